Background: an optimization exercise with open tools, aiming at small area. Do not read the settings as production practice. The RTL was checked by simulation tests, not by an equivalence proof against the original design. Order is by start time. A run may have started before the one above it ended, and the first run may already hold edits. Not every run is shown, and edits may drop behaviour that the tests do not exercise. Power is estimated from default activity; no workload was simulated.

## flow/design.v

```verilog
module adder(
    input logic [31:0] a,
    input logic [31:0] b,
    output logic [31:0] out);
    assign out = a + b;
endmodule
module sub(
    input logic [31:0] a,
    input logic [31:0] b,
    output logic [31:0] out
);
    assign out = a - b;
endmodule
module multiplier(
    input logic [31:0] a,
    input logic [31:0] b,
    output logic [31:0] out
);
    assign out = a * b;
endmodule
module divider(
    input logic [31:0] a,
    input logic [31:0] b,
    output logic [31:0] out
);
    assign out = (b == 32'd0) ? 32'hFFFFFFFF : a / b;
endmodule
module alu(
    input logic [31:0] a,
    input logic [31:0] b,
    input logic [1:0] sel,
    output logic [31:0] out
);
    logic [31:0] y1;
    adder add(.a (a), .b (b), .out (y1));
    logic [31:0] y2;
    sub sub2(.a (a), .b (b), .out (y2));
    logic [31:0] y3;
    multiplier mul(.a (a), .b (b), .out (y3));
    logic [31:0] y4;
    divider div(.a (a), .b (b), .out (y4));
    assign out = sel[1] ? (sel[0] ? y4 : y3)
            : (sel[0] ? y2 : y1);
endmodule
module cpu_register(
    input logic [4:0] addr1,
    input logic [4:0] addr2,
    input logic [4:0] addrw,
    input logic writeen,
    input logic [31:0] writeint,
    input logic clk,
    output logic [31:0] RD1,
    output logic [31:0] RD2
);
    logic [31:0] DATA [31:0];
    assign RD1 = DATA[addr1];
    assign RD2 = DATA[addr2];
    always @(posedge clk) begin
        DATA[0] <= 49;
        DATA[1] <= 7;
        DATA[2] <= 3;
        if (writeen) DATA[addrw] <= writeint;
    end
endmodule
module cpuv1(
    input logic clk,
    input logic [31:0] inst,
    output logic [31:0] result
);
    logic [31:0] a,b;
    logic [1:0] sel;
    logic [31:0] out;
    alu a1(.*);
    logic [4:0] addr1, addr2, addrw;
    logic writeen;
    cpu_register r1(
        .addr1(addr1),
        .addr2(addr2),
        .addrw(addrw),
        .writeen(writeen),
        .writeint(out),
        .RD1(a),
        .RD2(b),
        .clk(clk));
    assign sel = {inst[1:0]};
    assign addr1 = {inst[12:8]};
    assign addr2 = {inst[17:13]};
    assign addrw = {inst[22:18]};
    assign writeen = (inst[2:0] < 4);
    assign result = out;
endmodule
```

## flow/run.sh

```bash
#!/bin/bash
# synth_recipe.tcl (not shown) runs the flow's synth.tcl, then flattens the netlist and writes it again
# the make line also repeats each setting of config.mk as NAME=value (left out here)
make -C /OpenROAD-flow-scripts/flow DESIGN_CONFIG=/design/flow/config.mk WORK_HOME=/design/flow/orfs CLKGATE_MAP_FILE= SYNTH_SCRIPT=/design/flow/synth_recipe.tcl finish
```

## flow/constraint.sdc

```tcl
create_clock -name core_clock -period 130.0 [get_ports {clk}]
set_input_delay 26.0000 -clock core_clock [delete_from_list [all_inputs] [get_ports {clk}]]
set_output_delay 26.0000 -clock core_clock [all_outputs]
set_load 0.01 [all_outputs]
```

## flow/config.mk

```make
export PLATFORM = sky130hd
export DESIGN_NAME = cpuv1
export DESIGN_NICKNAME = cpuv1
export VERILOG_FILES = /design/flow/design.v
export SDC_FILE = /design/flow/constraint.sdc
export NUM_CORES = 4
export LEC_CHECK = 0
export CAP_MARGIN = 20
export CORE_MARGIN = 2
export CORE_UTILIZATION = 40
export SLEW_MARGIN = 20
```

==> results of run 1 <==
## worst reg2reg max path, delay by kind of cell (launching register included)
family                     cells  cell delay, ns
AOI/OAI and AO/OA            209           41.53
DFF                            1            0.39
adders and majority gates     31            9.27
buffers and inverters         46            7.21
and+or+nand+nor               82           14.14
muxes                          9            2.69
## worst paths after layout
| path | start | end | slack, ns | depth (start not counted) |
|---|---|---|---|---|
| setup reg to reg | r1.DATA[30][20] | r1.DATA[20][0] | 54.43 | 377 |
| hold reg to reg | r1.DATA[0][22] | r1.DATA[2][22] | 1.76 | 9 |
| hold / removal | r1.DATA[0][22] | r1.DATA[2][22] | 1.76 | 9 |
| setup / recovery | inst[11] | result[0] | 2.91 | 381 |
## per-layer routing
metal  vias up  wire [um]  track usage (%)
met1     43800     160000             43.1
met5         -        141                0
met4        22      28200             18.5
met3      1162      46900             7.72
met2      4990     176000             49.2
li1      38900          -                -
## cell type report
type / instances / area, um^2
repair buffers: 2307 / 18200
clock buffers: 141 / 2910
multi-input cells: 7327 / 63500
diodes: 7 / 17.5
clock inverters: 59 / 652
well taps: 3167 / 3960
inverters: 724 / 2730
flip-flops and latches: 1024 / 29800
fillers: 21500 / 117000
## logic make-up (layout without fill, tap and decap cells)
| family | Yosys count | in the layout | synth area share (%) |
|---|---|---|---|
| AO/OA/AOI/OAI | 1959 | 1960 | 13.7 |
| XOR/XNOR | 482 | 482 | 4.40 |
| adder cells (fa/ha/maj) | 1097 | 1097 | 17.5 |
| buffers and inverters | 1181 | 3231 | 5.17 |
| flip-flops | 1024 | 1024 | 31.0 |
| multiplexers | 1017 | 1017 | 14.7 |
| other | 0 | 7 | 0 |
| AND/OR/NAND/NOR | 2771 | 2771 | 13.5 |
## through the flow
step / area [um^2] / setup slack, ns / hold WS, ns / TNS, ns
4_1_cts: 120000 / 0.0145 / 1.73 / 0
2_1_floorplan: 96100 / 0.00652 / 1.32 / 0
3_3_place_gp: 116000 / -3.31 / 1.73 / -3.95
6_report: 122000 / 2.91 / 1.76 / 0
3_5_place_dp: 116000 / -3.68 / 1.72 / -4.70
5_1_grt: 122000 / -0.346 / 1.81 / -0.346
## cell usage in the layout (no fill, tap or decap), types with 172 or more instances in the layout
cell	count
a21oi_1	387
nor3_1	207
mux2i_1	555
a22oi_1	182
a21o_1	172
nor2_1	729
xor2_1	175
o21ai_0	303
xnor2_1	307
nand2_1	870
mux4_2	298
ha_1	683
inv_1	709
nand3_1	211
buf_4	2183
edfxtp_1	928
fa_1	409
## what timing repair did
action / in CTS / in global routing
setup endpoints to repair: 2 / 2
buffers inserted: 21 / 52
pin swaps: 23 / 141
resized for setup: 106 / 296
cloned: 1 / 6
## synth_stat cells (87+ instances only)
| library cell | number | share of area, % |
|---|---|---|
| a22oi_1 | 182 | 1.4 |
| xnor2_1 | 307 | 2.8 |
| xor2_1 | 175 | 1.6 |
| buf_2 | 92 | 0.48 |
| inv_1 | 716 | 2.8 |
| o21a_1 | 148 | 1.2 |
| dfxtp_1 | 96 | 2.0 |
| edfxtp_1 | 928 | 29 |
| nand2b_1 | 87 | 0.57 |
| mux2i_1 | 571 | 6.0 |
| and2_1 | 87 | 0.57 |
| nand3_1 | 216 | 1.1 |
| nor2_1 | 779 | 3.0 |
| fa_1 | 409 | 8.5 |
| a21oi_1 | 451 | 2.4 |
| o21ai_0 | 352 | 1.8 |
| mux4_2 | 298 | 7.0 |
| nand2_1 | 878 | 3.4 |
| mux2_2 | 146 | 1.7 |
| clkbuf_1 | 238 | 0.93 |
| nor2b_1 | 107 | 0.70 |
| a31oi_1 | 92 | 0.60 |
| ha_1 | 688 | 9.0 |
| nor3_1 | 221 | 1.2 |
| a21o_1 | 173 | 1.4 |
==> summary.md, run 1 <==
| Metric | Value |
|---|---|
| Num ports | `65` |
| Sink Count | `1024` |
| Via/cell ratio | `6.02` |
| Syn avg cell area | `10.1 um^2` |
| Final setup fails | `0` |
| Clk latency of the worst-skew pair | `0.72 ns` |
| Number of synthesized flops with an enable pin | `928` |
| Critical-path maximum fanout | `29` |
| Via count | `88900` |
| First-pass GRT wire length | `587000 um` |
| Routability Congestion | `0.997` |
| Fin nets | `12600` |
| Die X-Extent | `494 um` |
| Sequential fraction of the synthesis area | `31.0%` |
| DIE AREA | `0.244 mm^2` |
| Die Y-Extent | `494 um` |
| Startpoint Class | `primary input` |
| Remaining antenna violation count | `0` |
| Largest regs | `r1.DATA (1024)` |
| Slowest stage delay, CP | `0.69 ns` |
| Final Non-Filler Cells | `14800` |
| Area grow syn2layout | `26.9%` |
| Hpwl dp | `301000 um` |
| Synth warn | `1` |
| Measured slew at the worst slew-check pin | `1.30 ns` |
| CTS buffer count | `105` |
| Worst Skew | `0.0292 ns` |
| Number of flip-flops in the largest register | `1024` |
| Worst-case clock buffer depth | `3` |
| Fraction of layout cells with a size suffix above 1 | `29.1%` |
| Most flops, register | `r1.DATA` |
| Core ar. | `0.238 mm^2` |
| Slew margin rel. | `13.1%` |
| Final Hold Fails | `0` |
| GRT Util Overall | `32.7%` |
| Initial drt markers | `10300` |
| Critical path buffers and inverters | `52` |
| Worst path slowest cell | `a222oi_1` |
| Row cnt | `179` |
| Largest net degree at the start of global routing | `130` |
| Top delay family on crit path | `compound AO/OA/AOI/OAI gates` |
| CTS root buf | `clkbuf_16` |
| CTS clock-pin slew for the worst setup and hold paths | `0.06 ns` |
| Initial antenna violation count | `26` |
| H-tree levels | `3` |
| Syn_nets | `10700` |
| Critical path arrival | `101.09 ns` |
| # DRC | `0` |
| GR Overflow Total | `0` |
| Input/output buffers | `50` |
| HP Class | `reg2reg` |
| Max Slew Vio Count | `0` |
| CP endpoint kind | `primary output` |
| Synth Flop Type | `edfxtp_1` |
| Critical path's most frequent cell | `buf_4` |
| Highest clock rate | `7.87 MHz` |
| TritonCTS clock tree | `built` |
| CP Class | `in2out` |
| Dpl cells | `14500` |
| Post-CTS Hold Buffers | `0` |
| Cell count after synthesis | `9531` |
| Post-synth cell types | `126` |
| Max cap viols | `0` |
| Outcome | `timing/DRC/antenna clean` |
| Routed len/inst | `27.9 um` |
| CP required | `104.00 ns` |
| Ys async rst share | `0%` |
| Final period utilization | `97.8%` |
| Drt pass-1 iters | `7` |
| Synthesized cell area | `0.0960 mm^2` |
| Layout Utilization | `51.1%` |
| Drt total wl | `411000 um` |
| Synthesis-stage register bit count | `1024` |
| Vias in the first global route | `87600` |
| Crit path time final | `127.09 ns` |
| Initial Util | `40.3%` |
Power of run 1 is left out: the tool's default activity adds up to more than one toggle a clock period on the data nets, which glitch-free logic cannot reach.
==> run 2: too many edits to list; what changed since run 1 <==
flow/design.v: 91 -> 8425 lines; modules unchanged: 0
  c_inv: new, 1 line
  c_nand2: new, 1 line
  c_nor2: new, 1 line
  c_and2: new, 1 line
  c_or2: new, 1 line
  c_xor2: new, 1 line
  c_xnor2: new, 1 line
  c_a21oi: new, 1 line
  c_o21ai: new, 1 line
  c_mux2i: new, 1 line
  c_a21o: new, 1 line
  c_o21a: new, 1 line
  c_mux2: new, 1 line
  c_o22ai: new, 1 line
  alu_ctl: new, 31 lines
  alu: edited, 17 -> 8249 lines, shown in part
  rf_aoi222: new, 3 lines
  rf_nand4: new, 3 lines
  rf_nand3: new, 3 lines
  rf_or3: new, 3 lines
  rf_or4: new, 3 lines
  rf_dec: new, 21 lines
  rf_rbit: new, 17 lines
  rf_rbitk: new, 18 lines
  cpu_register: edited, 20 -> 33 lines
  cpuv1: edited, 27 -> 27 lines
  removed: adder, sub, multiplier, divider
==> module c_inv as of run 2 <==
module c_inv(input logic a, output logic y); assign y = ~a; endmodule
==> module c_nand2 as of run 2 <==
module c_nand2(input logic a, b, output logic y); assign y = ~(a & b); endmodule
==> module c_nor2 as of run 2 <==
module c_nor2(input logic a, b, output logic y); assign y = ~(a | b); endmodule
==> module c_and2 as of run 2 <==
module c_and2(input logic a, b, output logic y); assign y = a & b; endmodule
==> module c_or2 as of run 2 <==
module c_or2(input logic a, b, output logic y); assign y = a | b; endmodule
==> module c_xor2 as of run 2 <==
module c_xor2(input logic a, b, output logic y); assign y = a ^ b; endmodule
==> module c_xnor2 as of run 2 <==
module c_xnor2(input logic a, b, output logic y); assign y = ~(a ^ b); endmodule
==> module c_a21oi as of run 2 <==
module c_a21oi(input logic a1, a2, b1, output logic y); assign y = ~((a1 & a2) | b1); endmodule
==> module c_o21ai as of run 2 <==
module c_o21ai(input logic a1, a2, b1, output logic y); assign y = ~((a1 | a2) & b1); endmodule
==> module c_mux2i as of run 2 <==
module c_mux2i(input logic s, a0, a1, output logic y); assign y = ~(s ? a1 : a0); endmodule
==> module c_a21o as of run 2 <==
module c_a21o(input logic a1, a2, b1, output logic y); assign y = (a1 & a2) | b1; endmodule
==> module c_o21a as of run 2 <==
module c_o21a(input logic a1, a2, b1, output logic y); assign y = (a1 | a2) & b1; endmodule
==> module c_mux2 as of run 2 <==
module c_mux2(input logic s, a0, a1, output logic y); assign y = s ? a1 : a0; endmodule
==> module c_o22ai as of run 2 <==
module c_o22ai(input logic a1, a2, b1, b2, output logic y); assign y = ~((a1 | a2) & (b1 | b2)); endmodule
==> module alu_ctl as of run 2 <==
module alu_ctl(
    input logic [31:0] a,
    input logic [31:0] b,
    input logic [1:0] sel,
    output logic [31:0] ca, can, cb, cbn, cb0, cb0n, r32, r32n, bp, bq,
    output logic [31:1] dh, dhn,
    output logic m, mn, dv, dvn, cin, cinn
);
    assign m = (sel == 2'd2);
    assign mn = ~m;
    assign dv = (sel == 2'd3);
    assign dvn = ~dv;
    assign cin = sel[0];
    assign cinn = ~sel[0];
    wire add = (sel == 2'd0);
    assign ca = a & {32{m}};
    assign can = ~ca;
    assign cb = ~b & {32{~m}};
    assign cbn = ~cb;
    assign cb0 = (add ? b : ~b) & {32{~m}};
    assign cb0n = ~cb0;
    assign r32 = a & {32{~m}};
    assign r32n = ~r32;
    assign bp = b;
    assign bq = ~b;
    genvar i;
    for (i = 1; i < 32; i = i + 1) begin : g_hz
        assign dh[i] = dv & ~|b[31:32-i];
        assign dhn[i] = ~dh[i];
    end
endmodule
==> module alu, changes in run 2, first 48 of 8256 lines <==
@@ -5,13 +5,8245 @@
     output logic [31:0] out
 );
-    logic [31:0] y1;
-    adder add(.a (a), .b (b), .out (y1));
-    logic [31:0] y2;
-    sub sub2(.a (a), .b (b), .out (y2));
-    logic [31:0] y3;
-    multiplier mul(.a (a), .b (b), .out (y3));
-    logic [31:0] y4;
-    divider div(.a (a), .b (b), .out (y4));
-    assign out = sel[1] ? (sel[0] ? y4 : y3)
-            : (sel[0] ? y2 : y1);
+    logic [31:0] ca, can, cb, cbn, cb0, cb0n, r32, r32n, bp, bq;
+    logic [31:1] dh, dhn;
+    logic m, mn, dv, dvn, cin, cinn;
+    alu_ctl ctl(.a(a), .b(b), .sel(sel), .ca(ca), .can(can), .cb(cb), .cbn(cbn),
+                .cb0(cb0), .cb0n(cb0n), .r32(r32), .r32n(r32n), .bp(bp), .bq(bq),
+                .dh(dh), .dhn(dhn), .m(m), .mn(mn), .dv(dv), .dvn(dvn), .cin(cin), .cinn(cinn));
+    wire w1;
+    c_o21ai u1(.a1(can[0]), .a2(bq[31]), .b1(cbn[0]), .y(w1));
+    wire w2;
+    c_nand2 u2(.a(r32[31]), .b(w1), .y(w2));
+    wire w3;
+    c_xnor2 u3(.a(r32[31]), .b(w1), .y(w3));
+    wire w4;
+    c_o21ai u4(.a1(w3), .a2(cinn), .b1(w2), .y(w4));
+    wire w5;
+    c_o22ai u5(.a1(m), .a2(dh[31]), .b1(m), .b2(w4), .y(w5));
+    wire w6;
+    c_inv u6(.a(w5), .y(w6));
+    wire w7;
+    c_xnor2 u7(.a(w3), .b(cin), .y(w7));
+    wire w8;
+    c_o22ai u8(.a1(w5), .a2(w7), .b1(w6), .b2(r32[31]), .y(w8));
+    wire w9;
+    c_o22ai u9(.a1(cb[0]), .a2(ca[0]), .b1(cb[0]), .b2(bp[30]), .y(w9));
+    wire w10;
+    c_nor2 u10(.a(r32n[30]), .b(w9), .y(w10));
+    wire w11;
+    c_xor2 u11(.a(r32n[30]), .b(w9), .y(w11));
+    wire w12;
+    c_o22ai u12(.a1(cb[1]), .a2(ca[1]), .b1(cb[1]), .b2(bp[30]), .y(w12));
+    wire w13;
+    c_or2 u13(.a(w8), .b(w12), .y(w13));
+    wire w14;
+    c_xnor2 u14(.a(w8), .b(w12), .y(w14));
+    wire w15;
==> module rf_aoi222 as of run 2 <==
module rf_aoi222(input logic a0, s0, a1, s1, a2, s2, output logic y);
    assign y = ~((a0 & s0) | (a1 & s1) | (a2 & s2));
endmodule
==> module rf_nand4 as of run 2 <==
module rf_nand4(input logic a, b, c, d, output logic y);
    assign y = ~(a & b & c & d);
endmodule
==> module rf_nand3 as of run 2 <==
module rf_nand3(input logic a, b, c, output logic y);
    assign y = ~(a & b & c);
endmodule
==> module rf_or3 as of run 2 <==
module rf_or3(input logic a, b, c, output logic y);
    assign y = a | b | c;
endmodule
==> module rf_or4 as of run 2 <==
module rf_or4(input logic a, b, c, d, output logic y);
    assign y = a | b | c | d;
endmodule
==> module rf_dec as of run 2 <==
module rf_dec(
    input logic [4:0] addr,
    input logic lw,                 
    input logic [4:0] la,
    output logic [31:3] s,
    output logic sl,
    output logic [3:0] kc
);
    wire z0 = (addr == 5'd0), z1 = (addr == 5'd1), z2 = (addr == 5'd2);
    genvar k;
    for (k = 3; k < 32; k = k + 1) begin : g_s
        assign s[k] = (addr == k);
    end
    wire hit = lw & (la == addr);
    assign sl = hit & (z0 | z1 | z2);
    wire c0 = z0 & ~hit, c1 = z1 & ~hit, c2 = z2 & ~hit;
    assign kc[0] = c0 | c1 | c2;    
    assign kc[1] = c1 | c2;         
    assign kc[2] = c1;              
    assign kc[3] = c0;              
endmodule
==> module rf_rbit as of run 2 <==
module rf_rbit(
    input logic [29:0] d,
    input logic [29:0] s,
    output logic y
);
    logic [9:0] x;
    genvar i;
    for (i = 0; i < 10; i = i + 1) begin : g_a
        rf_aoi222 u(.a0(d[3*i]), .s0(s[3*i]), .a1(d[3*i+1]), .s1(s[3*i+1]),
                    .a2(d[3*i+2]), .s2(s[3*i+2]), .y(x[i]));
    end
    logic n0, n1, n2;
    rf_nand4 u0(.a(x[0]), .b(x[1]), .c(x[2]), .d(x[3]), .y(n0));
    rf_nand3 u1(.a(x[4]), .b(x[5]), .c(x[6]), .y(n1));
    rf_nand3 u2(.a(x[7]), .b(x[8]), .c(x[9]), .y(n2));
    rf_or3 u3(.a(n0), .b(n1), .c(n2), .y(y));
endmodule
==> module rf_rbitk as of run 2 <==
module rf_rbitk(
    input logic [29:0] d,
    input logic [29:0] s,
    input logic k,
    output logic y
);
    logic [9:0] x;
    genvar i;
    for (i = 0; i < 10; i = i + 1) begin : g_a
        rf_aoi222 u(.a0(d[3*i]), .s0(s[3*i]), .a1(d[3*i+1]), .s1(s[3*i+1]),
                    .a2(d[3*i+2]), .s2(s[3*i+2]), .y(x[i]));
    end
    logic n0, n1, n2;
    rf_nand4 u0(.a(x[0]), .b(x[1]), .c(x[2]), .d(x[3]), .y(n0));
    rf_nand3 u1(.a(x[4]), .b(x[5]), .c(x[6]), .y(n1));
    rf_nand3 u2(.a(x[7]), .b(x[8]), .c(x[9]), .y(n2));
    rf_or4 u3(.a(n0), .b(n1), .c(n2), .d(k), .y(y));
endmodule
==> module cpu_register as of run 2 <==
module cpu_register(
    input logic [4:0] addr1,
    input logic [4:0] addr2,
    input logic lw,
    input logic [4:0] la,
    input logic [31:0] last,
    input logic [32*29-1:0] q,
    output logic [31:0] RD1,
    output logic [31:0] RD2
);
    logic [31:3] s1, s2;
    logic sl1, sl2;
    logic [3:0] k1, k2;
    rf_dec d1(.addr(addr1), .lw(lw), .la(la), .s(s1), .sl(sl1), .kc(k1));
    rf_dec d2(.addr(addr2), .lw(lw), .la(la), .s(s2), .sl(sl2), .kc(k2));
    genvar b, k;
    for (b = 0; b < 32; b = b + 1) begin : g_bit
        logic [29:0] dd;
        for (k = 3; k < 32; k = k + 1) begin : g_k
            assign dd[k-3] = q[32*(k-3) + b];
        end
        assign dd[29] = last[b];
        if (b == 0 || b == 1 || b == 2 || b == 4 || b == 5) begin : g_kc
            wire kk1 = (b == 0) ? k1[0] : (b == 1) ? k1[1] : (b == 2) ? k1[2] : k1[3];
            wire kk2 = (b == 0) ? k2[0] : (b == 1) ? k2[1] : (b == 2) ? k2[2] : k2[3];
            rf_rbitk p1(.d(dd), .s({sl1, s1}), .k(kk1), .y(RD1[b]));
            rf_rbitk p2(.d(dd), .s({sl2, s2}), .k(kk2), .y(RD2[b]));
        end else begin : g_n
            rf_rbit p1(.d(dd), .s({sl1, s1}), .y(RD1[b]));
            rf_rbit p2(.d(dd), .s({sl2, s2}), .y(RD2[b]));
        end
    end
endmodule
==> module cpuv1 as of run 2 <==
module cpuv1(
    input logic clk,
    input logic [31:0] inst,
    output logic [31:0] result
);
    wire [4:0] addr1 = inst[12:8];
    wire [4:0] addr2 = inst[17:13];
    wire [4:0] addrw = inst[22:18];
    wire writeen = ~inst[2];           
    logic [37:0] DATA [3:32];
    logic [31:0] out;
    always @(posedge clk) begin
        if (writeen && addrw >= 5'd3) DATA[addrw] <= {6'd0, out};
        DATA[32] <= {writeen, addrw, out};
    end
    logic [32*29-1:0] q;
    genvar k;
    for (k = 3; k < 32; k = k + 1) begin : g_q
        assign q[32*(k-3) +: 32] = DATA[k][31:0];
    end
    wire [37:0] lastw = DATA[32];
    logic [31:0] a, b;
    cpu_register r1(.addr1(addr1), .addr2(addr2), .lw(lastw[37]), .la(lastw[36:32]),
                    .last(lastw[31:0]), .q(q), .RD1(a), .RD2(b));
    alu a1(.a(a), .b(b), .sel(inst[1:0]), .out(out));
    assign result = out;
endmodule
--- a/flow/config.mk
+++ b/flow/config.mk
@@ -6,6 +6,9 @@
 export NUM_CORES = 4
 export LEC_CHECK = 0
-export CAP_MARGIN = 20
+export CAP_MARGIN = 5
 export CORE_MARGIN = 2
-export CORE_UTILIZATION = 40
-export SLEW_MARGIN = 20
+export CORE_UTILIZATION = 70
+export CTS_BUF_LIST = sky130_fd_sc_hd__clkbuf_8
+export GPL_TIMING_DRIVEN = 0
+export SLEW_MARGIN = 5
+export SYNTH_HIERARCHICAL = 1
==> run 2 against run 1 <==
Net effect:
- the run now fails in global routing
- synthesized cell count down 31%
- synthesized area is 33% lower
==> summary.md, run 2 <==
| Metric | Value |
|---|---|
| Hpwl dp | `186000 um (was 301000 um)` |
| Die X-Extent | `307 um (was 494 um)` |
| Failing step | `global routing` |
| Log Error | `[ERROR GRT-0232] Routing congestion too high. Check the congestion heatmap in the GUI.` |
| Dpl cells | `7947 (was 14500)` |
| H-tree levels | `4 (was 3)` |
| CTS buffer count | `131 (was 105)` |
| Worst-case clock buffer depth | `3 (unchanged)` |
| Num ports | `65 (unchanged)` |
| Row cnt | `111 (was 179)` |
| Cell count after synthesis | `6550 (was 9531)` |
| Input/output buffers | `47 (was 50)` |
| Largest net degree at the start of global routing | `83` |
| Synthesized cell area | `0.0644 mm^2 (was 0.0960 mm^2)` |
| Sink Count | `966 (was 1024)` |
| Syn_nets | `6583 (was 10700)` |
| Initial Util | `70.5% (was 40.3%)` |
| Area post-placement | `0.0702 mm^2 (was 0.116 mm^2)` |
| Die Y-Extent | `307 um (was 494 um)` |
| Routability Congestion | `1.08 (was 0.997)` |
| CTS root buf | `clkbuf_8 (was clkbuf_16)` |
| Outcome | `aborted with a tool error (was timing/DRC/antenna clean)` |
| Synth warn | `7 (was 1)` |
| Syn avg cell area | `9.84 um^2 (was 10.1 um^2)` |
| WEP type | `primary output` |
| Worst-path endpoint after global-route repair_timing | `result[27]` |
## run 2: how the worst max path moves through the flow
stage	end	depth (start not counted)	slack [ns]	startpoint
3_5_place_dp	result[27]	322	-17.59	inst[14]
3_3_place_gp	result[31]	320	-21.77	inst[15]
4_1_cts	result[27]	322	0.003	inst[17]
2_1_floorplan	result[31]	319	13.86	inst[13]
## run 2: timing repair
item,in CTS
hold buffers,0
gates cloned,1
pin swaps,7
resized for setup,91
buffers inserted,14
endpoints found under the setup margin,32
## run 2: per-stage QoR
stage | utilization [%] | setup WS (ns)
4_1_cts | 80.4 | 0.00345
3_3_place_gp | 72.6 | -21.77
3_5_place_dp | 76.9 | -17.59
2_1_floorplan | - | 13.86
==> run 3: changes to the inputs <==
--- a/flow/config.mk
+++ b/flow/config.mk
@@ -8,5 +8,5 @@
 export CAP_MARGIN = 5
 export CORE_MARGIN = 2
-export CORE_UTILIZATION = 70
+export CORE_UTILIZATION = 50
 export CTS_BUF_LIST = sky130_fd_sc_hd__clkbuf_8
 export GPL_TIMING_DRIVEN = 0
==> run 3 against run 2 <==
Net effect:
- now clean on timing, DRC and antenna
- synthesized cell count stayed put
- synthesized area stayed put
==> summary.md, run 3 <==
| Metric | Value |
|---|---|
| Outcome | `timing/DRC/antenna clean (was aborted with a tool error)` |
| Startpoint Class | `primary input` |
| Max cap viols | `0` |
| Post-CTS Hold Buffers | `0 (unchanged)` |
| Cell count after synthesis | `6550 (unchanged)` |
| Worst path slowest cell | `or3_1` |
| Final setup fails | `0` |
| Highest clock rate | `7.94 MHz` |
| Area grow syn2layout | `17.5%` |
| CTS buffer count | `135 (was 131)` |
| Area post-placement | `0.0712 mm^2 (was 0.0702 mm^2)` |
| Initial antenna violation count | `20` |
| Input/output buffers | `47 (unchanged)` |
| DIE AREA | `0.132 mm^2` |
| Critical-path maximum fanout | `25` |
| Slowest stage delay, CP | `0.70 ns` |
| Hpwl dp | `191000 um (was 186000 um)` |
| Clk latency of the worst-skew pair | `0.81 ns` |
| Critical path's most frequent cell | `o22ai_1` |
| HP Class | `reg2reg` |
| Fin nets | `6993` |
| Row cnt | `131 (was 111)` |
| Routability Congestion | `0.989 (was 1.08)` |
| Post-route design area | `0.0757 mm^2` |
| CP endpoint kind | `primary output` |
| Die X-Extent | `363 um (was 307 um)` |
| Initial drt markers | `10900` |
| Most flops, register | `DATA` |
| Drt total wl | `280000 um` |
| Max Slew Vio Count | `0` |
| TritonCTS clock tree | `built` |
| Via count | `63800` |
| Commonest non-fill, non-tap cell in the layout | `o22ai_1` |
| Multi-input logic area | `0.0365 mm^2` |
| Num ports | `65 (unchanged)` |
| Worst Skew | `0.0319 ns` |
| Hold slack | `1.71 ns` |
| Final Hold Fails | `0` |
| Layout fillers | `10800` |
| CTS root buf | `clkbuf_8 (unchanged)` |
| Fraction of layout cells with a size suffix above 1 | `11.3%` |
| Critical path arrival | `99.94 ns` |
| Core ar. | `0.128 mm^2` |
| H-tree levels | `4 (unchanged)` |
| Number of flip-flops in the largest register | `966` |
| Slew margin rel. | `8.93%` |
| Remaining antenna violation count | `0` |
| Sink Count | `966 (unchanged)` |
| GRT Util Overall | `40.8%` |
| First-pass GRT wire length | `395000 um` |
| CP Class | `in2out` |
| Worst-case clock buffer depth | `3 (unchanged)` |
| Largest net degree at the start of global routing | `90` |
| Drt pass-1 iters | `13` |
| Most frequent cells in the layout | `o22ai_1 (1157), edfxtp_1 (928), a222oi_1 (640), o21ai_1 (637), xnor2_1 (594)` |
| GR Overflow Total | `0` |
| Largest regs | `DATA (966)` |
| Synth warn | `7 (unchanged)` |
| CTS clock-pin slew for the worst setup and hold paths | `0.07 ns` |
| Reg area | `0.0286 mm^2` |
| Vias in the first global route | `59500` |
| # DRC | `0` |
| Crit path time final | `125.94 ns` |
| Initial Util | `50.5% (was 70.5%)` |
| Via/cell ratio | `7.30` |
| Routed len/inst | `32.0 um` |
| Measured slew at the worst slew-check pin | `1.36 ns` |
| Syn_nets | `6583 (unchanged)` |
| Die Y-Extent | `363 um (was 307 um)` |
| Synthesized cell area | `0.0644 mm^2 (unchanged)` |
| Final period utilization | `96.9%` |
| CP required | `104.00 ns` |
| Syn avg cell area | `9.84 um^2 (unchanged)` |
==> run 3: layer usage <==
metal	global-route usage [%]	wire [um]
met5	0.908	179
met3	9.83	34400
met1	49.4	97700
met4	29.4	23600
met2	63.8	124000
==> run 3: path summary, 6_finish.rpt <==
check,from,endpoint,slack (ns),depth (start not counted)
worst max-delay path,inst[14],result[18],4.06,316
worst min-delay path,DATA[28][0],DATA[32][1],1.71,10
worst max register to register,DATA[32][35],DATA[14][27],56.72,321
worst min register to register,DATA[28][0],DATA[32][1],1.71,10
==> run 3: cell type report <==
| type | count | area share (%) |
|---|---|---|
| sequential | 966 | 37.8 |
| clock inverter | 95 | 0.864 |
| clock buffer | 153 | 2.78 |
| multi-input combinational | 5172 | 48.2 |
| timing repair buffer | 278 | 5.37 |
| tap | 1662 | 2.75 |
| buffer | 56 | 0.431 |
| antenna | 3 | 0.00992 |
| inverter | 351 | 1.78 |
==> run 3: worst max-delay path, delay by kind of cell <==
family	cells	cell delay [ns]
buffers and inverters	58	11.36
AND/OR/NAND/NOR	10	3.21
XOR/XNOR	32	6.86
AO/OA/AOI/OAI	216	52.18
==> run 3: through the flow <==
stage / utilization, % / setup slack [ns] / instances / TNS, ns
3_3_place_gp: 52.5 / -23.24 / 8259 / -709.32
3_5_place_dp: 55.7 / -19.22 / 8430 / -576.55
4_1_cts: 58.4 / 0.0811 / 8689 / 0
2_1_floorplan: - / 13.86 / 6550 / 0
6_report: 59.3 / 4.06 / 8736 / 0
5_1_grt: 59.3 / -0.0661 / 8734 / -0.267
==> run 3: timing repair <==
action                                  CTS  global route
endpoints found under the setup margin   32            32
setup buffers                            16            42
pin swaps                                 9            22
gates resized for setup                 105           139
Power of run 3 is left out for the same reason.
==> run 4: changes to the inputs <==
--- a/flow/config.mk
+++ b/flow/config.mk
@@ -8,5 +8,5 @@
 export CAP_MARGIN = 5
 export CORE_MARGIN = 2
-export CORE_UTILIZATION = 50
+export CORE_UTILIZATION = 58
 export CTS_BUF_LIST = sky130_fd_sc_hd__clkbuf_8
 export GPL_TIMING_DRIVEN = 0
==> run 4 against run 3 <==
Net effect:
- non-clock buffer count decreased by 12
- design area decreased by 1.4%
- critical path depth increased by 6
- critical path type unchanged
==> summary.md, run 4 <==
| Metric | Value |
|---|---|
| CTS clock-pin slew for the worst setup and hold paths | `0.07 ns (about the same)` |
| DIE AREA | `0.114 mm^2 (was 0.132 mm^2)` |
| Die X-Extent | `337 um (was 363 um)` |
| Worst path slowest cell | `or3_1 (unchanged)` |
| Largest regs | `DATA (966) (unchanged)` |
| Sink Count | `966 (unchanged)` |
| CP endpoint kind | `primary output (unchanged)` |
| Slew margin rel. | `8.68% (was 8.93%)` |
| Initial drt markers | `12000 (was 10900)` |
| Critical path arrival | `100.60 ns (was 99.94 ns)` |
| Die Y-Extent | `337 um (was 363 um)` |
| Startpoint Class | `primary input (unchanged)` |
| CTS root buf | `clkbuf_8 (unchanged)` |
| Num ports | `65 (unchanged)` |
| Drt total wl | `275000 um (was 280000 um)` |
| Most flops, register | `DATA (unchanged)` |
| Final Hold Fails | `0 (unchanged)` |
| Largest net degree at the start of global routing | `89 (was 90)` |
| Vias in the first global route | `60300 (was 59500)` |
| Hold slack | `1.74 ns (was 1.71 ns)` |
| Critical-path maximum fanout | `22 (was 25)` |
| Commonest non-fill, non-tap cell in the layout | `o22ai_1 (unchanged)` |
| First-pass GRT wire length | `389000 um (was 395000 um)` |
| Initial antenna violation count | `23 (was 20)` |
| Worst-case clock buffer depth | `3 (unchanged)` |
| Routability Congestion | `1.01 (was 0.989)` |
| Max Slew Vio Count | `0 (unchanged)` |
| Area post-placement | `0.0707 mm^2 (was 0.0712 mm^2)` |
| Syn_nets | `6583 (unchanged)` |
| HP Class | `reg2reg (unchanged)` |
| Top delay family on crit path | `compound AO/OA/AOI/OAI gates (unchanged)` |
| GRT Util Overall | `46.8% (was 40.8%)` |
| Critical path's most frequent cell | `o22ai_1 (unchanged)` |
| Number of flip-flops in the largest register | `966 (unchanged)` |
| Via/cell ratio | `7.57 (was 7.30)` |
| Most frequent cells in the layout | `o22ai_1 (1175), edfxtp_1 (928), a222oi_1 (640), o21ai_1 (634), xnor2_1 (599) (was o22ai_1 (1157), edfxtp_1 (928), a222oi_1 (640), o21ai_1 (637), xnor2_1 (594))` |
| CTS buffer count | `135 (unchanged)` |
| Initial Util | `58.4% (was 50.5%)` |
| Highest clock rate | `7.90 MHz (was 7.94 MHz)` |
| Cell count after synthesis | `6550 (unchanged)` |
| Layout fillers | `8605 (was 10800)` |
| GR Overflow Total | `0 (unchanged)` |
| Critical path buffers and inverters | `59 (was 58)` |
| TritonCTS clock tree | `built (unchanged)` |
| Slowest stage delay, CP | `0.77 ns (was 0.70 ns)` |
| Fraction of layout cells with a size suffix above 1 | `10.4% (was 11.3%)` |
| Hpwl dp | `188000 um (was 191000 um)` |
| Core ar. | `0.110 mm^2 (was 0.128 mm^2)` |
| CP Class | `in2out (unchanged)` |
| H-tree levels | `4 (unchanged)` |
| Synthesized cell area | `0.0644 mm^2 (unchanged)` |
| Syn avg cell area | `9.84 um^2 (unchanged)` |
| Fin nets | `6982 (was 6993)` |
| Max cap viols | `0 (unchanged)` |
| Final setup fails | `0 (unchanged)` |
| Outcome | `timing/DRC/antenna clean (unchanged)` |
| Row cnt | `122 (was 131)` |
| # DRC | `0 (unchanged)` |
| Synth warn | `7 (unchanged)` |
| Layout Utilization | `67.6% (was 59.3%)` |
| Drt pass-1 iters | `21 (was 13)` |
| CP required | `104.00 ns (about the same)` |
| Final period utilization | `97.4% (was 96.9%)` |
| Worst Skew | `0.0514 ns (was 0.0319 ns)` |
| Area grow syn2layout | `15.8% (was 17.5%)` |
| Remaining antenna violation count | `0 (unchanged)` |
| Measured slew at the worst slew-check pin | `1.37 ns (was 1.36 ns)` |
| Routed len/inst | `32.2 um (was 32.0 um)` |
| Input/output buffers | `47 (unchanged)` |
| Clk latency of the worst-skew pair | `0.81 ns (about the same)` |
| Post-route design area | `0.0746 mm^2 (was 0.0757 mm^2)` |
| Via count | `64700 (was 63800)` |
| Crit path time final | `126.60 ns (was 125.94 ns)` |
==> run 4: worst reg2reg max path, delay by kind of cell (launching register included) <==
kind / cells / cell delay [ns]
AO/OA/AOI/OAI: 215 / 51.86
XOR/XNOR: 33 / 7.44
buffers and inverters: 55 / 9.82
AND/OR/NAND/NOR: 15 / 4.00
flip-flops: 1 / 0.33
==> run 4: routing by layer <==
layer	global-route usage, %	share of wire (%)	up-vias
met5	0	0.066	-
met2	71.2	43	5259
met3	14.6	14	1510
met4	38.9	10	16
li1	-	-	27800
met1	54.3	33	30200
==> run 4: layout make-up <==
type / instances / area [um^2] / share of cell area [%]
inverters: 351 / 1330 / 1.79
diodes: 10 / 25.0 / 0.0335
plain buffers: 56 / 327 / 0.438
multi-input cells: 5173 / 36200 / 48.5
flip-flops and latches: 966 / 28600 / 38.4
clock inverters: 88 / 408 / 0.547
repair buffers: 266 / 3830 / 5.13
clock buffers: 148 / 2040 / 2.73
well taps: 1488 / 1860 / 2.50
==> run 4: final timing paths <==
| path | end | depth (start not counted) | startpoint | slack (ns) |
|---|---|---|---|---|
| hold / removal | DATA[32][31] | 9 | DATA[19][31] | 1.74 |
| setup reg to reg | DATA[6][31] | 318 | DATA[32][36] | 56.29 |
| setup / recovery | result[31] | 322 | inst[17] | 3.40 |
| hold reg to reg | DATA[32][31] | 9 | DATA[19][31] | 1.74 |
==> run 4: through the flow <==
stage | instances | worst slack, ns | setup TNS (ns)
after floorplan | 6550 | 13.86 | 0
after global placement | 8085 | -22.25 | -679.64
after detailed placement | 8257 | -16.93 | -507.81
after CTS | 8502 | 0.0465 | 0
after global routing | 8537 | -0.312 | -1.22
final | 8546 | 3.40 | 0
==> run 4: what timing repair did <==
action,4_1_cts,5_1_grt
buffers inserted,13,34
hold buffers,0,0
pin swaps,7,21
endpoints found under the setup margin,32,32
gates resized for setup,96,105
cloned,1,0
Power of run 4 is left out for the same reason.
## Run 5: large edit since run 4, in outline
flow/design.v: 8425 -> 8509 lines; modules unchanged: 24
  alu: edited, 8249 -> 8329 lines, shown in part
  cpu_register: edited, 33 -> 37 lines
==> module alu, changes in run 5, first 49 of 11973 lines <==
@@ -22,5 +22,5 @@
     c_o22ai u5(.a1(m), .a2(dh[31]), .b1(m), .b2(w4), .y(w5));
     wire w6;
-    c_inv u6(.a(w5), .y(w6));
+    c_a21o u6(.a1(dh[31]), .a2(w4), .b1(m), .y(w6));
     wire w7;
     c_xnor2 u7(.a(w3), .b(cin), .y(w7));
@@ -46,5 +46,5 @@
     c_o22ai u17(.a1(m), .a2(dh[30]), .b1(m), .b2(w16), .y(w17));
     wire w18;
-    c_inv u18(.a(w17), .y(w18));
+    c_a21o u18(.a1(dh[30]), .a2(w16), .b1(m), .y(w18));
     wire w19;
     c_xnor2 u19(.a(w11), .b(cin), .y(w19));
@@ -82,5 +82,5 @@
     c_o22ai u35(.a1(m), .a2(dh[29]), .b1(m), .b2(w34), .y(w35));
     wire w36;
-    c_inv u36(.a(w35), .y(w36));
+    c_a21o u36(.a1(dh[29]), .a2(w34), .b1(m), .y(w36));
     wire w37;
     c_xnor2 u37(.a(w25), .b(cin), .y(w37));
@@ -130,5 +130,5 @@
     c_o22ai u59(.a1(m), .a2(dh[28]), .b1(m), .b2(w58), .y(w59));
     wire w60;
-    c_inv u60(.a(w59), .y(w60));
+    c_a21o u60(.a1(dh[28]), .a2(w58), .b1(m), .y(w60));
     wire w61;
     c_xnor2 u61(.a(w45), .b(cin), .y(w61));
@@ -190,5 +190,5 @@
     c_o22ai u89(.a1(m), .a2(dh[27]), .b1(m), .b2(w88), .y(w89));
     wire w90;
-    c_inv u90(.a(w89), .y(w90));
+    c_a21o u90(.a1(dh[27]), .a2(w88), .b1(m), .y(w90));
     wire w91;
     c_xnor2 u91(.a(w71), .b(cin), .y(w91));
@@ -262,5 +262,5 @@
     c_o22ai u125(.a1(m), .a2(dh[26]), .b1(m), .b2(w124), .y(w125));
     wire w126;
-    c_inv u126(.a(w125), .y(w126));
+    c_a21o u126(.a1(dh[26]), .a2(w124), .b1(m), .y(w126));
     wire w127;
     c_xnor2 u127(.a(w103), .b(cin), .y(w127));
@@ -358,7892 +358,7972 @@
     c_o22ai u173(.a1(m), .a2(dh[25]), .b1(m), .b2(w172), .y(w173));
     wire w174;
-    c_inv u174(.a(w173), .y(w174));
+    c_a21o u174(.a1(dh[25]), .a2(w172), .b1(m), .y(w174));
     wire w175;
-    c_xnor2 u175(.a(w141), .b(cin), .y(w175));
==> module cpu_register as of run 5 <==
module cpu_register(
    input logic [4:0] addr1,
    input logic [4:0] addr2,
    input logic lw,
    input logic [4:0] la,
    input logic [31:0] last,
    input logic [32*29-1:0] q,
    output logic [31:0] RD1,
    output logic [31:0] RD2
);
    localparam int NG = 1;
    logic [31:3] s1 [NG], s2 [NG];
    logic [NG-1:0] sl1, sl2;
    logic [3:0] k1 [NG], k2 [NG];
    genvar b, k, j;
    for (j = 0; j < NG; j = j + 1) begin : g_dec
        rf_dec d1(.addr(addr1), .lw(lw), .la(la), .s(s1[j]), .sl(sl1[j]), .kc(k1[j]));
        rf_dec d2(.addr(addr2), .lw(lw), .la(la), .s(s2[j]), .sl(sl2[j]), .kc(k2[j]));
    end
    for (b = 0; b < 32; b = b + 1) begin : g_bit
        localparam int G = b / (32 / NG);
        logic [29:0] dd;
        for (k = 3; k < 32; k = k + 1) begin : g_k
            assign dd[k-3] = q[32*(k-3) + b];
        end
        assign dd[29] = last[b];
        if (b == 0 || b == 1 || b == 2 || b == 4 || b == 5) begin : g_kc
            wire kk1 = (b == 0) ? k1[G][0] : (b == 1) ? k1[G][1] : (b == 2) ? k1[G][2] : k1[G][3];
            wire kk2 = (b == 0) ? k2[G][0] : (b == 1) ? k2[G][1] : (b == 2) ? k2[G][2] : k2[G][3];
            rf_rbitk p1(.d(dd), .s({sl1[G], s1[G]}), .k(kk1), .y(RD1[b]));
            rf_rbitk p2(.d(dd), .s({sl2[G], s2[G]}), .k(kk2), .y(RD2[b]));
        end else begin : g_n
            rf_rbit p1(.d(dd), .s({sl1[G], s1[G]}), .y(RD1[b]));
            rf_rbit p2(.d(dd), .s({sl2[G], s2[G]}), .y(RD2[b]));
        end
    end
endmodule
--- a/flow/config.mk
+++ b/flow/config.mk
@@ -8,5 +8,5 @@
 export CAP_MARGIN = 5
 export CORE_MARGIN = 2
-export CORE_UTILIZATION = 58
+export CORE_UTILIZATION = 50
 export CTS_BUF_LIST = sky130_fd_sc_hd__clkbuf_8
 export GPL_TIMING_DRIVEN = 0
==> run 5 against run 4 <==
Net effect:
- routed wire length rose by 4.8%
- cell count rose by 3.2%
- global-route usage fell by 4.9 points
- critical path depth fell by 31
- register-to-register slack improved by 0.44 ns
- synthesized area rose by 0.86%
- first-iteration DRC count fell by 6.4%
- design area rose by 1.3%
- critical endpoint unchanged
- largest cell class unchanged
==> summary.md, run 5 <==
| Metric | Value |
|---|---|
| Number of flip-flops in the largest register | `966 (unchanged)` |
| Post-route design area | `0.0756 mm^2 (was 0.0746 mm^2)` |
| TritonCTS clock tree | `built (unchanged)` |
| Largest net degree at the start of global routing | `142 (was 89)` |
| Die X-Extent | `365 um (was 337 um)` |
| Final period utilization | `97.1% (was 97.4%)` |
| CP endpoint kind | `primary output (unchanged)` |
| Area post-placement | `0.0719 mm^2 (was 0.0707 mm^2)` |
| CTS root buf | `clkbuf_8 (unchanged)` |
| Most frequent cells in the layout | `o22ai_1 (1189), edfxtp_1 (928), o21ai_1 (645), a222oi_1 (640), xnor2_1 (604) (was o22ai_1 (1175), edfxtp_1 (928), a222oi_1 (640), o21ai_1 (634), xnor2_1 (599))` |
| Synth warn | `12 (was 7)` |
| Hpwl dp | `202000 um (was 188000 um)` |
| Hold depth | `8 (was 9)` |
| Syn_nets | `6623 (was 6583)` |
| Fin nets | `6989 (was 6982)` |
| Sink Count | `966 (unchanged)` |
| Area grow syn2layout | `16.3% (was 15.8%)` |
| Fraction of layout cells with a size suffix above 1 | `10.0% (was 10.4%)` |
| Final Hold Fails | `0 (unchanged)` |
| CTS buffer count | `136 (was 135)` |
| Core ar. | `0.129 mm^2 (was 0.110 mm^2)` |
| CP Class | `in2out (unchanged)` |
| Measured slew at the worst slew-check pin | `1.37 ns (about the same)` |
| GR Overflow Total | `0 (unchanged)` |
| Outcome | `timing/DRC/antenna clean (unchanged)` |
| FF-to-FF Start | `DATA[32][35] (was DATA[32][36])` |
| DIE AREA | `0.133 mm^2 (was 0.114 mm^2)` |
| Crit path time final | `126.20 ns (was 126.60 ns)` |
| Synthesized cell area | `0.0650 mm^2 (was 0.0644 mm^2)` |
| Initial Util | `50.3% (was 58.4%)` |
| Leak Pwr | `24.7 nW` |
| Capturing point of the worst reg2reg path | `DATA[6][23] (was DATA[6][31])` |
| Internal power | `1.18 mW` |
| Comb power frac | `66.2%` |
| Routed len/inst | `32.7 um (was 32.2 um)` |
| Largest regs | `DATA (966) (unchanged)` |
| Cell Pwr Density | `30.3 mW/mm^2` |
| Syn avg cell area | `9.86 um^2 (was 9.84 um^2)` |
| GRT Util Overall | `41.9% (was 46.8%)` |
| Drt pass-1 iters | `12 (was 21)` |
| Highest clock rate | `7.92 MHz (was 7.90 MHz)` |
| R2R depth | `286 (was 318)` |
| Routability Congestion | `0.960 (was 1.01)` |
| Reg2reg setup slack | `56.73 ns (was 56.29 ns)` |
| Multi-input logic area | `0.0371 mm^2 (was 0.0362 mm^2)` |
| Sw frac | `48.5%` |
| Most flops, register | `DATA (unchanged)` |
| Die Y-Extent | `365 um (was 337 um)` |
| Reg area | `0.0286 mm^2 (unchanged)` |
| CP required | `104.00 ns (about the same)` |
| Clock network fraction of total power | `10.3%` |
| Critical path arrival | `100.20 ns (was 100.60 ns)` |
| Input/output buffers | `47 (unchanged)` |
| CP endpoint | `result[31] (unchanged)` |
| Num ports | `65 (unchanged)` |
| CTS clock-pin slew for the worst setup and hold paths | `0.06 ns (was 0.07 ns)` |
| Slew margin rel. | `8.26% (was 8.68%)` |
| Clk latency of the worst-skew pair | `0.82 ns (was 0.81 ns)` |
| Initial antenna violation count | `14 (was 23)` |
| Max cap viols | `0 (unchanged)` |
| Via count | `64500 (was 64700)` |
| Post-CTS Hold Buffers | `0 (unchanged)` |
| # DRC | `0 (unchanged)` |
| Commonest non-fill, non-tap cell in the layout | `o22ai_1 (unchanged)` |
| Final setup fails | `0 (unchanged)` |
| Drt total wl | `288000 um (was 275000 um)` |
| Vias in the first global route | `59700 (was 60300)` |
| Via/cell ratio | `7.31 (was 7.57)` |
| Row cnt | `132 (was 122)` |
| Layout fillers | `11100 (was 8605)` |
| Slowest stage delay, CP | `0.98 ns (was 0.77 ns)` |
| Maximum VDD drop | `28.7 uV` |
| Critical-path maximum fanout | `22 (unchanged)` |
| Worst-case clock buffer depth | `3 (unchanged)` |
| Worst path slowest cell | `or4_1 (was or3_1)` |
| First-pass GRT wire length | `403000 um (was 389000 um)` |
| Setup_tns | `0 ns (unchanged)` |
| Initial drt markers | `11300 (was 12000)` |
| Startpoint Class | `primary input (unchanged)` |
| Sequential share of power | `23.4%` |
| Worst Skew | `0.0420 ns (was 0.0514 ns)` |
| Cell count after synthesis | `6590 (was 6550)` |
| H-tree levels | `4 (unchanged)` |
| Critical path's most frequent cell | `o22ai_1 (unchanged)` |
| Switching power | `1.11 mW` |
| HP Class | `reg2reg (unchanged)` |
| Max Slew Vio Count | `0 (unchanged)` |
| CP startpoint | `inst[17] (unchanged)` |
| Remaining antenna violation count | `0 (unchanged)` |
-- run 5: routing by layer --
layer / track usage (%) / share of wire, %
met1: 49.8 / 35
met2: 64.6 / 44
met3: 9.11 / 11
met4: 36.0 / 10
met5: 0.726 / 0.064
-- run 5: repair_timing --
item / CTS / global route
gates resized for setup: 68 / 104
setup endpoints to repair: 32 / 32
gates cloned: 1 / 2
setup buffers: 3 / 5
pin swaps: 1 / 7
-- run 5: critical path: cells and delay by family --
family          cells  cell delay, ns
compound gates    220           59.26
xor+xnor           33            6.94
buf+inv            27            4.84
simple gates       11            2.80
-- run 5: worst min-delay path by stage --
stage                       from      endpoint
global route         DATA[31][7]  DATA[32][26]
detailed placement   DATA[28][0]   DATA[32][1]
global placement    DATA[19][31]  DATA[32][31]
finish               DATA[31][7]  DATA[32][26]
CTS                  DATA[28][7]  DATA[32][25]
floorplan            DATA[28][0]   DATA[32][0]
-- run 5: cell type report --
cell class              instances  share of cell area [%]
multi-input cells            5291                    49.1
flip-flops and latches        966                    37.9
inverters                     275                    1.38
plain buffers                  56                   0.430
clock inverters               101                   0.790
clock buffers                 150                    2.73
well taps                    1742                    2.88
diodes                          8                  0.0265
repair buffers                230                    4.82
-- run 5: metrics by stage --
| stage | hold slack (ns) | instances | util, % | total power [mW] | setup WS, ns |
|---|---|---|---|---|---|
| after floorplan | 1.62 | 6590 | - | 1.47 | 12.70 |
| after global placement | 2.63 | 8379 | 52.3 | 1.86 | -19.61 |
| after detailed placement | 1.83 | 8553 | 55.6 | 1.98 | -11.16 |
| after CTS | 1.76 | 8803 | 57.9 | 2.22 | 0.111 |
| after global routing | 1.84 | 8812 | 58.4 | 2.39 | -0.0667 |
| final | 1.81 | 8819 | 58.4 | 2.29 | 3.80 |
-- run 5: power groups by stage --
stage | combinational (mW) | clock, mW | sequential (mW)
6_report | 1.51 | 0.236 | 0.536
5_1_grt | 1.61 | 0.248 | 0.537
4_1_cts | 1.45 | 0.237 | 0.535
3_5_place_dp | 1.43 | 0 | 0.543
3_3_place_gp | 1.29 | 0 | 0.570
2_1_floorplan | 0.925 | 0 | 0.550
==> run 6: changes to the inputs <==
--- a/flow/config.mk
+++ b/flow/config.mk
@@ -8,6 +8,8 @@
 export CAP_MARGIN = 5
 export CORE_MARGIN = 2
-export CORE_UTILIZATION = 50
-export CTS_BUF_LIST = sky130_fd_sc_hd__clkbuf_8
+export CORE_UTILIZATION = 58
+export CTS_BUF_LIST = sky130_fd_sc_hd__clkbuf_16
+export CTS_CLUSTER_DIAMETER = 100
+export CTS_CLUSTER_SIZE = 22
 export GPL_TIMING_DRIVEN = 0
 export SLEW_MARGIN = 5
==> run 6 against run 5 <==
Net effect:
- still clean on timing, DRC and antenna
- sequential share of layout area rose by 0.67 points
- synthesized cell count is the same
- routed wire length is 3.6% lower
- global-route usage rose by 4.5 points
- total power is 2.4% lower
- critical endpoint is now result[26]
- largest cell class unchanged
==> summary.md, run 6 <==
| Metric | Value |
|---|---|
| CP endpoint kind | `primary output (unchanged)` |
| H-tree levels | `2 (was 4)` |
| HP Class | `reg2reg (unchanged)` |
| Synthesized cell area | `0.0650 mm^2 (unchanged)` |
| CTS root buf | `clkbuf_16 (was clkbuf_8)` |
| Row cnt | `122 (was 132)` |
| GR Overflow Total | `0 (unchanged)` |
| Worst Skew | `0.0289 ns (was 0.0420 ns)` |
| Final setup fails | `0 (unchanged)` |
| Clk latency of the worst-skew pair | `0.67 ns (was 0.82 ns)` |
| Leak Pwr | `24.2 nW (was 24.7 nW)` |
| Routability Congestion | `1.01 (was 0.960)` |
| Sink Count | `966 (unchanged)` |
| Critical path arrival | `100.61 ns (was 100.20 ns)` |
| Remaining antenna violation count | `0 (unchanged)` |
| Num ports | `65 (unchanged)` |
| Most flops, register | `DATA (unchanged)` |
| Dpl cells | `8300 (was 8553)` |
| Worst-case clock buffer depth | `3 (unchanged)` |
| Initial Util | `58.6% (was 50.3%)` |
| Input/output buffers | `47 (unchanged)` |
| Crit path time final | `126.61 ns (was 126.20 ns)` |
| Hold Path Sink | `DATA[32][26] (unchanged)` |
| Total power | `2.23 mW (was 2.29 mW)` |
| CTS clock-pin slew for the worst setup and hold paths | `0.09 ns (was 0.06 ns)` |
| Syn avg cell area | `9.86 um^2 (unchanged)` |
| # DRC | `0 (unchanged)` |
| Synth warn | `12 (unchanged)` |
| Post-CTS Hold Buffers | `0 (unchanged)` |
| Routing usage on met3 | `11.9% (was 9.11%)` |
| CP startpoint | `inst[17] (unchanged)` |
| Area post-placement | `0.0717 mm^2 (was 0.0719 mm^2)` |
| CP required | `104.00 ns (about the same)` |
| Post-route design area | `0.0743 mm^2 (was 0.0756 mm^2)` |
| Max Slew Vio Count | `0 (unchanged)` |
| PnR worst setup slack | `3.39 ns (was 3.80 ns)` |
| Vias in the first global route | `59700 (about the same)` |
| Fin nets | `6911 (was 6989)` |
| Hold depth | `8 (unchanged)` |
| Startpoint Class | `primary input (unchanged)` |
| GRT Util Overall | `46.4% (was 41.9%)` |
| Largest net degree at the start of global routing | `139 (was 142)` |
| Cell count after synthesis | `6590 (unchanged)` |
| Drt pass-1 iters | `11 (was 12)` |
| DIE AREA | `0.115 mm^2 (was 0.133 mm^2)` |
| Critical path buffers and inverters | `31 (was 27)` |
| Top delay family on crit path | `compound AO/OA/AOI/OAI gates (unchanged)` |
| Die X-Extent | `339 um (was 365 um)` |
| Max cap viols | `0 (unchanged)` |
| TritonCTS clock tree | `built (unchanged)` |
| Layout fillers | `8673 (was 11100)` |
| Routed len/inst | `33.0 um (was 32.7 um)` |
| Commonest non-fill, non-tap cell in the layout | `o22ai_1 (unchanged)` |
| Core ar. | `0.111 mm^2 (was 0.129 mm^2)` |
| Slew margin rel. | `6.98% (was 8.26%)` |
| CP Class | `in2out (unchanged)` |
| Final period utilization | `97.4% (was 97.1%)` |
| First-pass GRT wire length | `393000 um (was 403000 um)` |
| Most frequent cells in the layout | `o22ai_1 (1197), edfxtp_1 (928), o21ai_1 (646), a222oi_1 (640), xnor2_1 (604) (was o22ai_1 (1189), edfxtp_1 (928), o21ai_1 (645), a222oi_1 (640), xnor2_1 (604))` |
| Hpwl dp | `197000 um (was 202000 um)` |
| Outcome | `timing/DRC/antenna clean (unchanged)` |
| Syn_nets | `6623 (unchanged)` |
| Highest clock rate | `7.90 MHz (was 7.92 MHz)` |
| Pre-CTS setup slack | `-11.57 ns (was -11.16 ns)` |
| Initial drt markers | `11100 (was 11300)` |
| Critical-path maximum fanout | `31 (was 22)` |
| Reg2reg setup slack | `56.32 ns (was 56.73 ns)` |
| CTS buffer count | `49 (was 136)` |
| FF-to-FF Start | `DATA[32][36] (was DATA[32][35])` |
| Number of flip-flops in the largest register | `966 (unchanged)` |
| R2R depth | `289 (was 286)` |
| Hold Crit Start | `DATA[22][6] (was DATA[31][7])` |
| Area grow syn2layout | `14.3% (was 16.3%)` |
| Via count | `64400 (was 64500)` |
| Busiest grt layer | `met2 (unchanged)` |
| Via/cell ratio | `7.66 (was 7.31)` |
| Critical path's most frequent cell | `o22ai_1 (unchanged)` |
| Maximum VDD drop | `35.4 uV (was 28.7 uV)` |
| Cell Pwr Density | `30.0 mW/mm^2 (was 30.3 mW/mm^2)` |
| Largest regs | `DATA (966) (unchanged)` |
| Initial antenna violation count | `15 (was 14)` |
| Drt total wl | `278000 um (was 288000 um)` |
| Worst path slowest cell | `xnor2_1 (was or4_1)` |
| Final Non-Filler Cells | `8413 (was 8819)` |
| Met2 Use GR | `71.8% (was 64.6%)` |
| Final Hold Fails | `0 (unchanged)` |
| Slowest stage delay, CP | `0.87 ns (was 0.98 ns)` |
| Fraction of layout cells with a size suffix above 1 | `8.38% (was 10.0%)` |
| Measured slew at the worst slew-check pin | `1.39 ns (was 1.37 ns)` |
| Grt met1 use | `53.3% (was 49.8%)` |
| Capturing point of the worst reg2reg path | `DATA[5][26] (was DATA[6][23])` |
| Die Y-Extent | `339 um (was 365 um)` |
-- run 6: repair_timing --
item / 4_1_cts / 5_1_grt
cloned: 0 / 0
buffers inserted: 3 / 16
endpoints found under the setup margin: 32 / 32
gates resized for setup: 71 / 99
pin swaps: 2 / 8
-- run 6: metrics by stage --
stage,hold slack (ns),util [%],TNS [ns]
finish,1.83,66.9,0
global route,1.86,66.9,-2.25
CTS,1.83,66.3,0
detailed placement,1.77,64.6,-335.81
global placement,2.46,60.7,-595.07
floorplan,1.62,-,0
-- run 6: report_power, final --
group / leakage (nW) / switching, mW / internal [mW]
Combinational: 14.6 / 0.986 / 0.541
Sequential: 8.73 / 0.00806 / 0.528
Clock: 0.842 / 0.0964 / 0.0715
-- run 6: worst max path at each step --
stage,to,slack (ns),cells past startpoint
after floorplan,result[31],12.70,288
after global placement,result[19],-19.69,286
after detailed placement,result[25],-11.57,289
after CTS,result[31],0.02,292
after global routing,result[31],-0.33,294
final,result[26],3.39,292
-- run 6: metal layers --
metal | part of all wire [%] | routed length [um] | vias to the layer above
met3 | 13 | 37300 | 1319
met5 | 0.031 | 87 | -
met4 | 11 | 30000 | 12
met2 | 44 | 121000 | 4963
li1 | - | - | 27900
met1 | 32 | 89300 | 30200
-- run 6: worst register-to-register path: cells and delay by family, from the launching register on --
| family | cells | cell delay, ns |
|---|---|---|
| AO/OA/AOI/OAI | 216 | 58.30 |
| XOR/XNOR | 33 | 7.71 |
| buffers and inverters | 28 | 4.51 |
| flip-flops | 1 | 0.33 |
| AND/OR/NAND/NOR | 12 | 2.65 |
-- run 6: final cells by class --
type / count / area (um^2) / share of cell area [%]
Antenna cell: 6 / 15.0 / 0.0202
Buffer: 57 / 329 / 0.443
Clock buffer: 51 / 1280 / 1.72
Clock inverter: 41 / 159 / 0.214
Inverter: 275 / 1040 / 1.40
Multi-Input combinational cell: 5288 / 37100 / 49.9
Sequential cell: 966 / 28600 / 38.6
Tap cell: 1488 / 1860 / 2.51
Timing Repair Buffer: 241 / 3880 / 5.23
==> run 7: changes to the inputs <==
--- a/flow/config.mk
+++ b/flow/config.mk
@@ -9,7 +9,5 @@
 export CORE_MARGIN = 2
 export CORE_UTILIZATION = 58
-export CTS_BUF_LIST = sky130_fd_sc_hd__clkbuf_16
-export CTS_CLUSTER_DIAMETER = 100
-export CTS_CLUSTER_SIZE = 22
+export CTS_BUF_LIST = sky130_fd_sc_hd__clkbuf_8
 export GPL_TIMING_DRIVEN = 0
 export SLEW_MARGIN = 5
==> run 7 against run 6 <==
Net effect:
- cell count is 1.8% higher
- design area is 1.3% higher
- total power is 2.8% higher
- still clean
- highest routed layer unchanged
- critical endpoint is now result[27]
- largest cell class unchanged
- die area stayed put
- clock skew is 0.019 ns higher
==> summary.md, run 7 <==
| Metric | Value |
|---|---|
| Startpoint Class | `primary input (unchanged)` |
| Initial antenna violation count | `24 (was 15)` |
| Most flops, register | `DATA (unchanged)` |
| Sink Count | `966 (unchanged)` |
| Fraction of layout cells with a size suffix above 1 | `9.70% (was 8.38%)` |
| Syn_nets | `6623 (unchanged)` |
| Comb power frac | `66.9% (was 68.5%)` |
| Layout Utilization | `67.8% (was 66.9%)` |
| Routed len/inst | `32.7 um (was 33.0 um)` |
| Hold Path Sink | `DATA[32][1] (was DATA[32][26])` |
| Vias in the first global route | `60600 (was 59700)` |
| FF-to-FF Start | `DATA[32][36] (unchanged)` |
| Hold Crit Start | `DATA[31][0] (was DATA[22][6])` |
| Hpwl dp | `197000 um (unchanged)` |
| Slowest stage delay, CP | `0.92 ns (was 0.87 ns)` |
| Via count | `65100 (was 64400)` |
| Clk latency of the worst-skew pair | `0.78 ns (was 0.67 ns)` |
| Critical path arrival | `100.80 ns (was 100.61 ns)` |
| First-pass GRT wire length | `396000 um (was 393000 um)` |
| Leak Pwr | `24.7 nW (was 24.2 nW)` |
| Hold slack | `1.92 ns (was 1.83 ns)` |
| Core ar. | `0.111 mm^2 (unchanged)` |
| Final period utilization | `97.5% (was 97.4%)` |
| Commonest non-fill, non-tap cell in the layout | `o22ai_1 (unchanged)` |
| CP endpoint kind | `primary output (unchanged)` |
| Num ports | `65 (unchanged)` |
| Sw frac | `48.5% (was 48.9%)` |
| Layout fillers | `8588 (was 8673)` |
| Outcome | `timing/DRC/antenna clean (unchanged)` |
| CP Class | `in2out (unchanged)` |
| Final setup fails | `0 (unchanged)` |
| Syn avg cell area | `9.86 um^2 (unchanged)` |
| CTS root buf | `clkbuf_8 (was clkbuf_16)` |
| Critical path buffers and inverters | `31 (unchanged)` |
| Measured slew at the worst slew-check pin | `1.32 ns (was 1.39 ns)` |
| Synth warn | `12 (unchanged)` |
| Area grow syn2layout | `15.8% (was 14.3%)` |
| Worst Skew | `0.0475 ns (was 0.0289 ns)` |
| Pre-CTS setup slack | `-11.57 ns (unchanged)` |
| Multi-input logic area | `0.0370 mm^2 (was 0.0371 mm^2)` |
| Post-CTS Hold Buffers | `0 (unchanged)` |
| Max Slew Vio Count | `0 (unchanged)` |
| Clock network fraction of total power | `9.7% (was 7.5%)` |
| Largest net degree at the start of global routing | `139 (unchanged)` |
| Remaining antenna violation count | `0 (unchanged)` |
| Highest clock rate | `7.89 MHz (was 7.90 MHz)` |
| Most frequent cells in the layout | `o22ai_1 (1200), edfxtp_1 (928), o21ai_1 (646), a222oi_1 (640), xnor2_1 (604) (was o22ai_1 (1197), edfxtp_1 (928), o21ai_1 (646), a222oi_1 (640), xnor2_1 (604))` |
| Synthesized cell area | `0.0650 mm^2 (unchanged)` |
| CP required | `104.00 ns (about the same)` |
| Critical-path maximum fanout | `31 (unchanged)` |
| Top delay family on crit path | `compound AO/OA/AOI/OAI gates (unchanged)` |
| Worst-case clock buffer depth | `3 (unchanged)` |
| Maximum VDD drop | `36.0 uV (was 35.4 uV)` |
| # DRC | `0 (unchanged)` |
| Cell count after synthesis | `6590 (unchanged)` |
| Fin nets | `6995 (was 6911)` |
| Crit path time final | `126.80 ns (was 126.61 ns)` |
| R2R depth | `291 (was 289)` |
| HP Class | `reg2reg (unchanged)` |
| Die Y-Extent | `339 um (unchanged)` |
| Initial drt markers | `11200 (was 11100)` |
| DIE AREA | `0.115 mm^2 (unchanged)` |
| Sequential share of power | `23.4% (was 24.0%)` |
| Largest regs | `DATA (966) (unchanged)` |
| Die X-Extent | `339 um (unchanged)` |
| Hold depth | `10 (was 8)` |
| Via/cell ratio | `7.60 (was 7.66)` |
| Input/output buffers | `47 (unchanged)` |
| Number of flip-flops in the largest register | `966 (unchanged)` |
| Capturing point of the worst reg2reg path | `DATA[9][27] (was DATA[5][26])` |
| Final Hold Fails | `0 (unchanged)` |
| Reg2reg setup slack | `56.44 ns (was 56.32 ns)` |
| CTS buffer count | `133 (was 49)` |
| Max cap viols | `0 (unchanged)` |
| Critical path's most frequent cell | `o22ai_1 (unchanged)` |
| Cell Pwr Density | `30.5 mW/mm^2 (was 30.0 mW/mm^2)` |
| Drt total wl | `281000 um (was 278000 um)` |
| Switching power | `1.11 mW (was 1.09 mW)` |
| GR Overflow Total | `0 (unchanged)` |
| GRT Util Overall | `46.9% (was 46.4%)` |
| Initial Util | `58.6% (unchanged)` |
| Slew margin rel. | `11.5% (was 6.98%)` |
| TritonCTS clock tree | `built (unchanged)` |
| Reg area | `0.0286 mm^2 (unchanged)` |
| PnR worst setup slack | `3.20 ns (was 3.39 ns)` |
| H-tree levels | `4 (was 2)` |
| CTS clock-pin slew for the worst setup and hold paths | `0.06 ns (was 0.09 ns)` |
| Drt pass-1 iters | `22 (was 11)` |
| Worst path slowest cell | `or3_1 (was xnor2_1)` |
| Row cnt | `122 (unchanged)` |
| Internal power | `1.18 mW (was 1.14 mW)` |
| Routability Congestion | `1.01 (unchanged)` |
-- run 7: worst max path at each step --
stage | start | to | slack, ns | cells past startpoint
final | inst[17] | result[27] | 3.20 | 293
after global routing | inst[14] | result[27] | -0.21 | 294
after CTS | inst[14] | result[31] | 0.11 | 291
after detailed placement | inst[16] | result[25] | -11.57 | 289
after global placement | inst[16] | result[19] | -19.69 | 286
after floorplan | inst[13] | result[31] | 12.70 | 288
-- run 7: per-stage QoR --
step	setup TNS [ns]	instance area [um^2]	std cells	power (mW)
floorplan	0	65000	6590	1.47
global placement	-595.07	67300	8125	1.85
detailed placement	-335.81	71700	8300	1.98
CTS	0	74500	8534	2.21
global route	-0.857	75200	8556	2.40
finish	0	75200	8566	2.29
-- run 7: worst min-delay path: cells and delay by family (launching register included) --
family / cells / cell delay, ns
compound gates: 3 / 0.29
buf+inv: 2 / 0.23
flops: 1 / 0.34
simple gates: 4 / 0.76
xor+xnor: 1 / 0.17
-- run 7: area by class of cell --
type                       count  area share (%)
sequential                   966            38.0
clock buffer                 139            2.54
multi-input combinational   5288            49.2
buffer                        57           0.437
antenna                       15          0.0499
tap                         1488            2.47
inverter                     275            1.38
clock inverter                97           0.712
timing repair buffer         241            5.20
-- run 7: power by group through the flow --
stage               sequential [mW]  combinational, mW  clock (mW)
floorplan                     0.550              0.925           0
global placement              0.570               1.28           0
detailed placement            0.543               1.43           0
CTS                           0.536               1.45       0.222
global route                  0.538               1.63       0.234
finish                        0.536               1.53       0.223
-- run 7: what timing repair did --
item	in CTS	in global routing
resized for setup	64	93
pin swaps	3	10
setup buffers	2	17
endpoints found under the hold margin	0	0
setup endpoints to repair	32	32
-- run 7: per-layer routing --
metal / global-route usage [%] / part of all wire [%] / up-vias / wire length [um]
met1: 53.0 / 32 / 30400 / 90900
met2: 72.2 / 43 / 5137 / 122000
met3: 12.8 / 13 / 1439 / 37400
met4: 43.5 / 11 / 12 / 30200
li1: - / - / 28100 / -
met5: 0 / 0.031 / - / 86
==> run 8: changes to the inputs <==
--- a/flow/config.mk
+++ b/flow/config.mk
@@ -9,5 +9,7 @@
 export CORE_MARGIN = 2
 export CORE_UTILIZATION = 58
-export CTS_BUF_LIST = sky130_fd_sc_hd__clkbuf_8
+export CTS_BUF_LIST = sky130_fd_sc_hd__clkbuf_16
+export CTS_CLUSTER_DIAMETER = 100
+export CTS_CLUSTER_SIZE = 26
 export GPL_TIMING_DRIVEN = 0
 export SLEW_MARGIN = 5
==> run 8 against run 7 <==
Net effect:
- still clean
- sequential cell count unchanged
- combinational power is essentially flat
- register-to-register slack got worse by 0.63 ns
- design area decreased by 1.5%
- total power decreased by 2.9%
- setup slack got worse by 0.17 ns
- clock-buffer cell count down 96
- sequential power hardly changed
==> summary.md, run 8 <==
| Metric | Value |
|---|---|
| Outcome | `timing/DRC/antenna clean (unchanged)` |
| Via count | `64500 (was 65100)` |
| Critical path buffers and inverters | `29 (was 31)` |
| Post-route design area | `0.0741 mm^2 (was 0.0752 mm^2)` |
| CP Class | `in2out (unchanged)` |
| Worst Skew | `0.0357 ns (was 0.0475 ns)` |
| Routed len/inst | `33.1 um (was 32.7 um)` |
| Die Y-Extent | `339 um (unchanged)` |
| Top delay family on crit path | `compound AO/OA/AOI/OAI gates (unchanged)` |
| Die X-Extent | `339 um (unchanged)` |
| Drt pass-1 iters | `15 (was 22)` |
| Fraction of layout cells with a size suffix above 1 | `8.37% (was 9.70%)` |
| Capturing point of the worst reg2reg path | `DATA[7][26] (was DATA[9][27])` |
| Final Hold Fails | `0 (unchanged)` |
| Largest net degree at the start of global routing | `139 (unchanged)` |
| Comb power frac | `68.8% (was 66.9%)` |
| HP Class | `reg2reg (unchanged)` |
| GRT Util Overall | `46.5% (was 46.9%)` |
| CP endpoint kind | `primary output (unchanged)` |
| Input/output buffers | `47 (unchanged)` |
| Setup_tns | `0 ns (unchanged)` |
| Clk latency of the worst-skew pair | `0.65 ns (was 0.78 ns)` |
| Remaining antenna violation count | `0 (unchanged)` |
| Commonest non-fill, non-tap cell in the layout | `o22ai_1 (unchanged)` |
| Initial antenna violation count | `22 (was 24)` |
| Syn_nets | `6623 (unchanged)` |
| Most flops, register | `DATA (unchanged)` |
| Highest clock rate | `7.88 MHz (was 7.89 MHz)` |
| Sink Count | `966 (unchanged)` |
| Measured slew at the worst slew-check pin | `1.35 ns (was 1.32 ns)` |
| Startpoint Class | `primary input (unchanged)` |
| Synth warn | `12 (unchanged)` |
| Reg2reg setup slack | `55.81 ns (was 56.44 ns)` |
| Cell count after synthesis | `6590 (unchanged)` |
| Post-CTS Hold Buffers | `0 (unchanged)` |
| CTS root buf | `clkbuf_16 (was clkbuf_8)` |
| Crit path time final | `126.97 ns (was 126.80 ns)` |
| Max Slew Vio Count | `0 (unchanged)` |
| Final setup fails | `0 (unchanged)` |
| Multi-input logic area | `0.0371 mm^2 (was 0.0370 mm^2)` |
| Hold depth | `7 (was 10)` |
| Most frequent cells in the layout | `o22ai_1 (1198), edfxtp_1 (928), o21ai_1 (646), a222oi_1 (640), xnor2_1 (604) (was o22ai_1 (1200), edfxtp_1 (928), o21ai_1 (646), a222oi_1 (640), xnor2_1 (604))` |
| Initial Util | `58.6% (unchanged)` |
| Core ar. | `0.111 mm^2 (unchanged)` |
| Fin nets | `6908 (was 6995)` |
| Layout fillers | `8663 (was 8588)` |
| Internal power | `1.13 mW (was 1.18 mW)` |
| Max cap viols | `0 (unchanged)` |
| Synthesized cell area | `0.0650 mm^2 (unchanged)` |
| R2R depth | `288 (was 291)` |
| Clock network fraction of total power | `7.1% (was 9.7%)` |
| Drt total wl | `278000 um (was 281000 um)` |
| Final Non-Filler Cells | `8412 (was 8566)` |
| Pre-CTS setup slack | `-11.57 ns (unchanged)` |
| Syn avg cell area | `9.86 um^2 (unchanged)` |
| H-tree levels | `2 (was 4)` |
| Routability Congestion | `1.01 (unchanged)` |
| Initial drt markers | `11300 (was 11200)` |
| Switching power | `1.09 mW (was 1.11 mW)` |
| Slew margin rel. | `9.56% (was 11.5%)` |
| Largest regs | `DATA (966) (unchanged)` |
| Critical path arrival | `100.97 ns (was 100.80 ns)` |
| Hold Crit Start | `DATA[19][7] (was DATA[31][0])` |
| CTS buffer count | `43 (was 133)` |
| Worst-case clock buffer depth | `3 (unchanged)` |
| Via/cell ratio | `7.67 (was 7.60)` |
| Slowest stage delay, CP | `0.72 ns (was 0.92 ns)` |
| Row cnt | `122 (unchanged)` |
| Cell Pwr Density | `30.0 mW/mm^2 (was 30.5 mW/mm^2)` |
| Vias in the first global route | `59800 (was 60600)` |
| Sw frac | `49.2% (was 48.5%)` |
| Leak Pwr | `24.1 nW (was 24.7 nW)` |
| Critical path's most frequent cell | `o22ai_1 (unchanged)` |
| Dpl cells | `8300 (unchanged)` |
| Hold Path Sink | `DATA[32][25] (was DATA[32][1])` |
| CP required | `104.00 ns (about the same)` |
| Sequential share of power | `24.1% (was 23.4%)` |
| FF-to-FF Start | `DATA[32][36] (unchanged)` |
| Area grow syn2layout | `14.1% (was 15.8%)` |
| Area post-placement | `0.0717 mm^2 (unchanged)` |
| Num ports | `65 (unchanged)` |
| First-pass GRT wire length | `394000 um (was 396000 um)` |
| Worst path slowest cell | `nand4_1 (was or3_1)` |
| Final period utilization | `97.7% (was 97.5%)` |
| PnR worst setup slack | `3.03 ns (was 3.20 ns)` |
| Hpwl dp | `197000 um (unchanged)` |
| Number of flip-flops in the largest register | `966 (unchanged)` |
| GR Overflow Total | `0 (unchanged)` |
| CTS clock-pin slew for the worst setup and hold paths | `0.10 ns (was 0.06 ns)` |
| DIE AREA | `0.115 mm^2 (unchanged)` |
| Critical-path maximum fanout | `31 (unchanged)` |
| Reg area | `0.0286 mm^2 (unchanged)` |
| Maximum VDD drop | `36.5 uV (was 36.0 uV)` |
| # DRC | `0 (unchanged)` |
| TritonCTS clock tree | `built (unchanged)` |
[run 8: cell count changes in the layout (fill, tap and decap cells not counted), moves of 3 or more]
cell,before,now
clkbuf_8,139,0
clkinv_2,17,0
or3_4,3,9
clkinv_1,41,1
clkbuf_16,0,43
or3_1,56,50
buf_4,62,67
bufinv_16,5,0
clkinvlp_4,6,1
o22ai_2,63,66
[run 8: cell type report]
cell class / count / area share [%]
inverters: 275 / 1.40
plain buffers: 57 / 0.444
flip-flops and latches: 966 / 38.6
well taps: 1488 / 2.51
diodes: 15 / 0.0506
clock buffers: 43 / 1.45
clock inverters: 36 / 0.268
repair buffers: 244 / 5.27
multi-input cells: 5288 / 50.0
[run 8: worst reg2reg max path: cells and delay by family, from the launching register on]
family / cells / cell delay [ns]
buf+inv: 27 / 4.32
simple gates: 12 / 2.67
xor+xnor: 33 / 7.70
compound gates: 216 / 58.82
flops: 1 / 0.34
[run 8: layer usage]
layer / track usage [%] / wire length, um / vias to the layer above
li1: - / - / 27900
met1: 53.1 / 90000 / 30100
met4: 41.7 / 29700 / 6
met3: 12.4 / 37100 / 1359
met2: 71.7 / 121000 / 5125
met5: 0 / 43 / -
[run 8: worst max path at each step]
stage,from,end,slack [ns],cells past startpoint
global placement,inst[16],result[19],-19.69,286
floorplan,inst[13],result[31],12.70,288
CTS,inst[17],result[31],0.02,292
global route,inst[17],result[31],-0.26,291
detailed placement,inst[16],result[25],-11.57,289
finish,inst[17],result[26],3.03,290
[run 8: per-stage QoR]
stage	hold WS (ns)	power, mW	util, %
floorplan	1.62	1.47	-
global placement	2.46	1.85	60.7
finish	1.75	2.23	66.8
detailed placement	1.77	1.98	64.6
CTS	1.68	2.14	66.1
global route	1.78	2.33	66.8
[run 8: repair_timing]
item | CTS | global route
endpoints found under the setup margin | 32 | 32
pin swaps | 2 | 12
resized for setup | 72 | 96
buffers inserted | 3 | 19
[run 8: power groups by stage]
stage	registers, mW	logic [mW]	clock network [mW]
floorplan	0.550	0.925	0
global placement	0.570	1.28	0
detailed placement	0.543	1.43	0
CTS	0.535	1.45	0.156
global route	0.537	1.63	0.166
finish	0.536	1.53	0.158

separate check: timing with driven ports:
The results above use ideal ports. As a check the final layouts listed here were re-extracted and re-timed, cells and wires unchanged.
Step 1 assumes that a clkbuf_16 drives the clock port and a buf_2 every other input.
Step 2, shift: input delay + t, output delay - t, t = (earliest + latest rising clock arrival at the registers) / 2. This alone moves slack from input paths to output paths.
a / b / c = no drivers / after step 1 / after step 2; a / b = the first two.
run | t (ns) | setup WS [ns] | cell pins on the clock port's net
run 1 | 0.800 | 2.906 / 2.746 / 2.746 | 1
run 3 | 0.866 | 4.064 / 4.037 / 4.037 | 1
run 4 | 0.848 | 3.401 / 3.370 / 3.370 | 1
run 5 | 0.860 | 3.796 / 3.772 / 3.772 | 1
run 6 | 0.724 | 3.388 / 3.364 / 3.364 | 1
run 7 | 0.830 | 3.203 / 3.178 / 3.178 | 1
run 8 | 0.698 | 3.032 / 3.008 / 3.008 | 1
After both steps setup and hold are still met in every run listed. The setup slack of run 1, which loses most, moves by -0.160 ns with the drivers and by -0.160 ns with both steps.
